Background: an optimization exercise with open tools, aiming at small area, a short achievable clock period and few clock cycles. Do not read the settings as production practice. At most, simulation tests tie the RTL to the original design; equivalence was not proved. The runs stand in the order in which they began. Some may have run side by side, so a run need not build on the results above it, and the first need not be the original design. Not every run is shown, and edits may drop behaviour that the tests do not exercise. The RTL of runs 2, 3 and 10 to 12 was laid out without a check of its function. Power figures rest on the tool's default switching activity, not on a simulated workload.

`flow/design.v`:
```
module double_latch(input wire              clk,
		    input wire 		    reset,
		    input wire 		    s_valid,
		    output wire 	    s_ready,
		    input wire [WIDTH-1:0]  s_data,
		    output wire 	    m_valid,
		    input wire 		    m_ready,
		    output wire [WIDTH-1:0] m_data
		    );
   parameter WIDTH = 64;
   reg [WIDTH-1:0] 			    storage;
   reg [WIDTH-1:0] 			    storageB;
   reg [1:0] 				    state;
   assign s_ready 	= (state != 2);
   assign m_valid 	= (state != 0);
   assign m_data	= storage;
   always @(posedge clk)
     begin
	case (state)
	  0: begin
	     if (s_valid) begin
		storage <= s_data;
		state <= 1;
	     end
	  end
	  1: begin
	     if (s_valid) begin
		if (!m_ready) begin
		   storageB <= s_data;
		   state <= 2;
		end else   begin
		   storage <= s_data;
		end
	     end else if (m_ready) begin
		state <= 0;
		storage <= {WIDTH{1'bx}};
	     end
	  end
	  2: begin
	     if (m_ready) begin
		storageB <= {WIDTH{1'bx}};
	     storage <= storageB;
	     state <= 1;
	  end
	  end
	  default: begin
	  end
	endcase  
        if (reset) begin
           state <= 0;
        end
     end  
endmodule  
module i_steer4(input wire 	  clk,
		input wire 	   reset,
		input wire 	   I_TVALID,
		output wire 	   I_TREADY,
		input wire [63:0]  I_TDATA,
		input wire 	   I_TLAST,
		output wire 	   O0_TVALID,
		input wire 	   O0_TREADY,
		output wire [63:0] O0_TDATA,
		output wire 	   O0_TLAST,
		output wire 	   O1_TVALID,
		input wire 	   O1_TREADY,
		output wire [63:0] O1_TDATA,
		output wire 	   O1_TLAST,
		output wire 	   O2_TVALID,
		input wire 	   O2_TREADY,
		output wire [63:0] O2_TDATA,
		output wire 	   O2_TLAST,
		output wire 	   O3_TVALID,
		input wire 	   O3_TREADY,
		output wire [63:0] O3_TDATA,
		output wire 	   O3_TLAST
	    );
   parameter CONSUME_ROUTE = 0;		 
   parameter HDR_BIT = 30;		 
   wire [66:0] 			  storage_data_in;
   wire 			  s_valid;
   wire 			  s_ready;
   wire [66:0] 			  storage_data_out;
   wire 			  m_valid;
   wire 			  m_ready;
   wire [1:0]                     hdr_direction;
   wire [63:0]                    hdr_transformed;
   reg 				  is_header;
   reg [1:0] 			  routing_direction;
   double_latch #(.WIDTH(67))
     ST(.clk(clk), .reset(reset),
	.s_valid(s_valid), .s_ready(s_ready), .s_data(storage_data_in),
	.m_valid(m_valid), .m_ready(m_ready), .m_data(storage_data_out));
   wire [1:0] 			  out_direction = storage_data_out[65:64];
   assign s_valid       = I_TVALID;
   assign I_TREADY 	= s_ready;
   assign O0_TDATA	= storage_data_out[63:0];
   assign O1_TDATA	= storage_data_out[63:0];
   assign O2_TDATA	= storage_data_out[63:0];
   assign O3_TDATA	= storage_data_out[63:0];
   assign O0_TLAST      = storage_data_out[66];
   assign O1_TLAST      = storage_data_out[66];
   assign O2_TLAST      = storage_data_out[66];
   assign O3_TLAST      = storage_data_out[66];
   assign O0_TVALID     = out_direction == 2'b00 ? m_valid : 2'h0;
   assign O1_TVALID     = out_direction == 2'b01 ? m_valid : 2'h0;
   assign O2_TVALID     = out_direction == 2'b10 ? m_valid : 2'h0;
   assign O3_TVALID     = out_direction == 2'b11 ? m_valid : 2'h0;
   assign m_ready       = m_valid & (out_direction == 2'b00 ? O0_TREADY :
				     out_direction == 2'b01 ? O1_TREADY :
				     out_direction == 2'b10 ? O2_TREADY :
				     out_direction == 2'b11 ? O3_TREADY :
				     1'b0);
   assign hdr_direction = CONSUME_ROUTE ? I_TDATA[49:48] :  
                          I_TDATA[HDR_BIT+1:HDR_BIT];  
   assign hdr_transformed = { I_TDATA[63:56],
                              ( CONSUME_ROUTE ? {2'b00, I_TDATA[55:50]} : I_TDATA[55:48]),
                              I_TDATA[47:0] };
   assign storage_data_in[66:0] = {I_TLAST,
				   is_header ? hdr_direction : routing_direction,
				   is_header ? hdr_transformed : I_TDATA[63:0]};
   always @(posedge clk)
     begin
	if (s_ready && s_valid) begin
	   if (is_header) begin
	      routing_direction <= hdr_direction;
	      if (!I_TLAST) is_header <= 0;
	   end else begin
	      if (I_TLAST) is_header <= 1;
	   end
	end  
        if (reset) begin
	   is_header <= 1;
	   routing_direction <= 0;
	end
     end
endmodule
module i_merge4(input wire 	   clk,
		input wire 	   reset,
		input wire 	   I0_TVALID,
		output wire 	   I0_TREADY,
		input wire [63:0]  I0_TDATA,
		input wire 	   I0_TLAST,
		input wire 	   I1_TVALID,
		output wire 	   I1_TREADY,
		input wire [63:0]  I1_TDATA,
		input wire 	   I1_TLAST,
		input wire 	   I2_TVALID,
		output wire 	   I2_TREADY,
		input wire [63:0]  I2_TDATA,
		input wire 	   I2_TLAST,
		input wire 	   I3_TVALID,
		output wire 	   I3_TREADY,
		input wire [63:0]  I3_TDATA,
		input wire 	   I3_TLAST,
		output wire 	   O_TVALID,
		input wire 	   O_TREADY,
		output wire [63:0] O_TDATA,
		output wire 	   O_TLAST
		);
   parameter PROD_ROUTE = 1;	 
   localparam ID0 = 2'b00;
   localparam ID1 = 2'b01;
   localparam ID2 = 2'b10;
   localparam ID3 = 2'b11;
   reg 				  is_header;
   reg [1:0] 			  routing_direction;
   wire [1:0]			  input_select;
   wire [64:0] 			  storage_data_in;
   wire [64:0] 			  storage_data_out;
   wire 			  s_valid;
   wire 			  s_ready;
   wire 			  m_valid;
   wire 			  m_ready;
   double_latch #(.WIDTH(65))
     ST(.clk(clk), .reset(reset),
	.s_valid(s_valid), .s_ready(s_ready), .s_data(storage_data_in),
	.m_valid(m_valid), .m_ready(m_ready), .m_data(storage_data_out));
   assign I0_TREADY 	= s_ready &&
			  ((is_header && I0_TVALID) ||
			   (!is_header && (routing_direction == 0)));
   assign I1_TREADY 	= s_ready &&
			  ((is_header && !I0_TVALID && I1_TVALID) ||
			   (!is_header && (routing_direction == 1)));
   assign I2_TREADY 	= s_ready &&
			  ((is_header && !I0_TVALID && !I1_TVALID && I2_TVALID) ||
			   (!is_header && (routing_direction == 2)));
   assign I3_TREADY 	= s_ready &&
			  ((is_header && !I0_TVALID && !I1_TVALID && !I2_TVALID && I3_TVALID) ||
			   (!is_header && (routing_direction == 3)));
   assign O_TVALID      = m_valid;
   assign O_TDATA	= storage_data_out[63:0];
   assign O_TLAST       = storage_data_out[64];
   assign m_ready       = O_TREADY;
   assign input_select = is_header ? (I0_TVALID ? 0 :
				      I1_TVALID ? 1 :
				      I2_TVALID ? 2 :
				      I3_TVALID ? 3 :
				      2'b00) :
			 routing_direction;
   wire [63:0] 			  i0_hdr_transformed;
   wire [63:0] 			  i1_hdr_transformed;
   wire [63:0] 			  i2_hdr_transformed;
   wire [63:0] 			  i3_hdr_transformed;
   wire [63:0] 			  i0_din;
   wire [63:0] 			  i1_din;
   wire [63:0] 			  i2_din;
   wire [63:0] 			  i3_din;
   assign i0_hdr_transformed = { I0_TDATA[63:56],
                                 (PROD_ROUTE ? { I0_TDATA[53:48], ID0 } : I0_TDATA[55:48]),
                                 I0_TDATA[47:0] };
   assign i1_hdr_transformed = { I1_TDATA[63:56],
                                 (PROD_ROUTE ? { I1_TDATA[53:48], ID1 } : I1_TDATA[55:48]),
                                 I1_TDATA[47:0] };
   assign i2_hdr_transformed = { I2_TDATA[63:56],
                                 (PROD_ROUTE ? { I2_TDATA[53:48], ID2 } : I2_TDATA[55:48]),
                                 I2_TDATA[47:0] };
   assign i3_hdr_transformed = { I3_TDATA[63:56],
                                 (PROD_ROUTE ? { I3_TDATA[53:48], ID3 } : I3_TDATA[55:48]),
                                 I3_TDATA[47:0] };
   assign i0_din = is_header ? i0_hdr_transformed : I0_TDATA[63:0];
   assign i1_din = is_header ? i1_hdr_transformed : I1_TDATA[63:0];
   assign i2_din = is_header ? i2_hdr_transformed : I2_TDATA[63:0];
   assign i3_din = is_header ? i3_hdr_transformed : I3_TDATA[63:0];
   assign storage_data_in[64:0] = input_select == 0 ? {I0_TLAST, i0_din} :
				  input_select == 1 ? {I1_TLAST, i1_din} :
				  input_select == 2 ? {I2_TLAST, i2_din} :
				  input_select == 3 ? {I3_TLAST, i3_din} :
				  65'h0;
   assign s_valid = input_select == 0 ? I0_TVALID :
		    input_select == 1 ? I1_TVALID :
		    input_select == 2 ? I2_TVALID :
		    input_select == 3 ? I3_TVALID : 2'b00;
   always @(posedge clk)
     begin
	if (s_ready) begin
	   if (is_header) begin
	      if (I0_TVALID) begin
		 routing_direction <= 0;
		 if (!I0_TLAST) is_header <= 0;
	      end else if (I1_TVALID) begin
		 routing_direction <= 1;
		 if (!I1_TLAST) is_header <= 0;
	      end else if (I2_TVALID) begin
		 routing_direction <= 2;
		 if (!I2_TLAST) is_header <= 0;
	      end else if (I3_TVALID) begin
		 routing_direction <= 3;
		 if (!I3_TLAST) is_header <= 0;
	      end
	   end else begin  
	      if (routing_direction == 0 && I0_TVALID) begin
		 if (I0_TLAST) is_header <= 1;
	      end else if (routing_direction == 1 && I1_TVALID) begin
		 if (I1_TLAST) is_header <= 1;
	      end else if (routing_direction == 2 && I2_TVALID) begin
		 if (I2_TLAST) is_header <= 1;
	      end else if (routing_direction == 3 && I3_TVALID) begin
		 if (I3_TLAST) is_header <= 1;
	      end
	   end  
	end
	if (reset) begin
	   is_header <= 1;
	   routing_direction <= 0;
        end
     end
endmodule  
module mic_4r4c(input wire 	   clk,
		input wire 	   reset,
		input wire 	   R0I_TVALID,
		output wire 	   R0I_TREADY,
		input wire [63:0]  R0I_TDATA,
		input wire 	   R0I_TLAST,
		output wire 	   R0O_TVALID,
		input wire 	   R0O_TREADY,
		output wire [63:0] R0O_TDATA,
		output wire 	   R0O_TLAST,
		input wire 	   R1I_TVALID,
		output wire 	   R1I_TREADY,
		input wire [63:0]  R1I_TDATA,
		input wire 	   R1I_TLAST,
		output wire 	   R1O_TVALID,
		input wire 	   R1O_TREADY,
		output wire [63:0] R1O_TDATA,
		output wire 	   R1O_TLAST,
		input wire 	   R2I_TVALID,
		output wire 	   R2I_TREADY,
		input wire [63:0]  R2I_TDATA,
		input wire 	   R2I_TLAST,
		output wire 	   R2O_TVALID,
		input wire 	   R2O_TREADY,
		output wire [63:0] R2O_TDATA,
		output wire 	   R2O_TLAST,
		input wire 	   R3I_TVALID,
		output wire 	   R3I_TREADY,
		input wire [63:0]  R3I_TDATA,
		input wire 	   R3I_TLAST,
		output wire 	   R3O_TVALID,
		input wire 	   R3O_TREADY,
		output wire [63:0] R3O_TDATA,
		output wire 	   R3O_TLAST,
		output wire 	   C0O_TVALID,
		input wire 	   C0O_TREADY,
		output wire [63:0] C0O_TDATA,
		output wire 	   C0O_TLAST,
		input wire 	   C0I_TVALID,
		output wire 	   C0I_TREADY,
		input wire [63:0]  C0I_TDATA,
		input wire 	   C0I_TLAST,
		output wire 	   C1O_TVALID,
		input wire 	   C1O_TREADY,
		output wire [63:0] C1O_TDATA,
		output wire 	   C1O_TLAST,
		input wire 	   C1I_TVALID,
		output wire 	   C1I_TREADY,
		input wire [63:0]  C1I_TDATA,
		input wire 	   C1I_TLAST,
		output wire 	   C2O_TVALID,
		input wire 	   C2O_TREADY,
		output wire [63:0] C2O_TDATA,
		output wire 	   C2O_TLAST,
		input wire 	   C2I_TVALID,
		output wire 	   C2I_TREADY,
		input wire [63:0]  C2I_TDATA,
		input wire 	   C2I_TLAST,
		output wire 	   C3O_TVALID,
		input wire 	   C3O_TREADY,
		output wire [63:0] C3O_TDATA,
		output wire 	   C3O_TLAST,
		input wire 	   C3I_TVALID,
		output wire 	   C3I_TREADY,
		input wire [63:0]  C3I_TDATA,
		input wire 	   C3I_TLAST
		);
   parameter ROUTE_BIT = 30; 	 
   wire        r0c0_tv;
   wire        r0c0_tr;
   wire [63:0] r0c0_td;
   wire        r0c0_tl;
   wire        r0c1_tv;
   wire        r0c1_tr;
   wire [63:0] r0c1_td;
   wire        r0c1_tl;
   wire        r0c2_tv;
   wire        r0c2_tr;
   wire [63:0] r0c2_td;
   wire        r0c2_tl;
   wire        r0c3_tv;
   wire        r0c3_tr;
   wire [63:0] r0c3_td;
   wire        r0c3_tl;
   wire        r1c0_tv;
   wire        r1c0_tr;
   wire [63:0] r1c0_td;
   wire        r1c0_tl;
   wire        r1c1_tv;
   wire        r1c1_tr;
   wire [63:0] r1c1_td;
   wire        r1c1_tl;
   wire        r1c2_tv;
   wire        r1c2_tr;
   wire [63:0] r1c2_td;
   wire        r1c2_tl;
   wire        r1c3_tv;
   wire        r1c3_tr;
   wire [63:0] r1c3_td;
   wire        r1c3_tl;
   wire        r2c0_tv;
   wire        r2c0_tr;
   wire [63:0] r2c0_td;
   wire        r2c0_tl;
   wire        r2c1_tv;
   wire        r2c1_tr;
   wire [63:0] r2c1_td;
   wire        r2c1_tl;
   wire        r2c2_tv;
   wire        r2c2_tr;
   wire [63:0] r2c2_td;
   wire        r2c2_tl;
   wire        r2c3_tv;
   wire        r2c3_tr;
   wire [63:0] r2c3_td;
   wire        r2c3_tl;
   wire        r3c0_tv;
   wire        r3c0_tr;
   wire [63:0] r3c0_td;
   wire        r3c0_tl;
   wire        r3c1_tv;
   wire        r3c1_tr;
   wire [63:0] r3c1_td;
   wire        r3c1_tl;
   wire        r3c2_tv;
   wire        r3c2_tr;
   wire [63:0] r3c2_td;
   wire        r3c2_tl;
   wire        r3c3_tv;
   wire        r3c3_tr;
   wire [63:0] r3c3_td;
   wire        r3c3_tl;
   i_steer4
     #( .CONSUME_ROUTE(0), .HDR_BIT(ROUTE_BIT) )
   STEER_R0REQ
     (.clk(clk),
      .reset(reset),
      .I_TDATA(R0I_TDATA),
      .I_TVALID(R0I_TVALID),
      .I_TREADY(R0I_TREADY),
      .I_TLAST(R0I_TLAST),
      .O0_TDATA(r0c0_td),
      .O0_TVALID(r0c0_tv),
      .O0_TREADY(r0c0_tr),
      .O0_TLAST(r0c0_tl),
      .O1_TDATA(r0c1_td),
      .O1_TVALID(r0c1_tv),
      .O1_TREADY(r0c1_tr),
      .O1_TLAST(r0c1_tl),
      .O2_TDATA(r0c2_td),
      .O2_TVALID(r0c2_tv),
      .O2_TREADY(r0c2_tr),
      .O2_TLAST(r0c2_tl),
      .O3_TDATA(r0c3_td),
      .O3_TVALID(r0c3_tv),
      .O3_TREADY(r0c3_tr),
      .O3_TLAST(r0c3_tl)
      );
   i_steer4
     #( .CONSUME_ROUTE(0), .HDR_BIT(ROUTE_BIT) )
   STEER_R1REQ
     (.clk(clk),
      .reset(reset),
      .I_TDATA(R1I_TDATA),
      .I_TVALID(R1I_TVALID),
      .I_TREADY(R1I_TREADY),
      .I_TLAST(R1I_TLAST),
      .O0_TDATA(r1c0_td),
      .O0_TVALID(r1c0_tv),
      .O0_TREADY(r1c0_tr),
      .O0_TLAST(r1c0_tl),
      .O1_TDATA(r1c1_td),
      .O1_TVALID(r1c1_tv),
      .O1_TREADY(r1c1_tr),
      .O1_TLAST(r1c1_tl),
      .O2_TDATA(r1c2_td),
      .O2_TVALID(r1c2_tv),
      .O2_TREADY(r1c2_tr),
      .O2_TLAST(r1c2_tl),
      .O3_TDATA(r1c3_td),
      .O3_TVALID(r1c3_tv),
      .O3_TREADY(r1c3_tr),
      .O3_TLAST(r1c3_tl)
      );
   i_steer4
     #( .CONSUME_ROUTE(0), .HDR_BIT(ROUTE_BIT) )
   STEER_R2REQ
     (.clk(clk),
      .reset(reset),
      .I_TDATA(R2I_TDATA),
      .I_TVALID(R2I_TVALID),
      .I_TREADY(R2I_TREADY),
      .I_TLAST(R2I_TLAST),
      .O0_TDATA(r2c0_td),
      .O0_TVALID(r2c0_tv),
      .O0_TREADY(r2c0_tr),
      .O0_TLAST(r2c0_tl),
      .O1_TDATA(r2c1_td),
      .O1_TVALID(r2c1_tv),
      .O1_TREADY(r2c1_tr),
      .O1_TLAST(r2c1_tl),
      .O2_TDATA(r2c2_td),
      .O2_TVALID(r2c2_tv),
      .O2_TREADY(r2c2_tr),
      .O2_TLAST(r2c2_tl),
      .O3_TDATA(r2c3_td),
      .O3_TVALID(r2c3_tv),
      .O3_TREADY(r2c3_tr),
      .O3_TLAST(r2c3_tl)
      );
   i_steer4
     #( .CONSUME_ROUTE(0), .HDR_BIT(ROUTE_BIT) )
   STEER_R3REQ
     (.clk(clk),
      .reset(reset),
      .I_TDATA(R3I_TDATA),
      .I_TVALID(R3I_TVALID),
      .I_TREADY(R3I_TREADY),
      .I_TLAST(R3I_TLAST),
      .O0_TDATA(r3c0_td),
      .O0_TVALID(r3c0_tv),
      .O0_TREADY(r3c0_tr),
      .O0_TLAST(r3c0_tl),
      .O1_TDATA(r3c1_td),
      .O1_TVALID(r3c1_tv),
      .O1_TREADY(r3c1_tr),
      .O1_TLAST(r3c1_tl),
      .O2_TDATA(r3c2_td),
      .O2_TVALID(r3c2_tv),
      .O2_TREADY(r3c2_tr),
      .O2_TLAST(r3c2_tl),
      .O3_TDATA(r3c3_td),
      .O3_TVALID(r3c3_tv),
      .O3_TREADY(r3c3_tr),
      .O3_TLAST(r3c3_tl)
      );
   i_merge4
     #( .PROD_ROUTE(1) )
     C0MERGEREQ
       (.clk(clk),
	.reset(reset),
	.I0_TVALID(r0c0_tv),
	.I0_TREADY(r0c0_tr),
	.I0_TDATA(r0c0_td),
	.I0_TLAST(r0c0_tl),
	.I1_TVALID(r1c0_tv),
	.I1_TREADY(r1c0_tr),
	.I1_TDATA(r1c0_td),
	.I1_TLAST(r1c0_tl),
	.I2_TVALID(r2c0_tv),
	.I2_TREADY(r2c0_tr),
	.I2_TDATA(r2c0_td),
	.I2_TLAST(r2c0_tl),
	.I3_TVALID(r3c0_tv),
	.I3_TREADY(r3c0_tr),
	.I3_TDATA(r3c0_td),
	.I3_TLAST(r3c0_tl),
	.O_TVALID(C0O_TVALID),
	.O_TREADY(C0O_TREADY),
	.O_TDATA(C0O_TDATA),
	.O_TLAST(C0O_TLAST)
      );
   i_merge4
     #( .PROD_ROUTE(1) )
     C1MERGEREQ
       (.clk(clk),
	.reset(reset),
	.I0_TVALID(r0c1_tv),
	.I0_TREADY(r0c1_tr),
	.I0_TDATA(r0c1_td),
	.I0_TLAST(r0c1_tl),
	.I1_TVALID(r1c1_tv),
	.I1_TREADY(r1c1_tr),
	.I1_TDATA(r1c1_td),
	.I1_TLAST(r1c1_tl),
	.I2_TVALID(r2c1_tv),
	.I2_TREADY(r2c1_tr),
	.I2_TDATA(r2c1_td),
	.I2_TLAST(r2c1_tl),
	.I3_TVALID(r3c1_tv),
	.I3_TREADY(r3c1_tr),
	.I3_TDATA(r3c1_td),
	.I3_TLAST(r3c1_tl),
	.O_TVALID(C1O_TVALID),
	.O_TREADY(C1O_TREADY),
	.O_TDATA(C1O_TDATA),
	.O_TLAST(C1O_TLAST)
      );
   i_merge4
     #( .PROD_ROUTE(1) )
     C2MERGEREQ
       (.clk(clk),
	.reset(reset),
	.I0_TVALID(r0c2_tv),
	.I0_TREADY(r0c2_tr),
	.I0_TDATA(r0c2_td),
	.I0_TLAST(r0c2_tl),
	.I1_TVALID(r1c2_tv),
	.I1_TREADY(r1c2_tr),
	.I1_TDATA(r1c2_td),
	.I1_TLAST(r1c2_tl),
	.I2_TVALID(r2c2_tv),
	.I2_TREADY(r2c2_tr),
	.I2_TDATA(r2c2_td),
	.I2_TLAST(r2c2_tl),
	.I3_TVALID(r3c2_tv),
	.I3_TREADY(r3c2_tr),
	.I3_TDATA(r3c2_td),
	.I3_TLAST(r3c2_tl),
	.O_TVALID(C2O_TVALID),
	.O_TREADY(C2O_TREADY),
	.O_TDATA(C2O_TDATA),
	.O_TLAST(C2O_TLAST)
      );
      i_merge4
     #( .PROD_ROUTE(1) )
     C3MERGEREQ
       (.clk(clk),
	.reset(reset),
	.I0_TVALID(r0c3_tv),
	.I0_TREADY(r0c3_tr),
	.I0_TDATA(r0c3_td),
	.I0_TLAST(r0c3_tl),
	.I1_TVALID(r1c3_tv),
	.I1_TREADY(r1c3_tr),
	.I1_TDATA(r1c3_td),
	.I1_TLAST(r1c3_tl),
	.I2_TVALID(r2c3_tv),
	.I2_TREADY(r2c3_tr),
	.I2_TDATA(r2c3_td),
	.I2_TLAST(r2c3_tl),
	.I3_TVALID(r3c3_tv),
	.I3_TREADY(r3c3_tr),
	.I3_TDATA(r3c3_td),
	.I3_TLAST(r3c3_tl),
	.O_TVALID(C3O_TVALID),
	.O_TREADY(C3O_TREADY),
	.O_TDATA(C3O_TDATA),
	.O_TLAST(C3O_TLAST)
      );
   wire        c0r0_tv;
   wire        c0r0_tr;
   wire [63:0] c0r0_td;
   wire        c0r0_tl;
   wire        c0r1_tv;
   wire        c0r1_tr;
   wire [63:0] c0r1_td;
   wire        c0r1_tl;
   wire        c0r2_tv;
   wire        c0r2_tr;
   wire [63:0] c0r2_td;
   wire        c0r2_tl;
   wire        c0r3_tv;
   wire        c0r3_tr;
   wire [63:0] c0r3_td;
   wire        c0r3_tl;
   wire        c1r0_tv;
   wire        c1r0_tr;
   wire [63:0] c1r0_td;
   wire        c1r0_tl;
   wire        c1r1_tv;
   wire        c1r1_tr;
   wire [63:0] c1r1_td;
   wire        c1r1_tl;
   wire        c1r2_tv;
   wire        c1r2_tr;
   wire [63:0] c1r2_td;
   wire        c1r2_tl;
   wire        c1r3_tv;
   wire        c1r3_tr;
   wire [63:0] c1r3_td;
   wire        c1r3_tl;
   wire        c2r0_tv;
   wire        c2r0_tr;
   wire [63:0] c2r0_td;
   wire        c2r0_tl;
   wire        c2r1_tv;
   wire        c2r1_tr;
   wire [63:0] c2r1_td;
   wire        c2r1_tl;
   wire        c2r2_tv;
   wire        c2r2_tr;
   wire [63:0] c2r2_td;
   wire        c2r2_tl;
   wire        c2r3_tv;
   wire        c2r3_tr;
   wire [63:0] c2r3_td;
   wire        c2r3_tl;
   wire        c3r0_tv;
   wire        c3r0_tr;
   wire [63:0] c3r0_td;
   wire        c3r0_tl;
   wire        c3r1_tv;
   wire        c3r1_tr;
   wire [63:0] c3r1_td;
   wire        c3r1_tl;
   wire        c3r2_tv;
   wire        c3r2_tr;
   wire [63:0] c3r2_td;
   wire        c3r2_tl;
   wire        c3r3_tv;
   wire        c3r3_tr;
   wire [63:0] c3r3_td;
   wire        c3r3_tl;
   i_steer4
     #( .CONSUME_ROUTE(1) )
     STEER_C0RESP
       (.clk(clk),
	.reset(reset),
	.I_TVALID(C0I_TVALID),
	.I_TREADY(C0I_TREADY),
	.I_TDATA(C0I_TDATA),
	.I_TLAST(C0I_TLAST),
	.O0_TVALID(c0r0_tv),
	.O0_TREADY(c0r0_tr),
	.O0_TDATA(c0r0_td),
	.O0_TLAST(c0r0_tl),
	.O1_TVALID(c0r1_tv),
	.O1_TREADY(c0r1_tr),
	.O1_TDATA(c0r1_td),
	.O1_TLAST(c0r1_tl),
	.O2_TVALID(c0r2_tv),
	.O2_TREADY(c0r2_tr),
	.O2_TDATA(c0r2_td),
	.O2_TLAST(c0r2_tl),
	.O3_TVALID(c0r3_tv),
	.O3_TREADY(c0r3_tr),
	.O3_TDATA(c0r3_td),
	.O3_TLAST(c0r3_tl)
	);
   i_steer4
     #( .CONSUME_ROUTE(1) )
     STEER_C1RESP
       (.clk(clk),
	.reset(reset),
	.I_TVALID(C1I_TVALID),
	.I_TREADY(C1I_TREADY),
	.I_TDATA(C1I_TDATA),
	.I_TLAST(C1I_TLAST),
	.O0_TVALID(c1r0_tv),
	.O0_TREADY(c1r0_tr),
	.O0_TDATA(c1r0_td),
	.O0_TLAST(c1r0_tl),
	.O1_TVALID(c1r1_tv),
	.O1_TREADY(c1r1_tr),
	.O1_TDATA(c1r1_td),
	.O1_TLAST(c1r1_tl),
	.O2_TVALID(c1r2_tv),
	.O2_TREADY(c1r2_tr),
	.O2_TDATA(c1r2_td),
	.O2_TLAST(c1r2_tl),
	.O3_TVALID(c1r3_tv),
	.O3_TREADY(c1r3_tr),
	.O3_TDATA(c1r3_td),
	.O3_TLAST(c1r3_tl)
	);
   i_steer4
     #( .CONSUME_ROUTE(1) )
     STEER_C2RESP
       (.clk(clk),
	.reset(reset),
	.I_TVALID(C2I_TVALID),
	.I_TREADY(C2I_TREADY),
	.I_TDATA(C2I_TDATA),
	.I_TLAST(C2I_TLAST),
	.O0_TVALID(c2r0_tv),
	.O0_TREADY(c2r0_tr),
	.O0_TDATA(c2r0_td),
	.O0_TLAST(c2r0_tl),
	.O1_TVALID(c2r1_tv),
	.O1_TREADY(c2r1_tr),
	.O1_TDATA(c2r1_td),
	.O1_TLAST(c2r1_tl),
	.O2_TVALID(c2r2_tv),
	.O2_TREADY(c2r2_tr),
	.O2_TDATA(c2r2_td),
	.O2_TLAST(c2r2_tl),
	.O3_TVALID(c2r3_tv),
	.O3_TREADY(c2r3_tr),
	.O3_TDATA(c2r3_td),
	.O3_TLAST(c2r3_tl)
	);
   i_steer4
     #( .CONSUME_ROUTE(1) )
     STEER_C3RESP
       (.clk(clk),
	.reset(reset),
	.I_TVALID(C3I_TVALID),
	.I_TREADY(C3I_TREADY),
	.I_TDATA(C3I_TDATA),
	.I_TLAST(C3I_TLAST),
	.O0_TVALID(c3r0_tv),
	.O0_TREADY(c3r0_tr),
	.O0_TDATA(c3r0_td),
	.O0_TLAST(c3r0_tl),
	.O1_TVALID(c3r1_tv),
	.O1_TREADY(c3r1_tr),
	.O1_TDATA(c3r1_td),
	.O1_TLAST(c3r1_tl),
	.O2_TVALID(c3r2_tv),
	.O2_TREADY(c3r2_tr),
	.O2_TDATA(c3r2_td),
	.O2_TLAST(c3r2_tl),
	.O3_TVALID(c3r3_tv),
	.O3_TREADY(c3r3_tr),
	.O3_TDATA(c3r3_td),
	.O3_TLAST(c3r3_tl)
	);
   i_merge4
     #( .PROD_ROUTE(0) )
     MERGE_R0RESP
       (.clk(clk),
	.reset(reset),
	.I0_TVALID(c0r0_tv),
	.I0_TREADY(c0r0_tr),
	.I0_TDATA(c0r0_td),
	.I0_TLAST(c0r0_tl),
	.I1_TVALID(c1r0_tv),
	.I1_TREADY(c1r0_tr),
	.I1_TDATA(c1r0_td),
	.I1_TLAST(c1r0_tl),
	.I2_TVALID(c2r0_tv),
	.I2_TREADY(c2r0_tr),
	.I2_TDATA(c2r0_td),
	.I2_TLAST(c2r0_tl),
        .I3_TVALID(c3r0_tv),
	.I3_TREADY(c3r0_tr),
	.I3_TDATA(c3r0_td),
	.I3_TLAST(c3r0_tl),
	.O_TVALID(R0O_TVALID),
	.O_TREADY(R0O_TREADY),
	.O_TDATA(R0O_TDATA),
	.O_TLAST(R0O_TLAST)
	);
   i_merge4
     #( .PROD_ROUTE(0) )
     MERGE_R1RESP
       (.clk(clk),
	.reset(reset),
	.I0_TVALID(c0r1_tv),
	.I0_TREADY(c0r1_tr),
	.I0_TDATA(c0r1_td),
	.I0_TLAST(c0r1_tl),
	.I1_TVALID(c1r1_tv),
	.I1_TREADY(c1r1_tr),
	.I1_TDATA(c1r1_td),
	.I1_TLAST(c1r1_tl),
	.I2_TVALID(c2r1_tv),
	.I2_TREADY(c2r1_tr),
	.I2_TDATA(c2r1_td),
	.I2_TLAST(c2r1_tl),
        .I3_TVALID(c3r1_tv),
	.I3_TREADY(c3r1_tr),
	.I3_TDATA(c3r1_td),
	.I3_TLAST(c3r1_tl),
	.O_TVALID(R1O_TVALID),
	.O_TREADY(R1O_TREADY),
	.O_TDATA(R1O_TDATA),
	.O_TLAST(R1O_TLAST)
	);
   i_merge4
     #( .PROD_ROUTE(0) )
     MERGE_R2RESP
       (.clk(clk),
	.reset(reset),
	.I0_TVALID(c0r2_tv),
	.I0_TREADY(c0r2_tr),
	.I0_TDATA(c0r2_td),
	.I0_TLAST(c0r2_tl),
	.I1_TVALID(c1r2_tv),
	.I1_TREADY(c1r2_tr),
	.I1_TDATA(c1r2_td),
	.I1_TLAST(c1r2_tl),
	.I2_TVALID(c2r2_tv),
	.I2_TREADY(c2r2_tr),
	.I2_TDATA(c2r2_td),
	.I2_TLAST(c2r2_tl),
        .I3_TVALID(c3r2_tv),
	.I3_TREADY(c3r2_tr),
	.I3_TDATA(c3r2_td),
	.I3_TLAST(c3r2_tl),
	.O_TVALID(R2O_TVALID),
	.O_TREADY(R2O_TREADY),
	.O_TDATA(R2O_TDATA),
	.O_TLAST(R2O_TLAST)
	);
   i_merge4
     #( .PROD_ROUTE(0) )
     MERGE_R3RESP
       (.clk(clk),
	.reset(reset),
	.I0_TVALID(c0r3_tv),
	.I0_TREADY(c0r3_tr),
	.I0_TDATA(c0r3_td),
	.I0_TLAST(c0r3_tl),
	.I1_TVALID(c1r3_tv),
	.I1_TREADY(c1r3_tr),
	.I1_TDATA(c1r3_td),
	.I1_TLAST(c1r3_tl),
	.I2_TVALID(c2r3_tv),
	.I2_TREADY(c2r3_tr),
	.I2_TDATA(c2r3_td),
	.I2_TLAST(c2r3_tl),
        .I3_TVALID(c3r3_tv),
	.I3_TREADY(c3r3_tr),
	.I3_TDATA(c3r3_td),
	.I3_TLAST(c3r3_tl),
	.O_TVALID(R3O_TVALID),
	.O_TREADY(R3O_TREADY),
	.O_TDATA(R3O_TDATA),
	.O_TLAST(R3O_TLAST)
	);
endmodule
```
`flow/run.sh`:
```
#!/bin/bash
# synth_recipe.tcl (not shown) runs the flow's synth.tcl, then flattens the netlist and writes it again
# the make line also repeats each setting of config.mk as NAME=value (left out here)
make -C /OpenROAD-flow-scripts/flow DESIGN_CONFIG=/design/flow/config.mk WORK_HOME=/design/flow/orfs CLKGATE_MAP_FILE= SYNTH_SCRIPT=/design/flow/synth_recipe.tcl finish
```
`flow/config.mk`:
```
export PLATFORM = sky130hd
export DESIGN_NAME = mic_4r4c
export DESIGN_NICKNAME = mic_4r4c
export VERILOG_FILES = /design/flow/design.v
export SDC_FILE = /design/flow/constraint.sdc
export NUM_CORES = 4
export LEC_CHECK = 0
export CAP_MARGIN = 20
export CORE_MARGIN = 2
export CORE_UTILIZATION = 40
export SLEW_MARGIN = 20
```
`flow/constraint.sdc`:
```
create_clock -name core_clock -period 5.0 [get_ports {clk}]
set_input_delay 1.0000 -clock core_clock [delete_from_list [all_inputs] [get_ports {clk}]]
set_output_delay 1.0000 -clock core_clock [all_outputs]
set_load 0.01 [all_outputs]
```
==> notes.md, run 1 <==
CTS:
- The clock net in this run drives a total of 2192 sinks.
- The post-CTS setup-driven buffer insertion count is 0.
- The clock transition time at the flip-flop clock pins of the worst setup and hold paths is 0.06 ns.
- The longest clock path from root to sink contains 3 buffers.
- The number of buffers inserted by hold repair at cts is 0.
- Post-CTS repair changed the size of 0 cells.
- In this run the clock root is driven by a clkbuf_16.
- Buffers inserted during clock tree synthesis total 232.
- The CTS tree is yes.
- The clock latency reported for the late side of the worst-skew pair is 0.93 ns.
- The number of levels in the clock H-tree is 4.

Worst hold path:
- The count of cells along the worst hold path is 2.
- In this run the most critical hold path is launched from MERGE_R3RESP.ST.storageB[8].
- The worst hold path terminates at MERGE_R3RESP.ST.storage[8].
- The classification of the worst-slack hold path is reg -> reg.

Placement:
- The detailed placement HPWL is 259 mm.
- After detailed placement, the design holds a cell count of 12228.
- The total cell area at the placement stage is 116000 µm².
- The count of buffers added on input and output ports is 1073.
- Before CTS, the worst setup slack after placement is 0.846 ns.
- The congestion estimate from routability-driven global placement came to 0.908.

STA:
- Hold timing on the final database bottoms out at a slack of 0.403 ns.
- The final number of hold-violating endpoints came to 0.
- The shortest clock period the worst path allows after layout is 4.20 ns.
- For the final database, setup skew stands at 0.110 ns.
- The final setup violation count is 0.
- Setup repair after global routing left no endpoint under its margin.
- The worst-case setup margin in the final layout is 0.803 ns.
- For the pin with the worst max-slew slack, the measured transition is 1.23 ns.
- The achievable frequency is 238 MHz.
- Setup total negative slack on the finished layout was measured at 0 ns.
- The final number of max-transition violations is 0.
- The headroom to the max-slew limit is 17.8%.
- The post-route fraction of the period consumed by the critical path is 83.9%.

Job:
- The total of max-cap violations is 0.

Floorplan:
- The number of I/O pins is 1074.
- Measured along the y axis, the die boundary spans 506 µm.
- The starting density of the core is 40.2%.
- The floorplan die area is 256000 µm².
- The floorplan has 184 rows.
- The die is 506 µm wide.
- The standard cell core area is 251000 µm².

Global routing:
- Entering global routing, the biggest net connects 131 pins.
- The total overflow left after global routing is 0.
- The number of antenna violations at the first check in global routing is 63.
- The first global-routing pass estimated 535 mm of wire.
- Global routing used 29.2% of the available tracks.
- The number of global-route vias before repair is 69441.

Critical path:
- The setup slack of the worst register-to-register path is 0.80 ns.
- The worst setup path is launched from a flip-flop.
- The startpoint identified for the worst register-to-register timing path is STEER_R1REQ.ST.state[1].
- The setup path with the least slack is of type reg -> reg.
- The slowest library cell on the worst path is o32ai_1.
- Of all nets on the critical path, the largest fanout is 25.
- The worst setup path is captured at a flip-flop.
- For the worst setup path, the data arrival time is 4.78 ns.
- The critical register-to-register path endpoint is STEER_R1REQ.ST.storage[36].
- The peak per-stage delay on the critical path is 0.64 ns.
- Traced cell by cell, the critical path runs through nor2_1 -> or3_1 -> a311o_2 -> o32ai_1 -> o21a_1 -> mux2i_1 -> o21ai_4 -> buf_12.
- The number of cells on the worst reg-to-reg path is 8.
- The data required time of the worst path is 5.58 ns.

Synthesis:
- In this run, synthesis inferred 2112 flip-flops with an integrated enable.
- Yosys mapped the design onto 86 distinct sky130hd cell types.
- The number of nets in the synthesized netlist is 8723.
- Counting flops and latches in the post-synthesis netlist gives 2192.
- The dominant register cell in the synthesized netlist is edfxtp_1.
- The share of the yosys chip area belonging to registers is 64.4%.
- The yosys synthesis warning count is 6.
- The post-synthesis cell count is 8164.
- The netlist area before placement is 101000 µm².
- The async set-reset flop share out of synthesis is 0%.
- The synthesized area per cell is 12.4 µm².

Final layout:
- Leaving out fill and tap cells, the most frequent cell in the layout is nand2_1.
- The post-route standard cell area excluding fillers is 124000 µm².
- The post-layout instance count excluding filler cells is 12706.
- From synthesis to final layout, the design area changed by 23.1%.
- The post-route netlist has 13.1% of its cells at a drive strength greater than 1.
- The final net count is 9673.
- The top cell types in the final layout, fill and taps aside, are nand2_1 (2321), edfxtp_1 (2112), clkdlybuf4s50_1 (1072), mux2i_1 (821), mux2_2 (555).

Power:
- Across the VDD grid, the largest voltage drop is 0.547 mV.
- Power spread over the standard cell area amounts to 712 nW/µm².
- The static power due to leakage is 0.0479 µW.

Routing:
- In the detailed route, the total length drawn on met3 is 33.8 mm.
- The detailed router finished its first iteration with 7578 violations.
- After detailed routing, no signal wire sits above met5.
- Once detail routing completed, the nets flagged for antenna violations numbered 0.
- The total length of routed met2 wires is 182 mm.
- In the routed design, unresolved DRC markers number 0.
- The first detailed-routing pass ran for 9 iterations.
- The detail-routed via count per cell is 5.68.
- The routed length per placed instance is 30.3 µm.
- Detailed routing inserted a total of 72193 vias.
- Summed over all layers, the routed wires come to 386 mm.
- The detailed router put a total of 151 mm of wire on met1.

Status:
- The flow ran to the end and the layout has no timing, DRC or antenna violations.
## stage by stage
step                      total power [µW]  util, %
after global placement               69700     46.2
final                                88400     49.4
after detailed placement             70200     46.2
after global routing                 91800     49.4
after CTS                            88400     49.4
after floorplan                      52800        -
## critical path, delay by kind of cell (launching register included)
family / cells / cell delay, ns
flops: 1 / 0.58
mux: 1 / 0.14
buf+inv: 1 / 0.29
compound gates: 4 / 2.07
simple gates: 2 / 0.76
## worst max-delay path by stage
stage	startpoint	to	cells after the start
after detailed placement	STEER_R1REQ.ST.state[1]	STEER_R1REQ.ST.storage[36]	8
after global routing	STEER_R1REQ.ST.state[1]	STEER_R1REQ.ST.storage[44]	8
after CTS	STEER_C0RESP.ST.state[1]	C0I_TREADY	4
final	STEER_R1REQ.ST.state[1]	STEER_R1REQ.ST.storage[36]	8
after global placement	STEER_R1REQ.ST.state[1]	STEER_R1REQ.ST.storage[56]	8
after floorplan	STEER_R1REQ.ST.state[1]	C1MERGEREQ.ST.storageB[0]	9
## where the power goes
| part | switching (µW) | internal, µW | leakage (µW) |
|---|---|---|---|
| clock | 7850 | 10200 | 0.00386 |
| sequential | 4660 | 29800 | 0.0203 |
| combinational | 21500 | 14400 | 0.0237 |
| total | 34000 | 54500 | 0.0479 |
## per-layer routing
layer	vias up	global-route usage [%]
li1	31495	-
met3	709	5.68
met4	30	13.6
met5	-	0
met2	3921	47.6
met1	36038	37.6
## cells in the mapped netlist, types with 35 or more instances
| cell | instances | area, µm² |
|---|---|---|
| edfxtp_1 | 2112 | 63400 |
| mux2i_1 | 822 | 8230 |
| nor2b_1 | 51 | 319 |
| a21oi_1 | 292 | 1460 |
| inv_1 | 67 | 251 |
| a211oi_1 | 166 | 1250 |
| mux2_2 | 557 | 6270 |
| o21ai_0 | 84 | 420 |
| nor2_1 | 324 | 1220 |
| and3_1 | 61 | 382 |
| nand2_1 | 2325 | 8730 |
| dfxtp_1 | 80 | 1600 |
| a31oi_1 | 144 | 901 |
| and2_1 | 132 | 826 |
| buf_2 | 122 | 611 |
| clkbuf_1 | 339 | 1270 |
| nand3_1 | 35 | 175 |
## logic make-up (layout without fill, tap and decap cells)
group,Yosys count,in the layout,share of synthesized area [%]
muxes,1392,1392,14.7
AOI/OAI and AO/OA,905,905,5.83
xor gates and xnor gates,1,1,0.00868
DFF,2192,2192,64.4
buffers and inverters,602,1758,2.51
adders and majority gates,21,21,0.260
and+or+nand+nor,3051,3051,12.3
other,0,38,0
## area by class of cell
| class | count | area [µm²] |
|---|---|---|
| Clock inverter | 166 | 1930 |
| Tap cell | 3348 | 4190 |
| Multi-Input combinational cell | 5370 | 34000 |
| Clock buffer | 274 | 6030 |
| Inverter | 78 | 308 |
| Timing Repair Buffer | 1240 | 12600 |
| Antenna cell | 38 | 95.1 |
| Sequential cell | 2192 | 65000 |
| Fill cell | 21718 | 127000 |
Testbench counts, summed over its fixed seeds: cycles 13,277.
==> run 2, diff against run 1 <==
==> flow/design.v (replaced) <==
module i_merge4(input wire          clk,
		input wire          reset,
		input wire [3:0]    i_valid,
		output wire [3:0]   i_ready,
		input wire [255:0]  i_data,
		input wire [3:0]    i_last,
		output wire [3:0]   o_valid,
		input wire [3:0]    o_ready,
		output wire [255:0] o_data,
		output wire [3:0]   o_last);
   parameter REQ = 1;
   reg [3:0] act;
   reg [3:0] first;
   reg [7:0] route;
   wire [3:0] hdr = ~act | first;
   reg [3:0]   hreq [0:3];	 
   reg [3:0]   own  [0:3];	 
   reg [3:0]   gnt  [0:3];	 
   reg [255:0] xd;		 
   reg [1:0]   hdest [0:3];
   reg [3:0]   rdy;
   reg [3:0]   ovalid, olast;
   reg [255:0] odata;
   integer     i, j;
   always @(*) begin
      for (i = 0; i < 4; i = i + 1) begin
	 hdest[i] = REQ ? i_data[64*i+30 +: 2] : i_data[64*i+48 +: 2];
	 xd[64*i +: 64] = i_data[64*i +: 64];
	 if (hdr[i]) begin
	    if (REQ)
	      xd[64*i+48 +: 8] = {i_data[64*i+48 +: 6], i[1:0]};
	    else
	      xd[64*i+48 +: 8] = {2'b00, i_data[64*i+50 +: 6]};
	 end
      end
      for (j = 0; j < 4; j = j + 1) begin
	 for (i = 0; i < 4; i = i + 1) begin
	    hreq[j][i] = ~act[i] & i_valid[i] & (hdest[i] == j);
	    own[j][i]  = act[i] & (route[2*i +: 2] == j);
	 end
	 gnt[j] = own[j];
	 if (own[j] == 4'b0) begin
	    if (hreq[j][0])      gnt[j] = 4'b0001;
	    else if (hreq[j][1]) gnt[j] = 4'b0010;
	    else if (hreq[j][2]) gnt[j] = 4'b0100;
	    else if (hreq[j][3]) gnt[j] = 4'b1000;
	 end
	 ovalid[j] = |(gnt[j] & i_valid);
	 olast[j]  = |(gnt[j] & i_last);
	 odata[64*j +: 64] = 64'h0;
	 for (i = 0; i < 4; i = i + 1)
	   if (gnt[j][i]) odata[64*j +: 64] = odata[64*j +: 64] | xd[64*i +: 64];
      end
      for (i = 0; i < 4; i = i + 1)
	rdy[i] = (gnt[0][i] & o_ready[0]) | (gnt[1][i] & o_ready[1]) |
		 (gnt[2][i] & o_ready[2]) | (gnt[3][i] & o_ready[3]);
   end
   assign o_valid = ovalid;
   assign o_last  = olast;
   assign o_data  = odata;
   assign i_ready = rdy;
   wire [3:0] granted = gnt[0] | gnt[1] | gnt[2] | gnt[3];
   always @(posedge clk) begin
      for (i = 0; i < 4; i = i + 1) begin
	 if (!act[i]) begin
	    route[2*i +: 2] <= hdest[i];
	    first[i] <= ~rdy[i];
	    act[i] <= i_valid[i] & granted[i] & ~(rdy[i] & i_last[i]);
	 end else if (i_valid[i] & rdy[i]) begin
	    first[i] <= 1'b0;
	    if (i_last[i]) act[i] <= 1'b0;
	 end
      end
      if (reset)
	act <= 4'b0;
   end
endmodule
module mic_4r4c(input wire 	   clk,
		input wire 	   reset,
		input wire 	   R0I_TVALID,
		output wire 	   R0I_TREADY,
		input wire [63:0]  R0I_TDATA,
		input wire 	   R0I_TLAST,
		output wire 	   R0O_TVALID,
		input wire 	   R0O_TREADY,
		output wire [63:0] R0O_TDATA,
		output wire 	   R0O_TLAST,
		input wire 	   R1I_TVALID,
		output wire 	   R1I_TREADY,
		input wire [63:0]  R1I_TDATA,
		input wire 	   R1I_TLAST,
		output wire 	   R1O_TVALID,
		input wire 	   R1O_TREADY,
		output wire [63:0] R1O_TDATA,
		output wire 	   R1O_TLAST,
		input wire 	   R2I_TVALID,
		output wire 	   R2I_TREADY,
		input wire [63:0]  R2I_TDATA,
		input wire 	   R2I_TLAST,
		output wire 	   R2O_TVALID,
		input wire 	   R2O_TREADY,
		output wire [63:0] R2O_TDATA,
		output wire 	   R2O_TLAST,
		input wire 	   R3I_TVALID,
		output wire 	   R3I_TREADY,
		input wire [63:0]  R3I_TDATA,
		input wire 	   R3I_TLAST,
		output wire 	   R3O_TVALID,
		input wire 	   R3O_TREADY,
		output wire [63:0] R3O_TDATA,
		output wire 	   R3O_TLAST,
		output wire 	   C0O_TVALID,
		input wire 	   C0O_TREADY,
		output wire [63:0] C0O_TDATA,
		output wire 	   C0O_TLAST,
		input wire 	   C0I_TVALID,
		output wire 	   C0I_TREADY,
		input wire [63:0]  C0I_TDATA,
		input wire 	   C0I_TLAST,
		output wire 	   C1O_TVALID,
		input wire 	   C1O_TREADY,
		output wire [63:0] C1O_TDATA,
		output wire 	   C1O_TLAST,
		input wire 	   C1I_TVALID,
		output wire 	   C1I_TREADY,
		input wire [63:0]  C1I_TDATA,
		input wire 	   C1I_TLAST,
		output wire 	   C2O_TVALID,
		input wire 	   C2O_TREADY,
		output wire [63:0] C2O_TDATA,
		output wire 	   C2O_TLAST,
		input wire 	   C2I_TVALID,
		output wire 	   C2I_TREADY,
		input wire [63:0]  C2I_TDATA,
		input wire 	   C2I_TLAST,
		output wire 	   C3O_TVALID,
		input wire 	   C3O_TREADY,
		output wire [63:0] C3O_TDATA,
		output wire 	   C3O_TLAST,
		input wire 	   C3I_TVALID,
		output wire 	   C3I_TREADY,
		input wire [63:0]  C3I_TDATA,
		input wire 	   C3I_TLAST
		);
   wire [3:0]   rq_ov, rs_ov, rq_ol, rs_ol;
   wire [255:0] rq_od, rs_od;
   wire [3:0]   rq_ir, rs_ir;
   i_merge4 #(.REQ(1)) REQ_XBAR
     (.clk(clk), .reset(reset),
      .i_valid({R3I_TVALID, R2I_TVALID, R1I_TVALID, R0I_TVALID}),
      .i_ready(rq_ir),
      .i_data({R3I_TDATA, R2I_TDATA, R1I_TDATA, R0I_TDATA}),
      .i_last({R3I_TLAST, R2I_TLAST, R1I_TLAST, R0I_TLAST}),
      .o_valid(rq_ov),
      .o_ready({C3O_TREADY, C2O_TREADY, C1O_TREADY, C0O_TREADY}),
      .o_data(rq_od),
      .o_last(rq_ol));
   i_merge4 #(.REQ(0)) RSP_XBAR
     (.clk(clk), .reset(reset),
      .i_valid({C3I_TVALID, C2I_TVALID, C1I_TVALID, C0I_TVALID}),
      .i_ready(rs_ir),
      .i_data({C3I_TDATA, C2I_TDATA, C1I_TDATA, C0I_TDATA}),
      .i_last({C3I_TLAST, C2I_TLAST, C1I_TLAST, C0I_TLAST}),
      .o_valid(rs_ov),
      .o_ready({R3O_TREADY, R2O_TREADY, R1O_TREADY, R0O_TREADY}),
      .o_data(rs_od),
      .o_last(rs_ol));
   assign {R3I_TREADY, R2I_TREADY, R1I_TREADY, R0I_TREADY} = rq_ir;
   assign {C3I_TREADY, C2I_TREADY, C1I_TREADY, C0I_TREADY} = rs_ir;
   assign {C3O_TVALID, C2O_TVALID, C1O_TVALID, C0O_TVALID} = rq_ov;
   assign {C3O_TLAST, C2O_TLAST, C1O_TLAST, C0O_TLAST} = rq_ol;
   assign {C3O_TDATA, C2O_TDATA, C1O_TDATA, C0O_TDATA} = rq_od;
   assign {R3O_TVALID, R2O_TVALID, R1O_TVALID, R0O_TVALID} = rs_ov;
   assign {R3O_TLAST, R2O_TLAST, R1O_TLAST, R0O_TLAST} = rs_ol;
   assign {R3O_TDATA, R2O_TDATA, R1O_TDATA, R0O_TDATA} = rs_od;
endmodule
==> notes.md, run 2 <==
Synthesis:
- The number of nets handed over by synthesis was 2761.
- After synthesis, the netlist uses 68 different library cells.
- The share of the yosys chip area belonging to registers is 6.33%.
- During synthesis, Yosys emitted a total of 10 warnings.
- The count of flip-flops with a built-in enable after synthesis is 24.
- The library cell occupying the most area in the post-synthesis netlist is a222oi_1.
- In this run the cell area of the synthesized design comes to 13900 µm².
- By count the netlist is led by nand2_1 (948), a222oi_1 (461), clkbuf_1 (159).
- The top cell type's share of synthesized area is 33.2%.
- A synthesized cell averages 6.26 µm².
- The async set-reset flop share out of synthesis is 0%.
- The most used flip-flop cell after synthesis is edfxtp_1.
- The synthesized design contains 32 register bits.
- Synthesis handed over a netlist of 2223 instances.
- nand2_1 is the most common cell in the netlist.
- In the post-synthesis netlist, the biggest area contributors are a222oi_1 (33%), nand2_1 (26%), edfxtp_1 (5.2%).

Status:
- It got as far as 3_2_place_iop and failed there.
- The run stopped with a tool error.
- The first error in the log reads "[ERROR PPL-0024] Number of IO pins (1074) exceeds maximum number of available positions (682). Increase the die perimeter from 761.88um to 1460.64um".

Floorplan:
- Measured along the y axis, the die boundary spans 190 µm.
- The starting density of the core is 40.5%.
- After floorplanning, the core was divided into 68 placement rows.
- The die width is 190 µm.
## run 2: changes by cell type after synthesis, moves of 254 or more
cell	delta
mux2i_1	-774
a21oi_1	-281
edfxtp_1	-2088
mux2_2	-556
a222oi_1	+460
nand2_1	-1377
nor2_1	-254
## run 2: cells by family after synthesis
family,Yosys count,synth area share [%]
multiplexers,54,4.35
flip-flops,32,6.33
buffers and inverters,263,8.48
AO/OA/AOI/OAI,665,43.9
AND/OR/NAND/NOR,1209,37.0
==> run 3, diff against run 2 <==
--- a/flow/design.v
+++ b/flow/design.v
@@ -7,26 +7,30 @@
 		output wire [3:0]   o_valid,
 		input wire [3:0]    o_ready,
 		output wire [255:0] o_data,
-		output wire [3:0]   o_last);
+		output wire [3:0]   o_last,
+		output wire [3:0]   hgo,
+		output wire [7:0]   hdst,
+		input wire [3:0]    park_v,
+		input wire [7:0]    park_sel);
    parameter REQ = 1;
-   reg [3:0] act;
    reg [3:0] first;
-   reg [7:0] route;
-   wire [3:0] hdr = ~act | first;
-   reg [3:0]   hreq [0:3];	 
-   reg [3:0]   own  [0:3];	 
-   reg [3:0]   gnt  [0:3];	 
+   reg [3:0] busy;
+   reg [3:0] sel [0:3];		 
+   reg [1:0]   hd [0:3];	 
+   reg [3:0]   ok [0:3];	 
+   reg [3:0]   wt [0:3];	 
    reg [255:0] xd;		 
-   reg [1:0]   hdest [0:3];
-   reg [3:0]   rdy;
+   reg [3:0]   rdy, tk;
    reg [3:0]   ovalid, olast;
    reg [255:0] odata;
+   reg [7:0]   hdst_r;
    integer     i, j;
    always @(*) begin
       for (i = 0; i < 4; i = i + 1) begin
-	 hdest[i] = REQ ? i_data[64*i+30 +: 2] : i_data[64*i+48 +: 2];
+	 hd[i] = REQ ? i_data[64*i+30 +: 2] : i_data[64*i+48 +: 2];
+	 hdst_r[2*i +: 2] = hd[i];
 	 xd[64*i +: 64] = i_data[64*i +: 64];
-	 if (hdr[i]) begin
+	 if (first[i]) begin
 	    if (REQ)
 	      xd[64*i+48 +: 8] = {i_data[64*i+48 +: 6], i[1:0]};
 	    else
@@ -34,45 +38,48 @@
 	 end
       end
       for (j = 0; j < 4; j = j + 1) begin
-	 for (i = 0; i < 4; i = i + 1) begin
-	    hreq[j][i] = ~act[i] & i_valid[i] & (hdest[i] == j);
-	    own[j][i]  = act[i] & (route[2*i +: 2] == j);
-	 end
-	 gnt[j] = own[j];
-	 if (own[j] == 4'b0) begin
-	    if (hreq[j][0])      gnt[j] = 4'b0001;
-	    else if (hreq[j][1]) gnt[j] = 4'b0010;
-	    else if (hreq[j][2]) gnt[j] = 4'b0100;
-	    else if (hreq[j][3]) gnt[j] = 4'b1000;
-	 end
-	 ovalid[j] = |(gnt[j] & i_valid);
-	 olast[j]  = |(gnt[j] & i_last);
+	 for (i = 0; i < 4; i = i + 1)
+	   ok[j][i] = sel[j][i] & (first[i] ? (hd[i] == j) : busy[j]);
+	 ovalid[j] = |(ok[j] & i_valid);
+	 olast[j]  = |(sel[j] & i_last);
 	 odata[64*j +: 64] = 64'h0;
 	 for (i = 0; i < 4; i = i + 1)
-	   if (gnt[j][i]) odata[64*j +: 64] = odata[64*j +: 64] | xd[64*i +: 64];
+	   if (sel[j][i]) odata[64*j +: 64] = odata[64*j +: 64] | xd[64*i +: 64];
       end
-      for (i = 0; i < 4; i = i + 1)
-	rdy[i] = (gnt[0][i] & o_ready[0]) | (gnt[1][i] & o_ready[1]) |
-		 (gnt[2][i] & o_ready[2]) | (gnt[3][i] & o_ready[3]);
+      for (i = 0; i < 4; i = i + 1) begin
+	 rdy[i] = (ok[0][i] & o_ready[0]) | (ok[1][i] & o_ready[1]) |
+		  (ok[2][i] & o_ready[2]) | (ok[3][i] & o_ready[3]);
+	 tk[i] = i_valid[i] & rdy[i];
+      end
+      for (j = 0; j < 4; j = j + 1)
+	for (i = 0; i < 4; i = i + 1)
+	  wt[j][i] = i_valid[i] & first[i] & (hd[i] == j) & ~tk[i];
    end
    assign o_valid = ovalid;
    assign o_last  = olast;
    assign o_data  = odata;
    assign i_ready = rdy;
-   wire [3:0] granted = gnt[0] | gnt[1] | gnt[2] | gnt[3];
+   assign hgo     = tk & first;
+   assign hdst    = hdst_r;
+   wire [3:0] otake = ovalid & o_ready;
+   wire [3:0] busy_n = (otake & ~olast) | (~otake & (busy | ovalid));
    always @(posedge clk) begin
-      for (i = 0; i < 4; i = i + 1) begin
-	 if (!act[i]) begin
-	    route[2*i +: 2] <= hdest[i];
-	    first[i] <= ~rdy[i];
-	    act[i] <= i_valid[i] & granted[i] & ~(rdy[i] & i_last[i]);
-	 end else if (i_valid[i] & rdy[i]) begin
-	    first[i] <= 1'b0;
-	    if (i_last[i]) act[i] <= 1'b0;
-	 end
+      for (i = 0; i < 4; i = i + 1)
+	if (tk[i]) first[i] <= i_last[i];
+      busy <= busy_n;
+      for (j = 0; j < 4; j = j + 1)
+	if (!busy_n[j]) begin
+	   if (wt[j][0])      sel[j] <= 4'b0001;
+	   else if (wt[j][1]) sel[j] <= 4'b0010;
+	   else if (wt[j][2]) sel[j] <= 4'b0100;
+	   else if (wt[j][3]) sel[j] <= 4'b1000;
+	   else if (park_v[j]) sel[j] <= 4'b0001 << park_sel[2*j +: 2];
+	end
+      if (reset) begin
+	 first <= 4'b1111;
+	 busy <= 4'b0000;
+	 for (j = 0; j < 4; j = j + 1) sel[j] <= 4'b0001;
       end
-      if (reset)
-	act <= 4'b0;
    end
 endmodule
 module mic_4r4c(input wire 	   clk,
@@ -145,6 +152,8 @@
    wire [3:0]   rq_ov, rs_ov, rq_ol, rs_ol;
    wire [255:0] rq_od, rs_od;
    wire [3:0]   rq_ir, rs_ir;
+   wire [3:0]   rq_hgo;
+   wire [7:0]   rq_hdst;
    i_merge4 #(.REQ(1)) REQ_XBAR
      (.clk(clk), .reset(reset),
       .i_valid({R3I_TVALID, R2I_TVALID, R1I_TVALID, R0I_TVALID}),
@@ -154,7 +163,9 @@
       .o_valid(rq_ov),
       .o_ready({C3O_TREADY, C2O_TREADY, C1O_TREADY, C0O_TREADY}),
       .o_data(rq_od),
-      .o_last(rq_ol));
+      .o_last(rq_ol),
+      .hgo(rq_hgo), .hdst(rq_hdst),
+      .park_v(4'b0), .park_sel(8'b0));
    i_merge4 #(.REQ(0)) RSP_XBAR
      (.clk(clk), .reset(reset),
       .i_valid({C3I_TVALID, C2I_TVALID, C1I_TVALID, C0I_TVALID}),
@@ -164,7 +175,9 @@
       .o_valid(rs_ov),
       .o_ready({R3O_TREADY, R2O_TREADY, R1O_TREADY, R0O_TREADY}),
       .o_data(rs_od),
-      .o_last(rs_ol));
+      .o_last(rs_ol),
+      .hgo(), .hdst(),
+      .park_v(rq_hgo), .park_sel(rq_hdst));
    assign {R3I_TREADY, R2I_TREADY, R1I_TREADY, R0I_TREADY} = rq_ir;
    assign {C3I_TREADY, C2I_TREADY, C1I_TREADY, C0I_TREADY} = rs_ir;
    assign {C3O_TVALID, C2O_TVALID, C1O_TVALID, C0O_TVALID} = rq_ov;
==> flow/flow/run.sh (new file) <==
#!/bin/bash
# Standard ORFS layout, with two changes to how it is made:
#  - port buffers are buf_2 cells instead of the default choice;
#  - IO pins may sit one routing track apart, so the die can be smaller.
set -uo pipefail
bash standard.sh \
  "BUFFER_PORTS_ARGS=-buffer_cell sky130_fd_sc_hd__buf_2" \
  "PLACE_PINS_ARGS=-min_distance 1 -min_distance_in_tracks" \
  finish > standard.log 2>&1
==> flow/standard.sh (new file) <==
#!/bin/bash
# synth_recipe.tcl (not shown) runs the flow's synth.tcl, then flattens the netlist and writes it again
# the make line also repeats each setting of config.mk as NAME=value (left out here)
make -C /OpenROAD-flow-scripts/flow DESIGN_CONFIG=/design/flow/config.mk WORK_HOME=/design/flow/orfs CLKGATE_MAP_FILE= SYNTH_SCRIPT=/design/flow/synth_recipe.tcl "${@:-finish}"
--- a/flow/config.mk
+++ b/flow/config.mk
@@ -6,6 +6,6 @@
 export NUM_CORES = 4
 export LEC_CHECK = 0
 export CAP_MARGIN = 20
-export CORE_MARGIN = 2
-export CORE_UTILIZATION = 40
+export CORE_AREA = 2 2 198 198
+export DIE_AREA = 0 0 200 200
 export SLEW_MARGIN = 20
removed: flow/run.sh
==> notes.md, run 3 <==
Synthesis:
- The library cell occupying the most area in the post-synthesis netlist is a22oi_1.
- The number of nets in the synthesized netlist is 2908.
- The most numerous cell in the Yosys netlist is a22oi_1.
- After synthesis, the netlist uses 71 different library cells.
- Counting flops and latches in the post-synthesis netlist gives 48.
- Sorting the synthesized cells by area gives the leading types as a22oi_1 (51%), nand2_1 (15%), dfxtp_1 (6.3%).
- The dominant register cell in the synthesized netlist is dfxtp_1.
- The share of the Yosys chip area taken by registers is 6.33%.
- The synthesized area per cell is 6.41 µm².
- The netlist area before placement is 15200 µm².
- The synthesized design contains 0 enable-type register cells.
- Counting every instance in the synthesized netlist gives 2370.
- The Yosys step of the flow raised 10 warnings.
- The commonest cells after synthesis are a22oi_1 (1040), nand2_1 (602), clkbuf_1 (170).
- The share of synthesized area in the top cell type comes to 51.4%.
- After synthesis, the share of flip-flops with an asynchronous set or reset is 0%.

CTS:
- The number of clock sinks is 48.
- The number of buffers inserted by hold repair at cts is 0.
- In this run the deepest clock path goes through 2 buffers.
- The H-tree generated during clock tree synthesis spans 2 levels.
- The root buffer selected by CTS is clkbuf_16.
- The post-cts resize count is 0.
- TritonCTS created 5 clock buffers.
- The post-CTS setup-driven buffer insertion count is 0.

Global routing:
- The number of global-route vias before repair was 26870.
- The pin count of the biggest net entering global routing is 69.
- Summed over all layers, the global routing overflow is 116.
- The first global-routing pass estimated 184 mm of wire.
- The global router's overall resource usage is 61.6%.

Floorplan:
- In this run the vertical extent of the chip is 200 µm.
- The number of core rows is 71.
- For this configuration, the core starts out at a cell density of 40.2%.
- The die width is 200 µm.
- 1074 I/O pins were placed.

Status:
- The flow did not finish.
- The failing step is 5_1_grt.
- The first error in the log reads "[ERROR GRT-0116] Global routing finished with congestion. Check the congestion regions in the DRC Viewer".

Placement:
- The routability congestion estimate is 1.25.
- The number of buffers added on ports is 1073.
- The number of placed instances, taps included, is 3737.
- Detailed placement finished with a half-perimeter wire length of 89.3 mm.
==> run 3: cell count changes after synthesis, sizes merged, moves of 43 or more <==
cell    before   now
a222oi     461     0
a22oi       11  1040
nand3       63    20
nor2        70    23
nand2      948   602
mux2         1    50
==> run 3: through the flow <==
stage	worst slack (ns)	area, µm²
floorplan	2.03	15200
global placement	1.61	20600
detailed placement	1.58	20600
CTS	1.50	20800
==> run 3: metal layers <==
layer | GRT overflow | global-route usage [%]
met2 | 89 | 81.5
met1 | 1 | 69.1
met3 | 1 | 38.9
met5 | 1 | 9.38
met4 | 24 | 47.9
==> run 3: kinds of logic after synthesis <==
logic type / after synthesis / share of synthesized area [%]
compound gates: 1168 / 57.5
simple gates: 791 / 22.9
buf+inv: 283 / 7.26
mux: 80 / 5.95
flops: 48 / 6.33
==> run 3: power groups by stage <==
stage | logic [µW] | registers [µW] | clock network, µW
2_1_floorplan | 1730 | 443 | 0
3_5_place_dp | 3220 | 665 | 0
3_3_place_gp | 3190 | 664 | 0
4_1_cts | 3230 | 656 | 414
==> run 3: worst max-delay path by stage <==
stage / startpoint / endpoint / slack (ns) / depth (start not counted)
4_1_cts: REQ_XBAR.sel[2][0] / R0I_TREADY / 1.50 / 4
3_5_place_dp: C2I_TDATA[48] / R2O_TVALID / 1.58 / 6
3_3_place_gp: C2I_TDATA[48] / R2O_TVALID / 1.61 / 6
2_1_floorplan: C2I_TDATA[49] / C2I_TREADY / 2.03 / 5
==> run 4, diff against run 3 <==
--- a/flow/design.v
+++ b/flow/design.v
@@ -53,7 +53,7 @@
       end
       for (j = 0; j < 4; j = j + 1)
 	for (i = 0; i < 4; i = i + 1)
-	  wt[j][i] = i_valid[i] & first[i] & (hd[i] == j) & ~tk[i];
+	  wt[j][i] = i_valid[i] & first[i] & (hd[i] == j) & ~sel[j][i];
    end
    assign o_valid = ovalid;
    assign o_last  = olast;
@@ -154,6 +154,8 @@
    wire [3:0]   rq_ir, rs_ir;
    wire [3:0]   rq_hgo;
    wire [7:0]   rq_hdst;
+   wire [3:0]   rs_fin = rs_ov & rs_ol & {R3O_TREADY, R2O_TREADY, R1O_TREADY, R0O_TREADY};
+   wire [1:0]   rs_fin_id = rs_fin[0] ? 2'd0 : rs_fin[1] ? 2'd1 : rs_fin[2] ? 2'd2 : 2'd3;
    i_merge4 #(.REQ(1)) REQ_XBAR
      (.clk(clk), .reset(reset),
       .i_valid({R3I_TVALID, R2I_TVALID, R1I_TVALID, R0I_TVALID}),
@@ -165,7 +167,7 @@
       .o_data(rq_od),
       .o_last(rq_ol),
       .hgo(rq_hgo), .hdst(rq_hdst),
-      .park_v(4'b0), .park_sel(8'b0));
+      .park_v({4{|rs_fin}}), .park_sel({4{rs_fin_id}}));
    i_merge4 #(.REQ(0)) RSP_XBAR
      (.clk(clk), .reset(reset),
       .i_valid({C3I_TVALID, C2I_TVALID, C1I_TVALID, C0I_TVALID}),
--- a/flow/config.mk
+++ b/flow/config.mk
@@ -6,6 +6,7 @@
 export NUM_CORES = 4
 export LEC_CHECK = 0
 export CAP_MARGIN = 20
-export CORE_AREA = 2 2 198 198
-export DIE_AREA = 0 0 200 200
+export CORE_AREA = 2 2 228 228
+export DIE_AREA = 0 0 230 230
+export SETUP_SLACK_MARGIN = 2.0
 export SLEW_MARGIN = 20
==> notes.md, run 4 <==
Placement:
- At the end of routability-driven placement, the weighted congestion stood at 1.12.
- The detailed placement HPWL is 84.2 mm.
- The number of buffers added on ports is 1073.

Status:
- The run stopped with a tool error.
- The flow stopped in 5_1_grt.
- The first error in the log reads "[ERROR GRT-0116] Global routing finished with congestion. Check the congestion regions in the DRC Viewer".

Synthesis:
- The netlist area before placement is 15300 µm².
- The dominant register cell in the synthesized netlist is dfxtp_1.
- Counting instances in the post-synthesis netlist gives the leading cell types as a22oi_1 (1032), nand2_1 (581), clkbuf_1 (172).
- The netlist uses 56 different library cells.
- The post-synthesis cell count is 2383.
- Summing the sequential cell areas from Yosys gives 6.27% of the chip area.
- After synthesis, the share of flip-flops with an asynchronous set or reset is 0%.
- Counting flops with a built-in enable in the synthesized netlist gives 0.
- The Yosys step of the flow raised 10 warnings.
- By area the synthesized netlist is led by a22oi_1 (51%), nand2_1 (14%), dfxtp_1 (6.3%).
- In this run, synthesis produced a sequential element count of 48.
- Summed over its instances, the top area cell type makes up 50.5% of the synthesized netlist area.
- The most numerous cell in the Yosys netlist is a22oi_1.
- Counting every net in the synthesized netlist gives 2921.
- The library cell occupying the most area in the post-synthesis netlist is a22oi_1.
- The synthesized area per cell is 6.44 µm².

Floorplan:
- The die width is 230 µm.
- During I/O placement, the number of pins put on the boundary was 1074.
- In this run the vertical extent of the chip is 230 µm.
- The initial utilization of the core area, before any placement, comes to 30.5%.
- The number of core rows is 82.

Global routing:
- The global router's overall resource usage is 45.1%.
- The global route total overflow is 26.
- The global-route wire length before repair is 181 mm.
- Entering global routing, the biggest net connects 70 pins.
- The number of global-route vias before repair was 26336.

CTS:
- The number of CTS-inserted buffers is 5.
- The number of levels in the clock H-tree is 2.
- The number of buffers inserted by hold repair at cts is 0.
- The root buffer selected by CTS is clkbuf_16.
- The number of clock sinks is 48.
- The maximum number of buffers from clock root to sink is 2.
-- run 4: cell types whose count changed after synthesis, sizes merged, moves of 7 or more --
cell / previous run / this run
nand2: 602 / 581
a21oi: 23 / 33
nor3: 5 / 15
a211oi: 10 / 1
nand4: 16 / 7
a211o: 0 / 8
a22oi: 1040 / 1032
o211ai: 22 / 30
o41ai: 0 / 7
-- run 4: cell families after synthesis --
| group | count (synthesis) | synth area share, % |
|---|---|---|
| compound gates | 1202 | 59.1 |
| buf+inv | 285 | 7.06 |
| flops | 48 | 6.27 |
| mux | 75 | 5.32 |
| simple gates | 773 | 22.2 |
-- run 4: worst max-delay path by stage --
stage	cells after the start	slack [ns]	end
3_5_place_dp	7	1.48	REQ_XBAR.sel[0][3]
2_1_floorplan	7	1.95	REQ_XBAR.sel[0][3]
4_1_cts	5	1.86	R2O_TVALID
3_3_place_gp	6	1.50	R1O_TVALID
-- run 4: through the flow --
step	cell area [µm²]	hold slack (ns)	instances	utilization, %	setup slack (ns)
floorplan	15300	0.517	2383	-	1.95
global placement	20900	0.482	3907	41.6	1.50
detailed placement	20900	0.493	3907	41.6	1.48
CTS	21700	0.509	3942	43.2	1.86
-- run 4: per-layer routing --
layer | track usage, % | GRT overflow
met1 | 48.7 | 0
met2 | 63.0 | 17
met3 | 28.0 | 0
met5 | 7.54 | 0
met4 | 33.2 | 9
-- run 4: power by group through the flow --
stage | clock [µW] | combinational (µW) | sequential, µW
detailed placement | 0 | 4030 | 720
floorplan | 0 | 2220 | 462
CTS | 470 | 4100 | 715
global placement | 0 | 4030 | 720
-- run 4: what timing repair did --
item,CTS
buffers inserted,27
pin swaps,22
gates resized for setup,112
setup endpoints to repair,376
Testbench counts for the RTL of run 4, summed over its fixed seeds: cycles 9,374.
==> run 5, diff against run 4 <==
==> flow/flow/run.sh (replaced) <==
#!/bin/bash
# Standard ORFS layout, with two changes to how it is made:
#  - IO pins are placed by flow/pins.tcl (each data bit's pins side by side)
#    before ORFS's pin placer runs, which then has nothing left to place;
#  - port buffers are buf_2 cells instead of the default choice.
set -uo pipefail
bash standard.sh \
  "PRE_IO_PLACEMENT_TCL=$PWD/flow/pins.tcl" \
  "BUFFER_PORTS_ARGS=-buffer_cell sky130_fd_sc_hd__buf_2" \
  finish > standard.log 2>&1
==> flow/flow/pins.tcl (new file) <==
# Place every IO pin: request half on the top edge, response half on the
# bottom edge, each data bit's 8 pins side by side, control pins in the middle.
set block [ord::get_db_block]
set die [$block getDieArea]
set dbu [[$block getTech] getDbUnitsPerMicron]
set W [expr {double([$die xMax]) / $dbu}]
set H [expr {double([$die yMax]) / $dbu}]

proc edge_list {side} {
  set L {}
  if {$side eq "top"} {
    set ins {R0I R1I R2I R3I}; set outs {C0O C1O C2O C3O}
    set bits {}
    for {set b 0} {$b < 32} {incr b} { lappend bits $b }
    lappend bits ctl
    for {set b 32} {$b < 64} {incr b} { lappend bits $b }
  } else {
    set ins {C0I C1I C2I C3I}; set outs {R0O R1O R2O R3O}
    set bits {}
    for {set b 18} {$b < 50} {incr b} { lappend bits $b }
    lappend bits ctl
    for {set b 50} {$b < 64} {incr b} { lappend bits $b }
    for {set b 0} {$b < 18} {incr b} { lappend bits $b }
  }
  foreach b $bits {
    if {$b eq "ctl"} {
      foreach k {0 1 2 3} {
        set i [lindex $ins $k]; set o [lindex $outs $k]
        lappend L ${i}_TVALID ${i}_TLAST ${i}_TREADY ${o}_TVALID ${o}_TLAST ${o}_TREADY
      }
    } else {
      foreach k {0 1 2 3} {
        lappend L "[lindex $ins $k]_TDATA\[$b\]" "[lindex $outs $k]_TDATA\[$b\]"
      }
    }
  }
  return $L
}

# met2 tracks: pitch 0.46 um, offset 0.23 um
foreach side {top bottom} {
  set L [edge_list $side]
  set n [llength $L]
  set ntr [expr {int(($W - 0.46) / 0.46)}]
  set step [expr {$ntr / $n}]
  if {$step < 1} { set step 1 }
  set first [expr {($ntr - ($n - 1) * $step) / 2}]
  set y [expr {$side eq "top" ? $H : 0}]
  set k 0
  foreach p $L {
    set x [expr {0.23 + 0.46 * ($first + $k * $step)}]
    place_pin -pin_name $p -layer met2 -location [list $x $y] -force_to_die_boundary
    incr k
  }
}
# met3 tracks: pitch 0.68 um, offset 0.34 um
set ym [expr {0.34 + 0.68 * int($H / 2 / 0.68)}]
place_pin -pin_name clk -layer met3 -location [list 0 $ym] -force_to_die_boundary
place_pin -pin_name reset -layer met3 -location [list $W $ym] -force_to_die_boundary
--- a/flow/config.mk
+++ b/flow/config.mk
@@ -6,7 +6,7 @@
 export NUM_CORES = 4
 export LEC_CHECK = 0
 export CAP_MARGIN = 20
-export CORE_AREA = 2 2 228 228
-export DIE_AREA = 0 0 230 230
+export CORE_AREA = 2 2 268 148
+export DIE_AREA = 0 0 270 150
 export SETUP_SLACK_MARGIN = 2.0
 export SLEW_MARGIN = 20
==> notes.md, run 5 <==
Global routing:
- The global route total overflow is 48.
- The global router's overall resource usage is 57.9%.
- The pin count of the biggest net entering global routing is 68.
- The number of global-route vias before repair came to 27774.
- The global-route wire length before repair is 181 mm.

CTS:
- The maximum number of buffers from clock root to sink is 2.
- The number of levels in the clock H-tree is 2.
- The number of CTS-inserted buffers is 5.
- The tree built by TritonCTS fans out to 48 sinks.
- The root buffer selected by CTS is clkbuf_16.

Placement:
- Detailed placement finished with a half-perimeter wire length of 82.9 mm.
- The worst slack after detailed placement is 1.16 ns.
- The number of buffers added on ports is 1073.
- Routability-driven placement finished with a final weighted congestion of 1.11.

Floorplan:
- In this run the core area contains 53 standard-cell rows.
- The die width is 270 µm.
- In this run the vertical extent of the chip is 150 µm.
- The number of I/O pins is 0.
- The starting density of the core is 40.1%.

Synthesis:
- The dominant register cell in the synthesized netlist is dfxtp_1.
- The post-synthesis cell count is 2383.
- The most common cell in the synthesized netlist is a22oi_1.
- By count the netlist is led by a22oi_1 (1032), nand2_1 (581), clkbuf_1 (172).
- The top cell type's share of synthesized area is 50.5%.
- Counting every net in the synthesized netlist gives 2921.
- Summing the sequential cell areas from Yosys gives 6.27% of the chip area.
- Yosys attributes the largest share of cell area to a22oi_1 (51%), nand2_1 (14%), dfxtp_1 (6.3%).
- The yosys synthesis warning count is 10.
- In this run, distinct cell masters in the synthesized netlist total 56.
- Of all flip-flops after synthesis, the portion carrying an async set or reset was 0%.
- Yosys mapped a number of flops with a built-in enable equal to 0.
- Dividing the synthesized area by the synthesized cell count gives 6.44 µm².
- The cell area that synthesis handed to floorplanning was 15300 µm².
- The largest total area in the synthesized netlist belongs to a22oi_1.
- The flop and latch count out of synthesis is 48.

Status:
- The tool reported: "[ERROR GRT-0116] Global routing finished with congestion. Check the congestion regions in the DRC Viewer".
- The failing step is 5_1_grt.
- The run stopped with a tool error.
## run 5: cell counts after synthesis
Identical to the previous run, type by type.
## run 5: worst max path at each step
stage                        from  depth (start not counted)                 end  slack [ns]
CTS                 C1I_TDATA[49]                          5          R2O_TVALID        1.86
detailed placement  C0I_TDATA[49]                          7  REQ_XBAR.sel[0][3]        1.16
global placement    C0I_TDATA[49]                          7  REQ_XBAR.sel[0][3]        1.21
floorplan           C1I_TDATA[48]                          7  REQ_XBAR.sel[0][3]        1.95
## run 5: per-layer routing
metal	track usage [%]	overflow
met1	68.5	0
met2	75.1	32
met3	32.8	0
met4	45.3	16
met5	7.18	0
## run 5: cells by family after synthesis
| group | count (synthesis) | synth area share, % |
|---|---|---|
| AOI/OAI and AO/OA | 1202 | 59.1 |
| buffers and inverters | 285 | 7.06 |
| DFF | 48 | 6.27 |
| muxes | 75 | 5.32 |
| and+or+nand+nor | 773 | 22.2 |
## run 5: power by group through the flow
stage	Combinational (µW)	Clock [µW]	Sequential [µW]
after global placement	3930	0	723
after floorplan	2220	0	462
after detailed placement	3970	0	718
after CTS	4050	368	713
## run 5: per-stage QoR
stage                     instances  area [µm²]  total power, µW  hold WS, ns  utilization (%)
after floorplan                2383       15300             2690        0.517                -
after CTS                      3819       21700             5130        0.586             56.7
after global placement         3768       20800             4650        0.578             54.4
after detailed placement       3768       20800             4690        0.567             54.4
## run 5: timing repair
action / CTS
hold buffers: 0
resized for setup: 110
setup buffers: 43
endpoints found under the setup margin: 357
pin swaps: 35
==> run 6, diff against run 5 <==
--- a/flow/config.mk
+++ b/flow/config.mk
@@ -6,7 +6,7 @@
 export NUM_CORES = 4
 export LEC_CHECK = 0
 export CAP_MARGIN = 20
-export CORE_AREA = 2 2 268 148
-export DIE_AREA = 0 0 270 150
-export SETUP_SLACK_MARGIN = 2.0
+export CORE_AREA = 2 2 268 178
+export DIE_AREA = 0 0 270 180
+export SETUP_SLACK_MARGIN = 2.3
 export SLEW_MARGIN = 20
==> notes.md, run 6 <==
Synthesis:
- In the synthesized netlist, mux cells make up 5.32% of the area.
- a22oi_1 is the most common cell in the netlist.
- By count the netlist is led by a22oi_1 (1032), nand2_1 (581), clkbuf_1 (172).
- After Yosys synthesis, full adders, half adders and majority gates account for 0% of the synthesized area.
- Counting every instance in the synthesized netlist gives 2383.
- The share of the yosys chip area belonging to registers is 6.27%.
- After synthesis the netlist holds a flip-flop and latch count of 48.
- After synthesis, the mean cell area works out to 6.44 µm².
- Of all cell types, the one taking the most synthesized area is a22oi_1.
- By area the synthesized netlist is led by a22oi_1 (51%), nand2_1 (14%), dfxtp_1 (6.3%).
- The simple-gate share of the synthesized area is 22.2%.
- The number of nets in the synthesized netlist is 2921.
- The synthesized netlist devotes 59.1% of its cell area to compound gates.
- The synthesized netlist contains 56 unique library cells.
- The netlist area before placement is 15300 µm².
- The largest family of logic cells by synthesized area is compound AO/OA/AOI/OAI gates.
- In the synthesized netlist the dominant register cell turns out to be dfxtp_1.
- The count of flip-flops with a built-in enable after synthesis is 0.
- Yosys printed 10 warnings.
- Of the post-synthesis cell area, the dominant cell type holds 50.5%.
- The synthesized-area fraction occupied by xor and xnor cells is 0%.
- Of all flip-flops after synthesis, the portion carrying an async set or reset was 0%.

CTS:
- The number of buffers inserted by hold repair at cts is 0.
- The root buffer selected by CTS is clkbuf_16.
- Counting every sink on the clock net gives 48.
- The maximum number of buffers from clock root to sink is 2.
- The H-tree was split into 2 levels.
- The number of CTS-inserted buffers is 5.

Placement:
- The congestion estimate from routability-driven global placement came to 1.05.
- Buffers placed on the I/O ports in this run total 1073.
- The HPWL after detailed placement is 79.8 mm.

Floorplan:
- The floorplan has 64 rows.
- Once the floorplan was initialized, standard cells occupied 33.2% of the core.
- The die width is 270 µm.
- The die span in y is 180 µm.
- During I/O placement, the number of pins put on the boundary was 0.

Status:
- The flow did not finish.
- The failing step is 5_1_grt.
- The tool reported: "[ERROR GRT-0116] Global routing finished with congestion. Check the congestion regions in the DRC Viewer".

Global routing:
- Across every metal layer, demand over resource in global routing totals 53.2%.
- The global route total overflow is 48.
- The first global-routing pass estimated 197 mm of wire.
- Entering global routing, the biggest net connects 68 pins.
- The number of global-route vias before repair is 28435.
## run 6: cell families after synthesis
kind of cell,count (synthesis)
compound gates,1202
simple gates,773
buf+inv,285
mux,75
flops,48
## run 6: power groups by stage
stage	registers (µW)	logic, µW	clock network [µW]
after floorplan	462	2230	0
after global placement	841	3800	0
after detailed placement	834	3840	0
after CTS	715	4450	361
## run 6: per-layer routing
metal / global-route usage, % / GRT overflow
met5: 3.31 / 0
met4: 42.1 / 11
met3: 28.8 / 0
met2: 68.9 / 37
met1: 63.8 / 0
## run 6: worst max path at each step
stage	startpoint	endpoint	slack, ns
after CTS	C1I_TDATA[49]	R2O_TVALID	1.88
after detailed placement	C0I_TDATA[49]	REQ_XBAR.sel[0][3]	1.18
after global placement	C0I_TDATA[49]	REQ_XBAR.sel[0][3]	1.25
after floorplan	C1I_TDATA[48]	REQ_XBAR.sel[0][3]	1.95
## run 6: repair_timing
action / CTS
setup buffers: 68
resized for setup: 449
hold endpoints to repair: 0
pin swaps: 188
gates cloned: 2
endpoints found under the setup margin: 545
## run 6: through the flow
step / worst slack (ns) / util [%] / instances / cell area [µm²]
after floorplan: 1.95 / - / 2383 / 15500
after global placement: 1.25 / 45.4 / 3862 / 21000
after detailed placement: 1.18 / 45.4 / 3862 / 21000
after CTS: 1.88 / 51.5 / 3940 / 23800
==> run 7, diff against run 6 <==
==> flow/flow/run.sh (replaced) <==
#!/bin/bash
# Standard ORFS layout, with two changes to how it is made:
#  - port buffers are buf_2 cells instead of the default choice;
#  - IO pins may sit one routing track apart, so the die can be smaller.
set -uo pipefail
bash standard.sh \
  "BUFFER_PORTS_ARGS=-buffer_cell sky130_fd_sc_hd__buf_2" \
  "PLACE_PINS_ARGS=-min_distance 1 -min_distance_in_tracks" \
  finish > standard.log 2>&1
--- a/flow/config.mk
+++ b/flow/config.mk
@@ -6,7 +6,7 @@
 export NUM_CORES = 4
 export LEC_CHECK = 0
 export CAP_MARGIN = 20
-export CORE_AREA = 2 2 268 178
-export DIE_AREA = 0 0 270 180
-export SETUP_SLACK_MARGIN = 2.3
+export CORE_AREA = 2 2 248 248
+export DIE_AREA = 0 0 250 250
+export SETUP_SLACK_MARGIN = 2.0
 export SLEW_MARGIN = 20
removed: flow/flow/pins.tcl
==> notes.md, run 7 <==
Routing:
- The detail-routed via count per cell is 6.65.
- The post-route antenna net violation count is 0.
- For this run, design rule violations remaining after detail routing come to 0.
- The pre-antenna-repair detailed-routing pass consisted of 27 iterations.
- Summing over every cut layer, the via total after detailed routing is 27587.
- The first routing iteration left 5558 violations.
- In the final routed layout, each cell accounts on average for 30.2 µm.
- The detailed-route wire length is 125 mm.

STA:
- Setup violations remaining at the end of the flow were counted as 0.
- Dividing the final minimum period by the clock period gives 63.8%.
- The routed design could run at a clock period as short as 3.19 ns.
- Hold timing on the final database bottoms out at a slack of 0.636 ns.
- Setup slack closes at 1.81 ns.
- Setup repair after global routing could not meet its margin everywhere.
- The summed negative setup slack over all endpoints is 0 ns.
- At the pin with the least slew margin, the transition time is 0.959 ns.
- The final number of max-transition violations came to 0.
- The final number of hold-violating endpoints is 0.
- The headroom to the max-slew limit is 36.0%.
- Static timing analysis puts the maximum clock frequency at 314 MHz.
- Between clock sinks in the finished design, the worst skew comes to 0.0125 ns.

Critical path:
- The slowest library cell on the worst path is or4_4.
- STA classifies the critical path endpoint as a primary output.
- Data on the critical path arrives at its endpoint at 2.19 ns.
- STA classifies the critical path startpoint as an input port.
- Traced cell by cell, the critical path runs through buf_8 -> and3b_1 -> o211a_1 -> or4_4 -> buf_8.
- The cell seen most often among critical-path stages is buf_8.
- The number of cells on the worst reg-to-reg path is 8.
- In this run the register-to-register setup slack is 2.21 ns.
- The maximum net fanout on the critical path is 7.
- For the worst setup path, the data required time is 4.00 ns.
- The worst register-to-register path ends at REQ_XBAR.sel[0][3].
- By startpoint and endpoint, the worst setup path is classified as in -> out.
- The largest delay contributor family on the critical path is simple AND/OR/NAND/NOR gates.
- The peak per-stage delay on the critical path is 0.51 ns.
- The depth of the critical timing path with buffers and inverters included is 5.
- The critical path contains buffers and inverters numbering 2 combined.
- The worst register-to-register path begins at RSP_XBAR.sel[0][3].

Floorplan:
- 1074 I/O pins were placed.
- The standard cell core area is 60100 µm².
- The floorplan has 90 rows.
- The die is 250 µm wide.
- The die covers 62500 µm².
- The starting density of the core is 25.5%.
- The die span in y is 250 µm.

Synthesis:
- Counting instances in the post-synthesis netlist gives the leading cell types as a22oi_1 (1032), nand2_1 (581), clkbuf_1 (172).
- In the synthesized netlist the async set-or-reset flop fraction comes to 0%.
- Synthesis produced 2383 cells.
- A synthesized cell averages 6.44 µm².
- The share of the yosys chip area belonging to registers is 6.27%.
- The number of nets in the synthesized netlist is 2921.
- The Yosys step of the flow raised 10 warnings.
- The top cell type's share of synthesized area is 50.5%.
- Ranked by total cell area, the synthesized netlist is headed by a22oi_1 (51%), nand2_1 (14%), dfxtp_1 (6.3%).
- Counting flops with a built-in enable in the synthesized netlist gives 0.
- In the post-synthesis netlist, the cell with the most instances is a22oi_1.
- The flop and latch count out of synthesis is 48.
- The library cell occupying the most area in the post-synthesis netlist is a22oi_1.
- The dominant register cell in the synthesized netlist is dfxtp_1.
- Yosys mapped the design onto 56 distinct sky130hd cell types.
- Summing every instance area after synthesis gives 15300 µm².

CTS:
- TritonCTS created 5 clock buffers.
- The tree is rooted in a clkbuf_16.
- TritonCTS built the clock tree.
- The clock tree synthesis step divided the H-tree into 2 levels.
- The clock transition time at the flip-flop clock pins of the worst setup and hold paths is 0.07 ns.
- The clock latency reported for the late side of the worst-skew pair is 0.31 ns.
- The maximum number of buffers from clock root to sink is 2.
- The tree built by TritonCTS fans out to 48 sinks.
- The number of buffers inserted by hold repair at cts is 0.

Global routing:
- The number of global-route vias before repair is 24607.
- The number of antenna violations at the first check in global routing is 88.
- The global router's overall resource usage is 37.1%.
- The global-route wire length before repair is 176 mm.
- The pin count of the biggest net entering global routing is 69.
- The global route total overflow is 0.

Status:
- The run finished with no timing, DRC or antenna violations.

Power:
- In this run the power density over the cells is 249 nW/µm².
- IR analysis of the VDD net gives a maximum drop of 0.182 mV.
- The static power due to leakage is 0.0107 µW.

Placement:
- The routability congestion estimate is 1.08.
- The number of buffers added on ports is 1073.
- Before CTS, the worst setup slack after placement is 1.44 ns.
- The HPWL after detailed placement is 88.0 mm.

Worst hold path:
- The startpoint identified for the worst hold timing path is RSP_XBAR.first[0].
- The path with the worst hold slack has its endpoint at RSP_XBAR.first[0].
- The min-delay analysis places its worst path in the category reg -> reg.
- The count of cells along the worst hold path is 2.

Final layout:
- The post-route netlist has 40.0% of its cells at a drive strength greater than 1.
- In the layout the commonest cells are buf_2 (1038), a22oi_1 (1025), nand2_1 (579), buf_4 (69), mux2_2 (42).
- The final net count is 3827.
- The library cell used most frequently in the layout, excluding fill and tap cells, is buf_2.
- The largest registers in the layout are REQ_XBAR.sel x16, RSP_XBAR.sel x16.
- The filler cell count is 6583.
- Relative to the synthesized area, the layout overhead comes to 46.8%.

Job:
- The total of max-cap violations is 0.
==> run 7: cell counts after synthesis <==
No cell type changed its count.
==> run 7: final cells by class <==
type | count | area [µm²] | share of cell area, %
clock buffers | 5 | 125 | 0.556
repair buffers | 1162 | 6520 | 29.0
well taps | 782 | 978 | 4.35
clock inverters | 3 | 42.5 | 0.189
flip-flops and latches | 48 | 1070 | 4.77
inverters | 22 | 82.6 | 0.367
multi-input cells | 2050 | 13500 | 60.0
diodes | 74 | 185 | 0.822
==> run 7: worst max-delay path by stage <==
stage / from / to / slack (ns)
2_1_floorplan: C1I_TDATA[48] / REQ_XBAR.sel[0][3] / 1.95
3_3_place_gp: C3I_TDATA[48] / REQ_XBAR.sel[0][3] / 1.50
3_5_place_dp: C3I_TDATA[48] / REQ_XBAR.sel[0][3] / 1.44
4_1_cts: C1I_TDATA[49] / R2O_TVALID / 1.84
5_1_grt: C2I_TDATA[49] / R2O_TVALID / 1.78
6_report: C2I_TDATA[49] / R2O_TVALID / 1.81
==> run 7: repair_timing <==
item,4_1_cts,5_1_grt
pin swaps,32,25
setup buffers,24,19
setup endpoints to repair,370,113
resized for setup,131,76
==> run 7: cells by family (layout without fill, tap and decap cells) <==
| logic type | count (synthesis) | in the layout | share of synthesized area, % |
|---|---|---|---|
| compound gates | 1202 | 1202 | 59.1 |
| mux | 75 | 75 | 5.32 |
| other cells | 0 | 74 | 0 |
| flops | 48 | 48 | 6.27 |
| buf+inv | 285 | 1192 | 7.06 |
| simple gates | 773 | 773 | 22.2 |
==> run 7: report_power, final <==
| part | switching [µW] | internal, µW |
|---|---|---|
| clock | 169 | 236 |
| combinational | 2780 | 1640 |
| sequential | 363 | 426 |
| total | 3310 | 2300 |
==> run 7: routing by layer <==
layer / vias up / global-route usage, % / wire length [µm]
met5: - / 4.56 / 249
met4: 38 / 27.1 / 12100
met3: 718 / 19.9 / 21000
met2: 2756 / 54.9 / 51200
met1: 12688 / 39.8 / 40500
li1: 11387 / - / -
==> run 7: stage by stage <==
step | instance area [µm²] | util (%) | total power [µW] | std cells
2_1_floorplan | 15300 | - | 2690 | 2383
3_3_place_gp | 21100 | 35.1 | 4780 | 4021
3_5_place_dp | 21100 | 35.1 | 4770 | 4021
4_1_cts | 21900 | 36.5 | 5260 | 4053
5_1_grt | 22500 | 37.3 | 5770 | 4122
6_report | 22500 | 37.4 | 5610 | 4146
==> run 7: worst reg2reg max path: cells and delay by family (launching register included) <==
family                 cells  cell delay [ns]
AOI/OAI and AO/OA          4             0.93
buffers and inverters      2             0.64
DFF                        1             0.63
muxes                      1             0.30
and+or+nand+nor            1             0.18
==> run 8, diff against run 7 <==
==> flow/flow/run.sh (replaced) <==
#!/bin/bash
# Standard ORFS layout, with two changes to how it is made:
#  - port buffers are buf_1 cells instead of the default choice;
#  - IO pins may sit one routing track apart, so the die can be smaller.
set -uo pipefail
bash standard.sh \
  "BUFFER_PORTS_ARGS=-buffer_cell sky130_fd_sc_hd__buf_1" \
  "PLACE_PINS_ARGS=-min_distance 1 -min_distance_in_tracks" \
  finish > standard.log 2>&1
--- a/flow/config.mk
+++ b/flow/config.mk
@@ -5,8 +5,9 @@
 export SDC_FILE = /design/flow/constraint.sdc
 export NUM_CORES = 4
 export LEC_CHECK = 0
+export ABC_CLOCK_PERIOD_IN_PS = 1500
 export CAP_MARGIN = 20
-export CORE_AREA = 2 2 248 248
-export DIE_AREA = 0 0 250 250
+export CORE_AREA = 2 2 238 238
+export DIE_AREA = 0 0 240 240
 export SETUP_SLACK_MARGIN = 2.0
 export SLEW_MARGIN = 20
==> notes.md, run 8 <==
Status:
- The flow did not finish.
- The flow stopped in 5_1_grt.
- The tool reported: "[ERROR GRT-0116] Global routing finished with congestion. Check the congestion regions in the DRC Viewer".

Synthesis:
- Counting instances in the post-synthesis netlist gives the leading cell types as a22oi_1 (1032), nand2_1 (581), clkbuf_1 (172).
- After synthesis, the share of flip-flops with an asynchronous set or reset is 0%.
- Counting every instance in the synthesized netlist gives 2383.
- The library cell occupying the most area in the post-synthesis netlist is a22oi_1.
- Synthesis produced a netlist with a net count of 2921.
- The synthesized design contains 48 register bits.
- The count of flip-flops with a built-in enable after synthesis is 0.
- The yosys synthesis warning count is 10.
- The most numerous cell in the Yosys netlist is a22oi_1.
- The top cell type's share of synthesized area is 50.5%.
- Averaged over all synthesized cells, the footprint is 6.44 µm².
- After synthesis, the netlist uses 56 different library cells.
- In the synthesized netlist the dominant register cell turns out to be dfxtp_1.
- The synthesized netlist occupies a cell area of 15300 µm².
- The share of the yosys chip area belonging to registers is 6.27%.
- In the post-synthesis netlist, the biggest area contributors are a22oi_1 (51%), nand2_1 (14%), dfxtp_1 (6.3%).

Floorplan:
- The floorplan step set the die width to 240 µm.
- During I/O placement, the number of pins put on the boundary was 1074.
- The die is 240 µm tall.
- For this configuration, the core starts out at a cell density of 27.8%.
- The number of core rows is 86.

Global routing:
- For this run, the total global-route usage over all layers was measured as 38.5%.
- The global route total overflow is 13.
- The number of global-route vias before repair is 25811.
- The first global-routing pass estimated 167 mm of wire.
- Entering global routing, the biggest net connects 70 pins.

CTS:
- The number of buffers inserted by hold repair at cts is 0.
- CTS built an H-tree with a depth of 2.
- The number of clock sinks is 48.
- Clock tree synthesis inserted a total of 5 buffers.
- The tree is rooted in a clkbuf_16.
- Counting along the longest clock path gives a buffer depth of 2.

Placement:
- The worst slack after detailed placement is 1.31 ns.
- The number of buffers added on ports is 1073.
- Detailed placement finished with a half-perimeter wire length of 81.4 mm.
- After detailed placement, the total cell area comes to 19700 µm².
- The routability congestion estimate is 1.07.
[run 8: cell counts after synthesis]
Identical to the previous run, type by type.
[run 8: worst min-delay path by stage]
stage                             from                 end
CTS                 REQ_XBAR.sel[1][2]  REQ_XBAR.sel[1][2]
global placement    REQ_XBAR.sel[1][2]  REQ_XBAR.sel[1][2]
detailed placement  REQ_XBAR.sel[1][2]  REQ_XBAR.sel[1][2]
floorplan             REQ_XBAR.busy[3]    REQ_XBAR.busy[3]
[run 8: through the flow]
stage          cells  utilization [%]
2_1_floorplan   2383                -
3_3_place_gp    3983             35.8
3_5_place_dp    3983             35.8
4_1_cts         4013             37.1
[run 8: routing by layer]
layer | GRT overflow | global-route usage (%)
met1 | 0 | 39.3
met2 | 12 | 55.0
met3 | 0 | 23.2
met5 | 0 | 5.11
met4 | 1 | 32.7
[run 8: kinds of logic after synthesis]
kind of cell | Yosys count | share of synthesized area, %
compound gates | 1202 | 59.1
simple gates | 773 | 22.2
buf+inv | 285 | 7.06
mux | 75 | 5.32
flops | 48 | 6.27
[run 8: power groups by stage]
stage               logic (µW)  registers (µW)  clock network [µW]
detailed placement        3730             700                   0
CTS                       3800             694                 403
global placement          3730             700                   0
floorplan                 2220             462                   0
[run 8: timing repair]
action                     in CTS
gates resized for setup       148
pin swaps                      24
gates cloned                    0
buffers inserted               22
setup endpoints to repair     447
==> run 9, diff against run 8 <==
--- a/flow/config.mk
+++ b/flow/config.mk
@@ -5,7 +5,6 @@
 export SDC_FILE = /design/flow/constraint.sdc
 export NUM_CORES = 4
 export LEC_CHECK = 0
-export ABC_CLOCK_PERIOD_IN_PS = 1500
 export CAP_MARGIN = 20
 export CORE_AREA = 2 2 238 238
 export DIE_AREA = 0 0 240 240
==> notes.md, run 9 <==
Synthesis:
- After synthesis the netlist holds a flip-flop and latch count of 48.
- The netlist area before placement is 15300 µm².
- The cell count after synthesis came out at 2383.
- After synthesis, the largest area contributor takes up 50.5% of total cell area.
- By area the synthesized netlist is led by a22oi_1 (51%), nand2_1 (14%), dfxtp_1 (6.3%).
- The count of flip-flops with a built-in enable after synthesis is 0.
- The yosys synthesis warning count is 10.
- The number of different library cells in the post-synthesis netlist is 56.
- The average instance in the mapped netlist occupies 6.44 µm².
- The async set-reset flop share out of synthesis is 0%.
- The commonest cells after synthesis are a22oi_1 (1032), nand2_1 (581), clkbuf_1 (172).
- The share of the yosys chip area belonging to registers is 6.27%.
- By instance count, the leading cell after synthesis is a22oi_1.
- The number of nets handed over by synthesis was 2921.
- The dominant register cell in the synthesized netlist is dfxtp_1.
- The library cell occupying the most area in the post-synthesis netlist is a22oi_1.

CTS:
- The number of clock sinks is 48.
- The number of levels in the clock H-tree is 2.
- In this run the clock root is driven by a clkbuf_16.
- The maximum number of buffers from clock root to sink is 2.
- The number of clock buffers added by TritonCTS is 5.
- The number of buffers inserted by hold repair at cts is 0.

Floorplan:
- Measured along the y axis, the die boundary spans 240 µm.
- The number of core rows is 86.
- The starting density of the core is 27.8%.
- In this run the count of I/O pins placed on the die edge is 1074.
- The die width is 240 µm.

Global routing:
- Across every metal layer, demand over resource in global routing totals 38.5%.
- Summed over all layers, the global routing overflow is 13.
- The number of global-route vias before repair is 25811.
- The global-route wire length before repair is 167 mm.
- The pin count of the biggest net entering global routing is 70.

Placement:
- The wire-length estimate of the detail-placed layout is 81.4 mm.
- The instance count after placement with tap cells included is 3983.
- At the end of routability-driven placement, the weighted congestion stood at 1.07.
- The count of buffers added on input and output ports is 1073.

Status:
- The run stopped with a tool error.
- The first error in the log reads "[ERROR GRT-0116] Global routing finished with congestion. Check the congestion regions in the DRC Viewer".
- The failing step is 5_1_grt.
[run 9: how the worst min path moves through the flow]
stage                         end
2_1_floorplan    REQ_XBAR.busy[3]
3_3_place_gp   REQ_XBAR.sel[1][2]
3_5_place_dp   REQ_XBAR.sel[1][2]
4_1_cts        REQ_XBAR.sel[1][2]
[run 9: metrics by stage]
step / total power, µW / hold WS (ns) / setup slack, ns / utilization (%) / area [µm²]
after CTS: 4900 / 0.568 / 1.85 / 37.1 / 20500
after detailed placement: 4430 / 0.556 / 1.31 / 35.8 / 19700
after floorplan: 2690 / 0.517 / 1.95 / - / 15300
after global placement: 4430 / 0.557 / 1.37 / 35.8 / 19700
[run 9: cells by family after synthesis]
logic type	Yosys count	share of synthesized area, %
and+or+nand+nor	773	22.2
buffers and inverters	285	7.06
muxes	75	5.32
DFF	48	6.27
AOI/OAI and AO/OA	1202	59.1
[run 9: power by group through the flow]
| stage | Clock, µW | Combinational [µW] | Sequential, µW |
|---|---|---|---|
| 3_3_place_gp | 0 | 3730 | 700 |
| 4_1_cts | 403 | 3800 | 694 |
| 3_5_place_dp | 0 | 3730 | 700 |
| 2_1_floorplan | 0 | 2220 | 462 |
[run 9: metal layers]
metal | GRT overflow | global-route usage, %
met3 | 0 | 23.2
met5 | 0 | 5.11
met1 | 0 | 39.3
met4 | 1 | 32.7
met2 | 12 | 55.0
[run 9: timing repair]
action | CTS
buffers inserted | 22
gates resized for setup | 148
setup endpoints to repair | 447
gates cloned | 0
pin swaps | 24
==> run 10, diff against run 9 <==
--- a/flow/design.v
+++ b/flow/design.v
@@ -17,6 +17,8 @@
    reg [3:0] busy;
    reg [3:0] sel [0:3];		 
    reg [1:0]   hd [0:3];	 
+   reg [3:0]   sp [0:3];
+   reg [3:0]   q  [0:3];
    reg [3:0]   ok [0:3];	 
    reg [3:0]   wt [0:3];	 
    reg [255:0] xd;		 
@@ -38,9 +40,12 @@
 	 end
       end
       for (j = 0; j < 4; j = j + 1) begin
-	 for (i = 0; i < 4; i = i + 1)
-	   ok[j][i] = sel[j][i] & (first[i] ? (hd[i] == j) : busy[j]);
-	 ovalid[j] = |(ok[j] & i_valid);
+	 for (i = 0; i < 4; i = i + 1) begin
+	    sp[j][i] = sel[j][i] & (first[i] | busy[j]);
+	    q[j][i]  = ~first[i] | (hd[i] == j);
+	    ok[j][i] = sp[j][i] & q[j][i];
+	 end
+	 ovalid[j] = |(sp[j] & q[j] & i_valid);
 	 olast[j]  = |(sel[j] & i_last);
 	 odata[64*j +: 64] = 64'h0;
 	 for (i = 0; i < 4; i = i + 1)
==> notes.md, run 10 <==
Status:
- The run stopped with a tool error.
- The failing step is 5_1_grt.
- The tool reported: "[ERROR GRT-0116] Global routing finished with congestion. Check the congestion regions in the DRC Viewer".

CTS:
- The root buffer selected by CTS is clkbuf_16.
- TritonCTS created 5 clock buffers.
- The number of buffers inserted by hold repair at cts is 0.
- No sink is reached through more buffers than the 2 on the longest clock path.
- The number of clock sinks is 48.
- The number of levels in the clock H-tree is 2.

Floorplan:
- For this configuration, the core starts out at a cell density of 27.9%.
- The number of I/O pins is 1074.
- In this run the horizontal extent of the chip is 240 µm.
- The floorplan step set the die height to 240 µm.
- The floorplan has 86 rows.

Synthesis:
- The share of the yosys chip area belonging to registers is 6.25%.
- The number of different library cells in the post-synthesis netlist is 71.
- Sorting the synthesized cells by how often they occur yields a22oi_1 (1040), nand2_1 (583), clkbuf_1 (178).
- The post-synthesis cell count is 2385.
- The flop and latch count out of synthesis is 48.
- The netlist area before placement is 15400 µm².
- The async set-reset flop share out of synthesis is 0%.
- During synthesis, Yosys emitted a total of 14 warnings.
- The count of flip-flops with a built-in enable after synthesis is 0.
- The top cell type's share of synthesized area is 50.8%.
- The dominant register cell in the synthesized netlist is dfxtp_1.
- In the post-synthesis netlist, the biggest area contributors are a22oi_1 (51%), nand2_1 (14%), dfxtp_1 (6.2%).
- The synthesized area per cell is 6.45 µm².
- The most numerous cell in the Yosys netlist is a22oi_1.
- The library cell occupying the most area in the post-synthesis netlist is a22oi_1.
- The number of nets in the synthesized netlist is 2923.

Placement:
- The congestion estimate from routability-driven global placement came to 1.15.
- The number of buffers added on ports is 1073.
- The worst slack after detailed placement is 1.38 ns.
- The detailed placement HPWL is 86.9 mm.

Global routing:
- The total overflow left after global routing is 30.
- The global router's overall resource usage is 43.2%.
- The number of global-route vias before repair came to 26056.
- Entering global routing, the biggest net connects 70 pins.
- The first global-routing pass estimated 184 mm of wire.
-- run 10: cell types whose count changed after synthesis, sizes merged, moves of 4 or more --
cell and change:
buf -11, or4 +5, a31oi +5, or2b +4, clkbuf +8, a22o -4
a22oi +8, a221o -4, a211oi +5
-- run 10: metal layers --
layer | GRT overflow | track usage, %
met1 | 2 | 45.4
met5 | 0 | 10.6
met3 | 0 | 29.2
met4 | 4 | 31.8
met2 | 24 | 59.6
-- run 10: what timing repair did --
action,4_1_cts
pin swaps,20
gates cloned,2
gates resized for setup,154
buffers inserted,23
setup endpoints to repair,458
-- run 10: worst max-delay path by stage --
stage,from,to,cells past startpoint
floorplan,C2I_TDATA[49],R0O_TVALID,3
global placement,R1I_TDATA[31],R1I_TREADY,5
detailed placement,R3I_TDATA[31],R3I_TREADY,5
CTS,C1I_TDATA[49],R2O_TVALID,5
-- run 10: kinds of logic after synthesis --
logic type	share of synthesized area [%]
AOI/OAI and AO/OA	58.6
and+or+nand+nor	22.4
buffers and inverters	7.52
muxes	5.22
DFF	6.25
-- run 10: stage by stage --
| stage | util [%] | cells | instance area (µm²) |
|---|---|---|---|
| after floorplan | - | 2385 | 15400 |
| after global placement | 35.7 | 3990 | 19700 |
| after detailed placement | 35.7 | 3990 | 19700 |
| after CTS | 37.3 | 4023 | 20500 |
-- run 10: power groups by stage --
stage / combinational (µW) / clock (µW) / sequential [µW]
after global placement: 3710 / 0 / 798
after CTS: 3800 / 409 / 782
after detailed placement: 3700 / 0 / 798
after floorplan: 2230 / 0 / 463
==> run 11, diff against run 10 <==
==> flow/flow/run.sh (replaced) <==
#!/bin/bash
# Standard ORFS layout, with three changes to how it is made:
#  - slow stacked OR/NOR-type cells are added to the don't-use list (for
#    synthesis and repair), so the valid/ready logic maps to faster gates;
#  - port buffers are buf_1 cells instead of the default choice;
#  - IO pins may sit one routing track apart, so the die can be smaller.
set -uo pipefail
slow=""
for c in or3 or3b or4 or4b or4bb nor3 nor3b nor4 nor4b nor4bb o41a o41ai a41o a41oi \
         o2111a o2111ai a2111o a2111oi o311a o311ai a311o a311oi; do
  for d in 0 1 2 4; do slow="$slow sky130_fd_sc_hd__${c}_$d"; done
done
export DONT_USE_CELLS="$slow"
bash standard.sh \
  "BUFFER_PORTS_ARGS=-buffer_cell sky130_fd_sc_hd__buf_1" \
  "PLACE_PINS_ARGS=-min_distance 1 -min_distance_in_tracks" \
  finish > standard.log 2>&1
==> notes.md, run 11 <==
Status:
- The run stopped with a tool error.
- The flow stopped in 5_1_grt.
- The first error in the log reads "[ERROR GRT-0116] Global routing finished with congestion. Check the congestion regions in the DRC Viewer".

Synthesis:
- Ranked by total cell area, the synthesized netlist is headed by a22oi_1 (51%), nand2_1 (14%), dfxtp_1 (6.2%).
- The yosys synthesis warning count is 14.
- The count of flip-flops with a built-in enable after synthesis is 0.
- The dominant register cell in the synthesized netlist is dfxtp_1.
- Summing every instance area after synthesis gives 15400 µm².
- The library cell occupying the most area in the post-synthesis netlist is a22oi_1.
- Summing the sequential cell areas from Yosys gives 6.25% of the chip area.
- The top cell type's share of synthesized area is 50.8%.
- Of all flip-flops after synthesis, the portion carrying an async set or reset was 0%.
- In this run, distinct cell masters in the synthesized netlist total 71.
- By count the netlist is led by a22oi_1 (1040), nand2_1 (583), clkbuf_1 (178).
- The post-synthesis cell count is 2385.
- The number of nets in the synthesized netlist is 2923.
- The synthesized area per cell is 6.45 µm².
- Counting flops and latches in the post-synthesis netlist gives 48.
- a22oi_1 is the most common cell in the netlist.

Placement:
- Summed over all nets, the half-perimeter wirelength after detailed placement is 86.9 mm.
- Buffers placed on the I/O ports in this run total 1073.
- Counting tap cells, the placed design contains a total of 3990 instances.
- The routability congestion estimate is 1.15.

CTS:
- Counting the buffers created by CTS gives 5.
- The H-tree was split into 2 levels.
- The number of buffers inserted by hold repair at cts is 0.
- The tree is rooted in a clkbuf_16.
- The number of clock sinks is 48.
- The clock passes through at most 2 buffers.

Global routing:
- The number of global-route vias before repair is 26056.
- The global route total overflow is 30.
- For this run, the total global-route usage over all layers was measured as 43.2%.
- The global-route wire length before repair is 184 mm.
- The pin count of the biggest net entering global routing is 70.

Floorplan:
- The die width is 240 µm.
- From bottom edge to top edge, the die measures 240 µm.
- Once the floorplan was initialized, standard cells occupied 27.9% of the core.
- For this design the top-level I/O count stands at 1074.
- The number of core rows is 86.
## run 11: how the worst max path moves through the flow
stage                   from         end  slack, ns
3_3_place_gp   R1I_TDATA[31]  R1I_TREADY       1.44
2_1_floorplan  C2I_TDATA[49]  R0O_TVALID       2.01
3_5_place_dp   R3I_TDATA[31]  R3I_TREADY       1.38
4_1_cts        C1I_TDATA[49]  R2O_TVALID       1.88
## run 11: per-stage QoR
stage	total power (µW)	setup slack (ns)	util (%)	cell area, µm²
detailed placement	4500	1.38	35.7	19700
floorplan	2690	2.01	-	15400
CTS	4990	1.88	37.3	20500
global placement	4510	1.44	35.7	19700
## run 11: cell families after synthesis
group	count (synthesis)	synth area share, %
mux	74	5.22
simple gates	777	22.4
compound gates	1203	58.6
buf+inv	283	7.52
flops	48	6.25
## run 11: power groups by stage
stage	logic [µW]	registers, µW	clock network, µW
floorplan	2230	463	0
global placement	3710	798	0
CTS	3800	782	409
detailed placement	3700	798	0
## run 11: timing repair
action / in CTS
resized for setup: 154
endpoints found under the hold margin: 0
buffers inserted: 23
gates cloned: 2
pin swaps: 20
endpoints found under the setup margin: 458
## run 11: metal layers
| metal | global-route usage, % | GRT overflow |
|---|---|---|
| met3 | 29.2 | 0 |
| met1 | 45.4 | 2 |
| met4 | 31.8 | 4 |
| met2 | 59.6 | 24 |
| met5 | 10.6 | 0 |
==> run 12, diff against run 11 <==
==> flow/flow/run.sh (replaced) <==
#!/bin/bash
# Standard ORFS layout, with three changes to how it is made:
#  - slow stacked OR/NOR-type cells are added to the don't-use list (for
#    synthesis and repair), so the valid/ready logic maps to faster gates;
#  - port buffers are buf_1 cells instead of the default choice;
#  - IO pins may sit one routing track apart, so the die can be smaller.
set -uo pipefail
slow=""
for c in a2111o_1 a2111o_2 a2111o_4 a2111oi_0 a2111oi_1 a2111oi_2 a2111oi_4 a311o_1 \
         a311o_2 a311o_4 a311oi_1 a311oi_2 a311oi_4 a41o_1 a41o_2 a41o_4 \
         a41oi_1 a41oi_2 a41oi_4 nor3_1 nor3_2 nor3_4 nor3b_1 nor3b_2 \
         nor3b_4 nor4_1 nor4_2 nor4_4 nor4b_1 nor4b_2 nor4b_4 nor4bb_1 \
         nor4bb_2 nor4bb_4 o2111a_1 o2111a_2 o2111a_4 o2111ai_1 o2111ai_2 o2111ai_4 \
         o311a_1 o311a_2 o311a_4 o311ai_0 o311ai_1 o311ai_2 o311ai_4 o41a_1 \
         o41a_2 o41a_4 o41ai_1 o41ai_2 o41ai_4 or3_1 or3_2 or3_4 \
         or3b_1 or3b_2 or3b_4 or4_1 or4_2 or4_4 or4b_1 or4b_2 \
         or4b_4 or4bb_1 or4bb_2 or4bb_4; do
  slow="$slow sky130_fd_sc_hd__$c"
done
base=$(sed -n '/DONT_USE_CELLS +=/,/^$/p' "$FLOW_HOME/platforms/sky130hd/config.mk" | grep -o 'sky130_fd_sc_hd__[a-z0-9_]*' | tr '\n' ' ')
bash standard.sh \
  "DONT_USE_CELLS=$base$slow" \
  "BUFFER_PORTS_ARGS=-buffer_cell sky130_fd_sc_hd__buf_1" \
  "PLACE_PINS_ARGS=-min_distance 1 -min_distance_in_tracks" \
  finish > standard.log 2>&1
--- a/flow/config.mk
+++ b/flow/config.mk
@@ -6,7 +6,7 @@
 export NUM_CORES = 4
 export LEC_CHECK = 0
 export CAP_MARGIN = 20
-export CORE_AREA = 2 2 238 238
-export DIE_AREA = 0 0 240 240
+export CORE_AREA = 2 2 248 248
+export DIE_AREA = 0 0 250 250
 export SETUP_SLACK_MARGIN = 2.0
 export SLEW_MARGIN = 20
==> notes.md, run 12 <==
Status:
- The tool reported: "[ERROR GRT-0116] Global routing finished with congestion. Check the congestion regions in the DRC Viewer".
- The flow did not finish.
- The failing step is 5_1_grt.

Floorplan:
- The starting density of the core is 25.2%.
- In this run the horizontal extent of the chip is 250 µm.
- Measured along the y axis, the die boundary spans 250 µm.
- In this run the count of I/O pins placed on the die edge is 1074.
- In this run the core area contains 90 standard-cell rows.

Synthesis:
- Summing every instance area after synthesis gives 15100 µm².
- The synthesized design spends more area on one cell type than any other, namely a22oi_1.
- Ranked by instance count, the synthesized netlist is headed by a22oi_1 (1041), nand2_1 (576), clkbuf_1 (172).
- Among all flip-flop cells after synthesis, the most frequent one is dfxtp_1.
- The top cell type's share of synthesized area is 51.6%.
- The synthesized netlist contains 44 unique library cells.
- After synthesis, flip-flops and latches occupy 6.35% of the total area.
- The count of flip-flops with a built-in enable after synthesis is 0.
- Synthesis produced 2381 cells.
- After synthesis, the cell types taking the most area are a22oi_1 (52%), nand2_1 (14%), dfxtp_1 (6.3%).
- The number of nets in the synthesized netlist is 2919.
- Synthesis inferred 48 register bits.
- a22oi_1 is the most common cell in the netlist.
- After synthesis, the share of flip-flops with an asynchronous set or reset is 0%.
- The yosys synthesis warning count is 14.
- Each instance of the synthesized netlist takes up on average 6.36 µm².

Global routing:
- The number of global-route vias before repair was 25817.
- Summed over all layers, the global routing overflow is 1.
- The pin count of the biggest net entering global routing is 67.
- The first global-routing pass estimated 170 mm of wire.
- The global router's overall resource usage is 35.9%.

Placement:
- OpenSTA, run right after detailed placement, puts the worst setup slack at 1.52 ns.
- During placement, the flow inserted port buffers numbering 1073.
- The routability congestion estimate is 1.12.
- After legalization and detailed placement, the total HPWL measured 81.4 mm.

CTS:
- The number of CTS-inserted buffers is 5.
- The number of clock sinks is 48.
- The H-tree generated during clock tree synthesis spans 2 levels.
- Counting along the longest clock path gives a buffer depth of 2.
- The cell sitting at the root of the clock tree is a clkbuf_16.
==> run 12: metal layers <==
layer	GRT usage [%]	GRT overflow
met1	37.0	0
met2	51.4	0
met3	21.2	0
met4	29.9	1
met5	5.79	0
==> run 12: worst min-delay path by stage <==
stage                    endpoint
2_1_floorplan  RSP_XBAR.sel[0][1]
4_1_cts        RSP_XBAR.sel[0][0]
3_5_place_dp   RSP_XBAR.sel[0][0]
3_3_place_gp   RSP_XBAR.sel[0][0]
==> run 12: kinds of logic after synthesis <==
| logic type | after synthesis | share of synthesized area, % |
|---|---|---|
| AOI/OAI and AO/OA | 1176 | 57.7 |
| buffers and inverters | 267 | 6.65 |
| DFF | 48 | 6.35 |
| muxes | 74 | 5.35 |
| and+or+nand+nor | 816 | 24.0 |
==> run 12: stage by stage <==
step,cells,area (µm²)
2_1_floorplan,2381,15200
3_3_place_gp,4029,19600
3_5_place_dp,4029,19600
4_1_cts,4046,20200
==> run 12: power by group through the flow <==
stage | Clock, µW | Sequential, µW | Combinational, µW
after floorplan | 0 | 456 | 2130
after global placement | 0 | 769 | 3510
after detailed placement | 0 | 771 | 3520
after CTS | 341 | 764 | 3550
==> run 12: what timing repair did <==
action | 4_1_cts
resized for setup | 110
endpoints found under the hold margin | 0
hold buffers | 0
endpoints found under the setup margin | 437
pin swaps | 11
buffers inserted | 10
==> run 13, diff against run 12 <==
--- a/flow/design.v
+++ b/flow/design.v
@@ -1,3 +1,15 @@
+module i_steer4(input wire       en,
+		input wire       first,
+		input wire [1:0] d,
+		output wire      q);
+   parameter J = 0;
+   assign q = en & (~first | (d == J));
+endmodule
+module i_andor4(input wire [3:0] s,
+		input wire [3:0] a,
+		output wire      y);
+   assign y = |(s & a);
+endmodule
 module i_merge4(input wire          clk,
 		input wire          reset,
 		input wire [3:0]    i_valid,
@@ -45,20 +57,40 @@
 	    q[j][i]  = ~first[i] | (hd[i] == j);
 	    ok[j][i] = sp[j][i] & q[j][i];
 	 end
-	 ovalid[j] = |(sp[j] & q[j] & i_valid);
 	 olast[j]  = |(sel[j] & i_last);
 	 odata[64*j +: 64] = 64'h0;
 	 for (i = 0; i < 4; i = i + 1)
 	   if (sel[j][i]) odata[64*j +: 64] = odata[64*j +: 64] | xd[64*i +: 64];
       end
-      for (i = 0; i < 4; i = i + 1) begin
-	 rdy[i] = (ok[0][i] & o_ready[0]) | (ok[1][i] & o_ready[1]) |
-		  (ok[2][i] & o_ready[2]) | (ok[3][i] & o_ready[3]);
-	 tk[i] = i_valid[i] & rdy[i];
-      end
       for (j = 0; j < 4; j = j + 1)
 	for (i = 0; i < 4; i = i + 1)
 	  wt[j][i] = i_valid[i] & first[i] & (hd[i] == j) & ~sel[j][i];
+   end
+   wire [3:0] tv [0:3];		 
+   wire [3:0] tr [0:3];		 
+   wire [3:0] ov_w, rdy_w;
+   genvar gi, gj;
+   generate
+      for (gj = 0; gj < 4; gj = gj + 1) begin : G_J
+	 for (gi = 0; gi < 4; gi = gi + 1) begin : G_I
+	    i_steer4 #(.J(gj)) QV
+	      (.en(i_valid[gi]), .first(first[gi]),
+	       .d(REQ ? i_data[64*gi+30 +: 2] : i_data[64*gi+48 +: 2]),
+	       .q(tv[gj][gi]));
+	    i_steer4 #(.J(gj)) QR
+	      (.en(o_ready[gj]), .first(first[gi]),
+	       .d(REQ ? i_data[64*gi+30 +: 2] : i_data[64*gi+48 +: 2]),
+	       .q(tr[gi][gj]));
+	 end
+	 i_andor4 OV (.s(sp[gj]), .a(tv[gj]), .y(ov_w[gj]));
+	 i_andor4 RD (.s({sp[3][gj], sp[2][gj], sp[1][gj], sp[0][gj]}),
+		      .a(tr[gj]), .y(rdy_w[gj]));
+      end
+   endgenerate
+   always @(*) begin
+      ovalid = ov_w;
+      rdy = rdy_w;
+      tk = i_valid & rdy_w;
    end
    assign o_valid = ovalid;
    assign o_last  = olast;
--- a/flow/flow/run.sh
+++ b/flow/flow/run.sh
@@ -2,7 +2,7 @@
 # Standard ORFS layout, with three changes to how it is made:
 #  - slow stacked OR/NOR-type cells are added to the don't-use list (for
 #    synthesis and repair), so the valid/ready logic maps to faster gates;
-#  - port buffers are buf_1 cells instead of the default choice;
+#  - port buffers are buf_2 cells instead of the default choice;
 #  - IO pins may sit one routing track apart, so the die can be smaller.
 set -uo pipefail
 slow=""
@@ -20,6 +20,6 @@
 base=$(sed -n '/DONT_USE_CELLS +=/,/^$/p' "$FLOW_HOME/platforms/sky130hd/config.mk" | grep -o 'sky130_fd_sc_hd__[a-z0-9_]*' | tr '\n' ' ')
 bash standard.sh \
   "DONT_USE_CELLS=$base$slow" \
-  "BUFFER_PORTS_ARGS=-buffer_cell sky130_fd_sc_hd__buf_1" \
+  "BUFFER_PORTS_ARGS=-buffer_cell sky130_fd_sc_hd__buf_2" \
   "PLACE_PINS_ARGS=-min_distance 1 -min_distance_in_tracks" \
   finish > standard.log 2>&1
--- a/flow/config.mk
+++ b/flow/config.mk
@@ -6,7 +6,9 @@
 export NUM_CORES = 4
 export LEC_CHECK = 0
 export CAP_MARGIN = 20
-export CORE_AREA = 2 2 248 248
-export DIE_AREA = 0 0 250 250
+export CORE_AREA = 2 2 258 258
+export DIE_AREA = 0 0 260 260
 export SETUP_SLACK_MARGIN = 2.0
 export SLEW_MARGIN = 20
+export SYNTH_HIERARCHICAL = 1
+export SYNTH_MINIMUM_KEEP_SIZE = 0
==> notes.md, run 13 <==
Status:
- The run finished with no timing, DRC or antenna violations.

Final layout:
- The area growth from synthesis to layout is 41.2%.
- The final net count is 3855.
- Leaving out fill and tap cells, the most frequent cell in the layout is a22oi_1.
- The final standard cell utilization of the core is 34.5%.
- In the layout the commonest cells are a22oi_1 (1063), buf_2 (1051), nand2_1 (575), nand2b_1 (59), mux2_2 (51).
- The ratio of cells with drive above 1 in the final layout is 38.3%.
- After routing the design area is 22300 µm².
- The post-layout instance count excluding filler cells is 4221.
- In the final layout, the registers with the most flip-flops are REQ_XBAR.sel x16, RSP_XBAR.sel x16.

Placement:
- The total cell area at the placement stage is 21600 µm².
- The number of buffers added on ports is 1073.
- At the end of routability-driven placement, the weighted congestion stood at 1.03.
- The detailed placement HPWL is 91.4 mm.
- The instance count after placement with tap cells included is 4160.
- The worst slack after detailed placement is 1.58 ns.

Floorplan:
- The floorplan step defined a die boundary enclosing 67600 µm².
- The floorplan has 93 rows.
- 1074 I/O pins were placed.
- For this configuration, the core starts out at a cell density of 24.4%.
- Measured along the x axis, the die boundary spans 260 µm.
- Measured along the y axis, the die boundary spans 260 µm.
- The standard cell core area is 64600 µm².

CTS:
- The number of clock sinks is 48.
- The clock reaches the later pin of the worst-skew pair after 0.31 ns.
- TritonCTS built the clock tree.
- The number of buffers inserted by hold repair at cts is 0.
- In this run the deepest clock path goes through 2 buffers.
- The number of CTS-inserted buffers is 5.
- The H-tree was split into 2 levels.
- The root buffer cell chosen for the clock tree is clkbuf_16.
- Clock-pin slew was measured on the worst setup and hold paths at 0.07 ns.

Routing:
- The number of design-rule violations left by the first detailed-router iteration is 5192.
- The iteration count of the initial detailed-routing pass is 24.
- Once detail routing completed, the nets flagged for antenna violations numbered 0.
- The detail-routed via count per cell is 6.55.
- Wires add up to 126 mm.
- In the routed design, unresolved DRC markers number 0.
- The routed length per placed instance is 29.8 µm.
- For this block, the via count after detailed routing is 27646.

STA:
- The final number of max-transition violations is 0.
- The shortest clock period the worst path allows after layout is 3.00 ns.
- The final number of hold-violating endpoints is 0.
- The headroom to the max-slew limit is 48.5%.
- The clock skew is 0.0102 ns.
- The worst-case setup margin in the final layout is 2.00 ns.
- Setup repair after global routing could not meet its margin everywhere.
- In the final timing run, aggregate negative setup slack is 0 ns.
- The slew at the pin closest to its max-slew limit is 0.772 ns.
- Setup violations remaining at the end of the flow were counted as 0.
- The achievable frequency is 333 MHz.
- The post-route fraction of the period consumed by the critical path is 60.1%.

Global routing:
- Global routing used 33.8% of the available tracks across all layers.
- The number of antenna violations at the first check in global routing is 56.
- Global routing finished with a remaining overflow of 0.
- The number of global-route vias before repair is 24846.
- The pin count of the biggest net entering global routing is 69.
- The global-route wire length before repair is 174 mm.

Synthesis:
- Synthesis produced a netlist with a net count of 2986.
- Summing every instance area after synthesis gives 15800 µm².
- For this run, the number of Yosys warnings is 32.
- The post-synthesis cell count is 2448.
- Dividing the synthesized area by the synthesized cell count gives 6.44 µm².

Critical path:
- The critical path class is in -> out.
- Along the worst path, the maximum fanout reaches 14.
- The slowest library cell on the worst path is mux2_4.
- The peak per-stage delay on the critical path is 0.32 ns.
- The worst setup path is captured at a primary output.
- The type of element launching the critical path is an input port.
- Traced cell by cell, the critical path runs through buf_4 -> mux2_4 -> a22oi_2 -> nand2_2 -> buf_6.
- The buffers plus inverters on the worst setup path is 2.
- Broken down by cell family, the worst path's largest delay share belongs to buffers and inverters.
- For the worst setup path, the data required time is 4.00 ns.
- Across all register-to-register paths, the minimum setup slack is 2.32 ns.
- The data arrival time at the worst-slack endpoint is 2.00 ns.

Job:
- The total of max-cap violations is 0.

Power:
- The power density of the placed cells is 328 nW/µm².
- For this design the static power due to leakage is 0.0107 µW.
- VDD sags by at most 0.167 mV.

Worst hold path:
- The worst hold path belongs to the class reg -> reg.
## run 13: what timing repair did
action                                  CTS  global route
hold endpoints to repair                  0             0
pin swaps                                 3             5
resized for setup                        64            48
endpoints found under the setup margin  336           112
cloned                                    0             0
setup buffers                             0             5
## run 13: cell type report
cell class | instances | area [µm²]
well taps | 855 | 1070
repair buffers | 1125 | 6000
inverters | 5 | 18.8
flip-flops and latches | 48 | 1070
clock inverters | 3 | 46.3
diodes | 48 | 120
multi-input cells | 2132 | 13800
clock buffers | 5 | 125
fillers | 7177 | 42300
## run 13: tightest hold or removal path: cells and delay by family, from the launching register on
kind	cells	cell delay, ns
flip-flops	1	0.43
AND/OR/NAND/NOR	1	0.11
multiplexers	1	0.06
## run 13: worst paths after layout
check	depth (start not counted)	end	start
hold reg to reg	2	RSP_XBAR.sel[2][2]	RSP_XBAR.sel[2][2]
hold / removal	2	RSP_XBAR.sel[2][2]	RSP_XBAR.sel[2][2]
setup / recovery	5	R1O_TDATA[49]	C0I_TDATA[49]
setup reg to reg	10	REQ_XBAR.sel[1][1]	RSP_XBAR.first[2]
## run 13: layer usage
metal / up-vias / wire [µm] / global-route usage [%]
met4: 24 / 11600 / 24.6
met3: 664 / 21500 / 16.8
met1: 12718 / 41800 / 38.0
met5: - / 248 / 1.92
met2: 2803 / 50700 / 49.1
li1: 11437 / - / -
## run 13: metrics by stage
step                      total power [µW]  hold WS [ns]
after detailed placement              6410         0.607
after global routing                  7530         0.678
after CTS                             6890         0.626
after floorplan                       3620         0.483
final                                 7310         0.646
after global placement                6420         0.591
## run 13: power breakdown
group          internal [µW]  switching, µW  total [µW]  leakage, µW
logic                   2140           3850        5990       0.0102
registers                452            440         892     0.000405
clock network            239            181         420    0.0000807
Testbench counts for the RTL of run 13, summed over its fixed seeds: cycles 9,374.

## what the ideal ports hide
The results above use ideal ports. As a check the final layouts listed here were re-extracted and re-timed, cells and wires unchanged. Step 1 assumes that a clkbuf_16 drives the clock port and a buf_2 every other input. Step 2 also shifts input and output timing later by t, the mid clock arrival at the registers, as if the neighbouring blocks saw the same clock. Three values: ideal ports, drivers, drivers and shift; two values: the first two.
run	shift t [ns]	slack for setup (ns)	worst hold slack (ns)	slew at the worst register clock pin (ns)
run 1	0.985	0.803 / 0.717 / 0.803	0.403 / 0.403 / 0.403	0.07 / 0.07
run 7	0.345	1.810 / 1.691 / 1.688	0.636 / 0.636 / 0.636	0.08 / 0.08
run 13	0.340	1.997 / 1.923 / 1.740	0.646 / 0.646 / 0.646	0.08 / 0.08
After both steps every run listed still meets setup and hold. The setup slack of run 13, which loses most, moves by -0.074 ns with the drivers and by -0.257 ns with both steps.
